Source: an optimization exercise on an open RTL-to-GDS flow (aim: a short achievable clock period and few clock cycles). Production flows keep margins and buffers that such runs may drop.
RTL that was checked went through simulation tests only; none was proved equivalent to the original.
Runs are listed by start time; runs that overlapped did not see each other's results, and the first one shown may already differ from the original design.
Not every run is shown, and edits may drop behaviour that the tests do not exercise.
For run 3, only the layout was checked, not whether the RTL still works.
Power is estimated from default activity; no workload was simulated.

$ cat design/flow/config.mk
export PLATFORM = sky130hd
export DESIGN_NAME = processor
export DESIGN_NICKNAME = processor
export VERILOG_FILES = /design/flow/design.v
export SDC_FILE = /design/flow/constraint.sdc
export NUM_CORES = 4
export LEC_CHECK = 0
export CAP_MARGIN = 20
export CORE_MARGIN = 2
export CORE_UTILIZATION = 40
export SLEW_MARGIN = 20
$ cat design/flow/constraint.sdc
create_clock -name core_clock -period 12.5 [get_ports {clk}]
set_input_delay 2.5000 -clock core_clock [delete_from_list [all_inputs] [get_ports {clk}]]
set_output_delay 2.5000 -clock core_clock [all_outputs]
set_load 0.01 [all_outputs]
$ cat design/flow/design.v
module processor( input         clk, reset,
                  output [31:0] PC,
                  input  [31:0] instruction,
                  output        WE,
                  output [31:0] address_to_mem,
                  output [31:0] data_to_mem,
                  input  [31:0] data_from_mem
                );
    wire 		PC_Jal_J;
    wire 		PC_Jr;
    wire 		Branch;
    wire 		RegWrite;
    wire 		MemToReg;
    wire 		RegDst;
    wire 		ALUSrc;
    wire [3:0]  ALUControl;
    control_unit control_inst(instruction[31:26], 
    						  instruction[5:0], 
    						  instruction[10:6], 
    						  PC_Jal_J, 
    						  PC_Jr, 
    						  Branch, 
    						  RegWrite, 
    						  MemToReg, 
    						  WE, 
    						  RegDst, 
    						  ALUSrc, 
    						  ALUControl);
    data_path  execution_inst(clk, 
    					      reset, 
    					      instruction, 
    					      data_from_mem, 
    					      ALUControl, 
    					      PC_Jal_J, 
    					      PC_Jr, 
    					      Branch, 
    					      RegWrite, 
    					      MemToReg, 
    					      RegDst, 
    					      ALUSrc, 
    					      PC, 
    					      address_to_mem, 
    					      data_to_mem);
endmodule
module control_unit (input [5:0] OpCode,
					 input [5:0] Funct,
					 input [4:0] Shamt,
					 output reg PC_Jal_J, PC_Jr, Branch, RegWrite, MemToReg, WE, RegDst, ALUSrc,
					 output reg [3:0] ALUControl);
always @(OpCode or Funct or Shamt) begin
	case(OpCode)
		6'b000010 :	begin		 
			{PC_Jal_J, PC_Jr, Branch, RegWrite, WE, MemToReg, ALUSrc, ALUControl, RegDst} = 12'b100000000000;
		end
		6'b000011 :	begin		 
			{PC_Jal_J, PC_Jr, Branch, RegWrite, WE, MemToReg, ALUSrc, ALUControl, RegDst} = 12'b100100000000;
		end
		6'b000111 :	begin		 
			{PC_Jal_J, PC_Jr, Branch, RegWrite, WE, MemToReg, ALUSrc, ALUControl, RegDst} = 12'b010000000000;
		end
		6'b000100 :	begin		 
			{PC_Jal_J, PC_Jr, Branch, RegWrite, WE, MemToReg, ALUSrc, ALUControl, RegDst} = 12'b001000001100;
		end
		6'b100011 :	begin		 
			{PC_Jal_J, PC_Jr, Branch, RegWrite, WE, MemToReg, ALUSrc, ALUControl, RegDst} = 12'b000101100100;
		end
		6'b101011 :	begin		 
			{PC_Jal_J, PC_Jr, Branch, RegWrite, WE, MemToReg, ALUSrc, ALUControl, RegDst} = 12'b000010100100;
		end
		6'b001000 :	begin		 
			{PC_Jal_J, PC_Jr, Branch, RegWrite, WE, MemToReg, ALUSrc, ALUControl, RegDst} = 12'b000100100100;
		end
		6'b011111 :	begin		 
			if (Funct == 6'b010000) begin
				case (Shamt) 
					5'b00000 : begin 		 
						{PC_Jal_J, PC_Jr, Branch, RegWrite, WE, MemToReg, ALUSrc, ALUControl, RegDst} = 12'b000100010001;
					end
					5'b00100 : begin 		 
						{PC_Jal_J, PC_Jr, Branch, RegWrite, WE, MemToReg, ALUSrc, ALUControl, RegDst} = 12'b000100010011;
					end
					default : begin 	     
						{PC_Jal_J, PC_Jr, Branch, RegWrite, WE, MemToReg, ALUSrc, ALUControl, RegDst} = 12'b000000000000;
					end
				endcase					
			end else begin 		 
				{PC_Jal_J, PC_Jr, Branch, RegWrite, WE, MemToReg, ALUSrc, ALUControl, RegDst} = 12'b000000000000;
			end
		end
		6'b000000 :	begin		 
			case (Funct) 
				6'b100000 : begin 		 
					{PC_Jal_J, PC_Jr, Branch, RegWrite, WE, MemToReg, ALUSrc, ALUControl, RegDst} = 12'b000100000101;
				end
				6'b100010 : begin 		 
					{PC_Jal_J, PC_Jr, Branch, RegWrite, WE, MemToReg, ALUSrc, ALUControl, RegDst} = 12'b000100001101;
				end 
				6'b100100 : begin 		 
					{PC_Jal_J, PC_Jr, Branch, RegWrite, WE, MemToReg, ALUSrc, ALUControl, RegDst} = 12'b000100000001;
				end
				6'b100101 : begin 		 
					{PC_Jal_J, PC_Jr, Branch, RegWrite, WE, MemToReg, ALUSrc, ALUControl, RegDst} = 12'b000100000011;
				end
				6'b101010 : begin 		 
					{PC_Jal_J, PC_Jr, Branch, RegWrite, WE, MemToReg, ALUSrc, ALUControl, RegDst} = 12'b000100001111;
				end
				6'b000100 : begin 		 
					{PC_Jal_J, PC_Jr, Branch, RegWrite, WE, MemToReg, ALUSrc, ALUControl, RegDst} = 12'b000100010101;
				end
				6'b000110 : begin 		 
					{PC_Jal_J, PC_Jr, Branch, RegWrite, WE, MemToReg, ALUSrc, ALUControl, RegDst} = 12'b000100010111;
				end	
				6'b000111 : begin 		 
					{PC_Jal_J, PC_Jr, Branch, RegWrite, WE, MemToReg, ALUSrc, ALUControl, RegDst} = 12'b000100011001;
				end
				default : begin 		 
					{PC_Jal_J, PC_Jr, Branch, RegWrite, WE, MemToReg, ALUSrc, ALUControl, RegDst} = 12'b000000000000;
				end	
			endcase
		end
		default : begin 	     
			{PC_Jal_J, PC_Jr, Branch, RegWrite, WE, MemToReg, ALUSrc, ALUControl, RegDst} = 12'b000000000000;
		end
	endcase	
end
endmodule
module data_path (input  		clk, reset,
				  input  [31:0] instruction,
				  input  [31:0] data_from_mem,
				  input  [3:0]  ALUControl,
				  input         PC_Jal_J, PC_Jr, Branch, RegWrite, MemToReg, RegDst, ALUSrc,
				  output [31:0] PC,
				  output [31:0] address_to_mem,
				  output [31:0] data_to_mem);
wire 		PC_Beq;
wire 		Zero;
wire [31:0] SrcA;
wire [31:0] SrcB;
wire [31:0] PC_Jal_J_v;
wire [31:0] PC_Beq_v;
wire [31:0] PCPlus4;
wire [31:0] PCNext;
wire [31:0] ExtData;
wire [31:0] ExtData4;
wire [31:0] Resault;
wire [31:0] WD3;
wire [4:0]  A3;
wire [4:0]  A3Dst;
alu 			alu32bit   (ALUControl, 			 
							SrcA, 					 
							SrcB, 					 
							address_to_mem, 		 
							Zero);					 
file_register 	registers  (WD3, 					 
							instruction[25:21], 	 
							instruction[20:16], 	 
							A3, 					 
							RegWrite, 				 
							clk, 					 
							SrcA, 					 
							data_to_mem);			 
summator_32    PCsummator  (PC,									  	 
							32'b00000000000000000000000000000100, 	 
							PCPlus4);								 
summator_32   BEQsummator  (ExtData4,								 
							PCPlus4, 								 
							PC_Beq_v);								 
and_1x1        andBeqZero  (Zero, 			 
							Branch, 		 
							PC_Beq);    	 
pc_jal_j  PC_Jal_J_vector  (PCPlus4[31:28],  		 
							instruction[25:0],		 
							PC_Jal_J_v);			 
sign_ext       signed_ext  (instruction[15:0], 		 
							ExtData);				 
left_shift_2  	     ls_2  (ExtData, 				 
							ExtData4);				 
mux_5_5      mux_WriteDst  (RegDst,					 
							instruction[20:16],		 
							instruction[15:11],		 
							A3Dst);					 
mux_5_5 mux_WriteJalOrDst  (PC_Jal_J,				 
							A3Dst,					 
							5'b11111,				 
							A3);					 
mux_32_32 mux_WriteDataReg (PC_Jal_J,				 
							Resault,				 
							PCPlus4,				 
							WD3);					 
mux_32_32      mux_ALUSrc  (ALUSrc,					 
							data_to_mem,			 
							ExtData,				 
							SrcB);					 
mux_32_32    mux_MemToReg  (MemToReg,				 
							address_to_mem,			 
							data_from_mem,			 
							Resault);				 
mux_PC		mux_PCounter   (PC_Jr,					 
							PC_Jal_J,				 
							PC_Beq,					 
							SrcA,					 
							PC_Jal_J_v,				 
							PC_Beq_v,				 
							PCPlus4,				 
							PCNext);				 
PCounter   CounterControl  (PCNext,					 
							clk,					 
							reset,					 
							PC);					 
endmodule
module alu (input 	   [3:0]  ALUControl,
            input 	   [31:0] SrcA, SrcB,
            output reg [31:0] ALUResult,
            output reg 		  Zero );
    always @(ALUControl or SrcA or SrcB) begin
    	case(ALUControl) 
    		4'b0010 : begin 					 
    			ALUResult = SrcA + SrcB;
    		end
    		4'b0110 : begin 					 
    			ALUResult = SrcA - SrcB;
    		end
    		4'b0000 : begin 					 
    			ALUResult = SrcA & SrcB;
    		end
			4'b0001 : begin 					 
    			ALUResult = SrcA | SrcB;
    		end
    		4'b0111 : begin 					 
    			if (SrcA < SrcB) begin
    				ALUResult = 32'b00000000000000000000000000000001;
    			end else begin
    				ALUResult = 32'b00000000000000000000000000000000;
    			end
    		end
    		4'b1000 : begin 					 
    			ALUResult[7:0]   = SrcA[7:0]   + SrcB[7:0];
    			ALUResult[15:8]  = SrcA[15:8]  + SrcB[15:8];
    			ALUResult[23:16] = SrcA[23:16] + SrcB[23:16];
    			ALUResult[31:24] = SrcA[31:24] + SrcB[31:24];
    		end
    		4'b1001 : begin 					 
				ALUResult[7:0] = SrcA[6:0] + SrcB[6:0];
				if ((ALUResult[7] && (SrcA[7] || SrcB[7])) || (!ALUResult[7] && SrcA[7] && SrcB[7])) begin
					ALUResult[7:0] = 8'b11111111;
				end else begin
					ALUResult[7] = ALUResult[7] + SrcA[7] + SrcB[7];
				end
				ALUResult[15:8] = SrcA[14:8] + SrcB[14:8];
				if ((ALUResult[15] && (SrcA[15] || SrcB[15])) || (!ALUResult[15] && SrcA[15] && SrcB[15])) begin
					ALUResult[15:8] = 8'b11111111;
				end else begin
					ALUResult[15] = ALUResult[15] + SrcA[15] + SrcB[15];
				end
				ALUResult[23:16] = SrcA[22:16] + SrcB[22:16];
				if ((ALUResult[23] && (SrcA[23] || SrcB[23])) || (!ALUResult[23] && SrcA[23] && SrcB[23])) begin
					ALUResult[23:16] = 8'b11111111;
				end else begin
					ALUResult[23] = ALUResult[23] + SrcA[23] + SrcB[23];
				end
				ALUResult[31:24] = SrcA[30:24] + SrcB[30:24];
				if ((ALUResult[31] && (SrcA[31] || SrcB[31])) || (!ALUResult[31] && SrcA[31] && SrcB[31])) begin
					ALUResult[31:24] = 8'b11111111;
				end else begin
					ALUResult[31] = ALUResult[31] + SrcA[31] + SrcB[31];
				end
    		end
    		4'b1010 : begin 					 
    			ALUResult = SrcB << (SrcA[4:0]);	
    		end
    		4'b1011 : begin 					 
				ALUResult = SrcB >> (SrcA[4:0]);
    		end
    		4'b1100 : begin 					 
    			case(SrcA[4:0]) 
    			5'b00000 : ALUResult = SrcB;
    			5'b00001 : ALUResult = {{1{SrcB[31]}},  SrcB[31:1]};
    			5'b00010 : ALUResult = {{2{SrcB[31]}},  SrcB[31:2]};
    			5'b00011 : ALUResult = {{3{SrcB[31]}},  SrcB[31:3]};
    			5'b00100 : ALUResult = {{4{SrcB[31]}},  SrcB[31:4]};
    			5'b00101 : ALUResult = {{5{SrcB[31]}},  SrcB[31:5]};
    			5'b00110 : ALUResult = {{6{SrcB[31]}},  SrcB[31:6]};
    			5'b00111 : ALUResult = {{7{SrcB[31]}},  SrcB[31:7]};
    			5'b01000 : ALUResult = {{8{SrcB[31]}},  SrcB[31:8]};
    			5'b01001 : ALUResult = {{9{SrcB[31]}},  SrcB[31:9]};
    			5'b01010 : ALUResult = {{10{SrcB[31]}}, SrcB[31:10]};
    			5'b01011 : ALUResult = {{11{SrcB[31]}}, SrcB[31:11]};
    			5'b01100 : ALUResult = {{12{SrcB[31]}}, SrcB[31:12]};
    			5'b01101 : ALUResult = {{13{SrcB[31]}}, SrcB[31:13]};
    			5'b01110 : ALUResult = {{14{SrcB[31]}}, SrcB[31:14]};
    			5'b01111 : ALUResult = {{15{SrcB[31]}}, SrcB[31:15]};
    			5'b10000 : ALUResult = {{16{SrcB[31]}}, SrcB[31:16]};
    			5'b10001 : ALUResult = {{17{SrcB[31]}}, SrcB[31:17]};
    			5'b10010 : ALUResult = {{18{SrcB[31]}}, SrcB[31:18]};
    			5'b10011 : ALUResult = {{19{SrcB[31]}}, SrcB[31:19]};
    			5'b10100 : ALUResult = {{20{SrcB[31]}}, SrcB[31:20]};
    			5'b10101 : ALUResult = {{21{SrcB[31]}}, SrcB[31:21]};
    			5'b10110 : ALUResult = {{22{SrcB[31]}}, SrcB[31:22]};
    			5'b10111 : ALUResult = {{23{SrcB[31]}}, SrcB[31:23]};
    			5'b11000 : ALUResult = {{24{SrcB[31]}}, SrcB[31:24]};
    			5'b11001 : ALUResult = {{25{SrcB[31]}}, SrcB[31:25]};
    			5'b11010 : ALUResult = {{26{SrcB[31]}}, SrcB[31:26]};
    			5'b11011 : ALUResult = {{27{SrcB[31]}}, SrcB[31:27]};
    			5'b11100 : ALUResult = {{28{SrcB[31]}}, SrcB[31:28]};
    			5'b11101 : ALUResult = {{29{SrcB[31]}}, SrcB[31:29]};
    			5'b11110 : ALUResult = {{30{SrcB[31]}}, SrcB[31:30]};
    			5'b11111 : ALUResult = {{31{SrcB[31]}}, SrcB[31]};
    			default  : ALUResult = {{31{SrcB[31]}}, SrcB[31]};
    			endcase
    		end
    		default : begin
    			ALUResult[31:0] = 32'b00000000000000000000000000000000;
    		end
    	endcase
    end
    always @(ALUResult) begin
    	if (ALUResult == 0) begin
    		Zero = 1'b1;
    	end else begin
    		Zero = 1'b0;
    	end
    end
endmodule
module file_register (input 	 [31:0] WriteData_3,
					  input 	 [4:0]  A1, A2, A3,
					  input 			WriteEnable_3, clk,		
					  output reg [31:0] RegistrData_1, RegistrData_2);
	reg [31:0] register[31:0];
	always @(*) begin
		RegistrData_1 = (A1 == 5'd0) ? 32'h00000000 : register[A1];
		RegistrData_2 = (A2 == 5'd0) ? 32'h00000000 : register[A2];
	end
	always @(posedge clk) begin
		if (WriteEnable_3 && A3 != 0) begin
			register[A3] <= WriteData_3;
		end
	end
endmodule
module summator_32 (input 	[31:0] Data_0, Data_1,
					output  [31:0] ReturnData);
	assign ReturnData = Data_1 + Data_0;
endmodule
module and_1x1 (input 	   Data_0, Data_1, 
				output reg ReturnData);
	always @(Data_0 or Data_1) begin
		ReturnData = Data_1 & Data_0;
	end
endmodule
module pc_jal_j (input 		[3:0]  PcLeft_4,
				 input 		[25:0] Imm_26,
				 output reg [31:0] Pc_Jal_J);
	always @(*) begin
		Pc_Jal_J = {PcLeft_4[3:0], Imm_26[25:0], {2{1'b0}}};
	end
endmodule
module sign_ext (input 		[15:0] imm_16,
				 output reg [31:0] imm_32);
always @(imm_16) begin
	if (imm_16[15] == 1) begin
		imm_32 = 32'b11111111111111110000000000000000 + imm_16;
	end else begin
		imm_32 = 32'b00000000000000000000000000000000 + imm_16;
	end
end
endmodule
module left_shift_2 (input 		[31:0] InputNum,
					 output reg [31:0] OutputNum);
	always @(InputNum) begin
		OutputNum = {InputNum[29:0], {2'b00}};
	end
endmodule
module mux_5_5 (input 			  Control,
				input 		[4:0] Data_0, Data_1,
				output reg  [4:0] ReturnData);
	always @(Data_0 or Data_1 or Control) begin
		if (Control == 0) begin
			ReturnData = Data_0;
		end else begin
			ReturnData = Data_1;
		end
	end
endmodule
module mux_32_32 (input 			Control,
				  input 	 [31:0] Data_0, Data_1,
				  output reg [31:0] ReturnData);
	always @(Control or Data_0 or Data_1) begin
		if (Control == 0) begin
			ReturnData = Data_0;	
		end else begin
			ReturnData = Data_1;
		end
	end
endmodule
module mux_PC (input 	   		 jr, jal_j, beq,
			   input 	  [31:0] jr_pc, jal_j_pc, beq_pc, pointer_pc, 
			   output reg [31:0] ret_pc);
	always @(*) begin
		if (jr == 1) begin
			ret_pc = jr_pc;
		end else if (jal_j == 1) begin
			ret_pc = jal_j_pc;
		end else if (beq == 1) begin
			ret_pc = beq_pc;
		end else begin
			ret_pc = pointer_pc;
		end
	end
endmodule
module PCounter (input 		[31:0] newPC,
				 input 			   clk, reset,
				 output reg [31:0] PC);
always @(posedge clk) begin
	if (reset) begin
		PC <= 32'b00000000000000000000000000000000;
	end
	else begin
		PC <= newPC;
	end
end
endmodule
$ cat design/flow/run.sh
#!/bin/bash
# synth_recipe.tcl (not shown) runs the flow's synth.tcl, then flattens the netlist and writes it again
# the make line also repeats each setting of config.mk as NAME=value (left out here)
make -C /OpenROAD-flow-scripts/flow DESIGN_CONFIG=/design/flow/config.mk WORK_HOME=/design/flow/orfs CLKGATE_MAP_FILE= SYNTH_SCRIPT=/design/flow/synth_recipe.tcl finish
==> qor.txt, run 1 <==
WL/cell = 40.5 um
RSZ-0062 raised after global routing = no
root buffer cell = clkbuf_16
fraction of synthesis flops using an asynchronous set or reset pin = 0
worst slew pin tran = 1.29 ns
Post-Syn Instances = 5,079
area of the die = 168,000 sq um
starting density of the core = 0.404
status = timing/DRC/antenna clean
most frequent CP cell = buf_4
Hold Path Class = reg -> reg
Worst Path Required = 10.00 ns
Pleak = 25.9 nW
vias in the first global route = 52,600
gr ovfl total = 0
FF/Latch Area = 31,400 sq um
layout overhead on the synthesized area = 15.2%
Hold Fails Final Rpt = 0
IO buf count = 162
Pre-antenna DRT Iters = 8
CTS clock-pin slew for the worst setup and hold paths = 0.06 ns
slew margin rel. = 0.136
Unique masters post-synth = 118
total track usage = 0.360
Rows = 148
EDFF count, synth = 1,024
multi-input logic area = 32,600 sq um
TritonCTS Buffers = 108
total wire length = 309,000 um
crit path time final = 12.24 ns
fin nets = 5,546
Ports = 163
Seq/Total Area, Yosys = 0.477
die width = 409 um
synthesized area = 65,800 sq um
routability cong. = 1.18
Setup crit start kind = primary input
uppermost layer routed = met5
Power Total = 10.5 mW
CTS tree = yes
Final setup viols = 0
Worst Path Arrival = 9.74 ns
Final TNS setup = 0 ns
maximum capacitance violations = 0
Crit. End Element = primary output
max-slew violations = 0
Longest Clk Path Bufs = 3
layout cells sized above 1 = 0.235
Worst-Skew Late Latency = 0.77 ns
Crit path largest cell delay = 0.58 ns
worst-path cell chain = clkdlybuf4s50_1 -> nor4b_1 -> o21a_1 -> buf_4 -> nand2_1 -> o21ai_1 -> ha_1 -> or3_1 -> o211ai_1 -> o21bai_1 -> or3_1 -> mux2i_1 -> o211ai_1 -> buf_4 -> a21oi_1 -> o2111ai_1 -> a21bo_2 -> o21bai_1 -> a211o_1 -> nand2_1 -> o311ai_0 -> buf_4 -> clkdlybuf4s50_1
Worst path slowest cell = nor4b_1
worst-path maximum fanout = 24
peak supply drop = 119 uV
CP Launch Point = instruction[27]
Main synth FF type = edfxtp_1
first-pass GRT wire length = 424,000 um
CP Class = in -> out
Non-Filler Instances = 7,615
clock sink count = 1,056
CTS Hold Bufs = 0
syn_area_per_cell = 12.9 sq um
DR WL met3 = 44,600 um
DRC Markers = 0
hold path start = execution_inst.CounterControl.PC[0]
Metal-1 WL = 108,000 um
synth warn = 11
DR vias/cell = 7.20
CTS H-Tree Depth = 3
Die Ht = 409 um
via count = 54,800
Filler cells = 14,500
Peak Freq = 81.7 MHz
Iter 0 DRT Violations = 9,066
Core Area = 163,000 sq um
Final Cycle Share = 0.979
met2 wire length = 132,000 um
post-route ant nets = 0
Placed Instances = 7,405
pwr dens = 138 nW/um^2
largest net degree at the start of global routing = 66
Post-DP HPWL = 211,000 um
initial antenna violation count = 10
Critical R2R Launch = execution_inst.registers.register[29][14]
final setup skew = 0.0407 ns
register bit total from synthesis = 1,056
placed cells by master (no fill, tap or decap), types with 32 or more instances in the layout:
| cell | netlist | layout |
|---|---|---|
| nand2_1 | 350 | 348 |
| a21oi_1 | 209 | 179 |
| o221ai_1 | 64 | 64 |
| nor4_1 | 46 | 42 |
| a22oi_1 | 64 | 64 |
| mux4_2 | 495 | 495 |
| a211o_1 | 39 | 39 |
| nor2_1 | 344 | 303 |
| conb_1 | 1 | 32 |
| xnor2_1 | 65 | 65 |
| o22ai_1 | 92 | 92 |
| mux2i_1 | 243 | 242 |
| dfxtp_1 | 32 | 32 |
| nor3_1 | 114 | 108 |
| clkbuf_16 | 0 | 108 |
| o211ai_1 | 55 | 55 |
| a21o_1 | 42 | 42 |
| a221oi_1 | 35 | 35 |
| nor2_4 | 0 | 36 |
| clkdlybuf4s50_1 | 0 | 153 |
| or3_1 | 33 | 33 |
| nand3_1 | 104 | 104 |
| and3_1 | 39 | 39 |
| buf_4 | 11 | 341 |
| o21ai_0 | 160 | 157 |
| a211oi_1 | 46 | 45 |
| a22o_1 | 68 | 68 |
| edfxtp_1 | 1024 | 1024 |
| a31oi_1 | 40 | 37 |
| inv_1 | 109 | 107 |
| ha_1 | 126 | 126 |
| o2111ai_1 | 33 | 33 |
report_power, final:
group | total [mW] | switching [mW] | internal, mW
Combinational | 2.93 | 2.00 | 0.927
Clock | 3.46 | 1.48 | 1.98
Sequential | 4.08 | 0.0135 | 4.07
cell usage after synthesis (all sizes together), types with 49 or more instances:
library cell	instances	area, sq um
o211ai	56	425
a211oi	49	383
buf	181	1150
a22oi	64	480
ha	126	1580
xnor2	65	569
mux4	500	11300
o221ai	64	561
inv	128	480
nor2	345	1300
o21ai	167	843
nor3	117	601
nand3	105	531
nand2	352	1330
clkbuf	224	841
o22ai	93	588
nor4	50	347
edfxtp	1024	30700
a21oi	210	1050
mux2i	246	2490
a22o	68	596
worst paths after layout:
check / endpoint / slack, ns / cells past startpoint
worst max-delay path: address_to_mem[31] / 0.26 / 23
worst min-delay path: execution_inst.CounterControl.PC[0] / 0.55 / 2
worst max register to register: execution_inst.CounterControl.PC[18] / 4.30 / 26
worst min register to register: execution_inst.CounterControl.PC[0] / 0.55 / 2
repair_timing:
| item | in CTS | in global routing |
|---|---|---|
| resized for setup | 0 | 3 |
| setup endpoints to repair | 1 | 2 |
| buffers inserted | 3 | 0 |
cell families (layout without fill, tap and decap cells):
logic type,after synthesis,in the layout,synth area share
adder cells (fa/ha/maj),136,136,0.0270
other,1,36,0.0000570
XOR/XNOR,89,89,0.0119
buffers and inverters,538,864,0.0380
multiplexers,778,778,0.215
AND/OR/NAND/NOR,1199,1199,0.0862
flip-flops,1056,1056,0.477
AO/OA/AOI/OAI,1282,1282,0.145
critical path, delay by kind of cell:
family	cells	cell delay (ns)
compound gates	11	3.20
simple gates	5	1.45
mux	1	0.26
buf+inv	5	1.96
fa+ha+maj	1	0.34
cell type report:
class	count	area share
clock inverters	78	0.0132
repair buffers	529	0.0627
clock buffers	124	0.0365
diodes	4	0.000132
flip-flops and latches	1056	0.414
well taps	2175	0.0359
inverters	133	0.00675
multi-input cells	3516	0.431
metrics by stage:
| stage | hold slack (ns) | area (sq um) | setup WS (ns) | utilization |
|---|---|---|---|---|
| finish | 0.550 | 75800 | 0.262 | 0.465 |
| CTS | 0.543 | 75800 | 0.0686 | 0.465 |
| global placement | 0.515 | 72000 | 0.0471 | 0.442 |
| detailed placement | 0.527 | 72000 | 0.00260 | 0.442 |
| global route | 0.585 | 75800 | 0.0408 | 0.465 |
| floorplan | 0.557 | 65900 | 1.15 | - |
flip-flops by register name (all words and copies together) (netlist names):
register / flops
execution_inst.registers.register: 1024
execution_inst.CounterControl.PC: 32
per-layer routing:
layer | up-vias | track usage
met2 | 4683 | 0.529
li1 | 21300 | -
met1 | 27600 | 0.454
met4 | 14 | 0.220
met3 | 1208 | 0.130
met5 | - | 0
Testbench counts, summed over its fixed seeds: cycles 250,272.
==> inputs of run 2 (changes only) <==
==> design/flow/design.v (replaced) <==
module processor( input         clk, reset,
                  output [31:0] PC,
                  input  [31:0] instruction,
                  output        WE,
                  output [31:0] address_to_mem,
                  output [31:0] data_to_mem,
                  input  [31:0] data_from_mem
                );
    reg  [31:0] pc_f;
    reg  [31:0] ras;
    reg         ras_v;
    reg         d_v;
    reg  [31:0] d_ins;
    reg  [31:0] d_pc4;
    reg  [31:0] d_pnpc;         
    reg         e_v;
    reg         e_add, e_sub, e_and, e_or, e_slt, e_sll, e_srl, e_sra, e_qb, e_qbs, e_link;
    reg         e_lw, e_sw, e_beq, e_jr, e_wen;
    reg  [4:0]  e_rd;
    reg  [31:0] e_a, e_b, e_bi;
    reg         e_fa_m, e_fa_w, e_fb_m, e_fb_w, e_fbi_m, e_fbi_w;
    reg  [31:0] e_alt;          
    reg  [31:0] e_pnpc;         
    reg  [31:0] e_pc4;
    reg         m_we, m_lw, m_wen;
    reg  [4:0]  m_rd;
    reg  [31:0] m_res, m_sd;
    reg         w_wen;
    reg  [4:0]  w_rd;
    reg  [31:0] w_val;
    reg  [31:0] rf [31:0];
    wire [31:0] pc4_f = pc_f + 32'd4;
    wire [5:0]  f_op  = instruction[31:26];
    wire        f_j   = (f_op[5:1] == 5'b00001);      
    wire        f_jal = (f_op == 6'b000011);
    wire        f_jr  = (f_op == 6'b000111) && ras_v;
    wire [5:0]  d_op = d_ins[31:26];
    wire [4:0]  d_rs = d_ins[25:21];
    wire [4:0]  d_rt = d_ins[20:16];
    wire [4:0]  d_rdf = d_ins[15:11];
    wire [4:0]  d_sh = d_ins[10:6];
    wire [5:0]  d_fn = d_ins[5:0];
    wire [31:0] d_imm = {{16{d_ins[15]}}, d_ins[15:0]};
    wire d_rtype = (d_op == 6'b000000);
    wire d_add  = d_rtype && d_fn == 6'h20;
    wire d_sub  = d_rtype && d_fn == 6'h22;
    wire d_and  = d_rtype && d_fn == 6'h24;
    wire d_or   = d_rtype && d_fn == 6'h25;
    wire d_slt  = d_rtype && d_fn == 6'h2a;
    wire d_sll  = d_rtype && d_fn == 6'h04;
    wire d_srl  = d_rtype && d_fn == 6'h06;
    wire d_sra  = d_rtype && d_fn == 6'h07;
    wire d_qbx  = (d_op == 6'h1f) && (d_fn == 6'h10);
    wire d_qb   = d_qbx && d_sh == 5'd0;
    wire d_qbs  = d_qbx && d_sh == 5'd4;
    wire d_addi = (d_op == 6'h08);
    wire d_lw   = (d_op == 6'h23);
    wire d_sw   = (d_op == 6'h2b);
    wire d_beqx = (d_op == 6'h04);
    wire d_beqs = d_beqx && (d_rs == d_rt);           
    wire d_beq  = d_beqx && (d_rs != d_rt);
    wire d_jal  = (d_op == 6'h03);
    wire d_jr   = (d_op == 6'h07);
    wire d_r3   = d_add | d_sub | d_and | d_or | d_slt | d_sll | d_srl | d_sra | d_qb | d_qbs;
    wire d_use_imm = d_addi | d_lw | d_sw;
    wire d_use_rs = d_r3 | d_use_imm | d_beq | d_jr;
    wire d_use_rt = d_r3 | d_sw | d_beq;
    wire [4:0] d_dst = d_jal ? 5'd31 : d_r3 ? d_rdf : (d_addi | d_lw) ? d_rt : 5'd0;
    wire d_wen = (d_r3 | d_addi | d_lw | d_jal) && (d_dst != 5'd0);
    wire [31:0] d_tgt = d_pc4 + {d_imm[29:0], 2'b00};
    wire e_w = e_v && e_wen;
    wire m_w = m_wen;
    wire haz_rs = d_use_rs && (d_rs != 5'd0);
    wire haz_rt = d_use_rt && (d_rt != 5'd0);
    wire d_stall = d_v && e_w && e_lw &&
                   ((haz_rs && e_rd == d_rs) || (haz_rt && e_rd == d_rt));
    wire fa_m = haz_rs && e_w && e_rd == d_rs;
    wire fa_w = haz_rs && !fa_m && m_w && m_rd == d_rs;
    wire fb_m = haz_rt && e_w && e_rd == d_rt;
    wire fb_w = haz_rt && !fb_m && m_w && m_rd == d_rt;
    wire [31:0] rf_a = (d_rs == 5'd0) ? 32'd0 :
                       (w_wen && w_rd == d_rs) ? w_val : rf[d_rs];
    wire [31:0] rf_b = (d_rt == 5'd0) ? 32'd0 :
                       (w_wen && w_rd == d_rt) ? w_val : rf[d_rt];
    wire [31:0] opa = e_fa_m ? m_res : e_fa_w ? w_val : e_a;
    wire [31:0] rtv = e_fb_m ? m_res : e_fb_w ? w_val : e_b;
    wire [31:0] opb = e_fbi_m ? m_res : e_fbi_w ? w_val : e_bi;
    wire [31:0] sum  = opa + opb;
    wire [31:0] diff = opa - opb;
    wire        lt   = opa < opb;
    wire [31:0] shl  = opb << opa[4:0];
    wire [31:0] shr  = opb >> opa[4:0];
    wire [63:0] sha64 = {{32{opb[31]}}, opb} >> opa[4:0];
    wire [31:0] sha  = sha64[31:0];
    reg  [31:0] qb, qbs;
    reg  [7:0]  lane;
    integer i;
    always @(*) begin
        for (i = 0; i < 4; i = i + 1) begin
            qb[8*i +: 8] = opa[8*i +: 8] + opb[8*i +: 8];
            lane = opa[8*i +: 7] + opb[8*i +: 7];
            if ((lane[7] && (opa[8*i+7] || opb[8*i+7])) || (!lane[7] && opa[8*i+7] && opb[8*i+7]))
                qbs[8*i +: 8] = 8'hff;
            else
                qbs[8*i +: 8] = {lane[7] ^ opa[8*i+7] ^ opb[8*i+7], lane[6:0]};
        end
    end
    wire [31:0] e_res = ({32{e_add}} & sum)  | ({32{e_sub}} & diff) |
                        ({32{e_and}} & (opa & opb)) | ({32{e_or}} & (opa | opb)) |
                        {31'd0, e_slt & lt} |
                        ({32{e_sll}} & shl) | ({32{e_srl}} & shr) | ({32{e_sra}} & sha) |
                        ({32{e_qb}} & qb) | ({32{e_qbs}} & qbs) |
                        ({32{e_link}} & e_pc4);
    wire e_eq = (opa == rtv);
    wire e_mis_beq = e_v && e_beq && e_eq;
    wire e_mis_jr  = e_v && e_jr && (opa != e_pnpc);
    wire e_redir   = e_mis_beq | e_mis_jr;
    wire [31:0] e_rpc = e_jr ? opa : e_alt;
    wire d_redir = d_v && d_beqs && !e_redir;
    wire hold    = d_stall && !e_redir;
    wire f_take  = !e_redir && !d_redir && !hold;
    wire [31:0] npc_early = e_redir ? e_rpc : d_redir ? d_tgt : hold ? pc_f : pc4_f;
    wire [31:0] jtgt = {pc4_f[31:28], instruction[25:0], 2'b00};
    wire [31:0] npc = (f_take && f_j)  ? jtgt :
                      (f_take && f_jr) ? ras  : npc_early;
    always @(posedge clk) begin
        if (reset) begin
            pc_f  <= 32'd0;
            ras_v <= 1'b0;
        end else begin
            pc_f <= npc;
            if (f_take && f_jal) begin
                ras   <= pc4_f;
                ras_v <= 1'b1;
            end
        end
    end
    always @(posedge clk) begin
        if (reset)
            d_v <= 1'b0;
        else if (!hold)
            d_v <= !e_redir && !d_redir;
        if (!hold) begin
            d_ins  <= instruction;
            d_pc4  <= pc4_f;
            d_pnpc <= (f_jr) ? ras : pc4_f;
        end
    end
    always @(posedge clk) begin
        if (reset)
            e_v <= 1'b0;
        else
            e_v <= d_v && !d_stall && !e_redir;
        e_add  <= d_add | d_addi | d_lw | d_sw;
        e_sub  <= d_sub;
        e_and  <= d_and;
        e_or   <= d_or;
        e_slt  <= d_slt;
        e_sll  <= d_sll;
        e_srl  <= d_srl;
        e_sra  <= d_sra;
        e_qb   <= d_qb;
        e_qbs  <= d_qbs;
        e_link <= d_jal;
        e_lw   <= d_lw;
        e_sw   <= d_sw;
        e_beq  <= d_beq;
        e_jr   <= d_jr;
        e_wen  <= d_wen;
        e_rd   <= d_dst;
        e_a    <= rf_a;
        e_b    <= rf_b;
        e_bi   <= d_use_imm ? d_imm : rf_b;
        e_fa_m <= fa_m;
        e_fa_w <= fa_w;
        e_fb_m <= fb_m;
        e_fb_w <= fb_w;
        e_fbi_m <= fb_m && !d_use_imm;
        e_fbi_w <= fb_w && !d_use_imm;
        e_alt  <= d_tgt;
        e_pnpc <= d_pnpc;
        e_pc4  <= d_pc4;
    end
    always @(posedge clk) begin
        if (reset) begin
            m_we  <= 1'b0;
            m_wen <= 1'b0;
        end else begin
            m_we  <= e_v && e_sw;
            m_wen <= e_v && e_wen;
        end
        m_lw  <= e_lw;
        m_rd  <= e_rd;
        m_res <= e_res;
        m_sd  <= rtv;
    end
    always @(posedge clk) begin
        if (reset)
            w_wen <= 1'b0;
        else
            w_wen <= m_wen;
        w_rd  <= m_rd;
        w_val <= m_lw ? data_from_mem : m_res;
    end
    always @(posedge clk) begin
        if (w_wen)
            rf[w_rd] <= w_val;
    end
    assign PC             = pc_f;
    assign WE             = m_we;
    assign address_to_mem = m_res;
    assign data_to_mem    = m_sd;
endmodule
==> run 2 against run 1 <==
Sequential power grew 42%. Sequential share of layout area grew 7.0 points. Critical path depth shrank 8. Still clean on timing, DRC and antenna. Area after synthesis grew 16%. Sequential cell count grew 463. Final area grew 14%. First-iteration DRC count shrank 31%. Power grew 23%. Critical path type is now reg -> reg. Synthesized cell count grew 4.4%. Clock skew shrank 0.0036 ns. Largest power group unchanged. Utilization shrank 0.87 points. Routed wire length shrank 11%.
==> qor.txt, run 2 <==
status = timing/DRC/antenna clean
Setup crit start kind = flop
max reg flops = 1,024
DRC Markers = 0
via count = 50,800
die width = 441 um
Final TNS setup = 0 ns
top cells by area, synth = edfxtp_1, mux4_2, dfxtp_1, mux2i_1, ha_1
CTS tree = yes
Filler cells = 16,600
Pleak = 29.9 nW
maximum capacitance violations = 0
CTS Hold Bufs = 0
DR vias/cell = 6.31
max-slew violations = 0
post_cts resized = 0
Worst Path Required = 13.24 ns
clock sink count = 1,519
worst-path maximum fanout = 19
Worst Path Arrival = 7.07 ns
Peak Freq = 158 MHz
register bit total from synthesis = 1,519
initial antenna violation count = 13
final setup skew = 0.0370 ns
Core Area = 190,000 sq um
Non-Filler Instances = 8,062
WL/cell = 33.9 um
IO buf count = 162
Main synth FF type = edfxtp_1
first-pass GRT wire length = 384,000 um
vias in the first global route = 49,900
multi-input logic area = 32,600 sq um
most numerous cell in the Yosys netlist = edfxtp_1
Post-CTS Setup Bufs = 0
slew margin rel. = 0.206
Final setup viols = 0
root buffer cell = clkbuf_16
TritonCTS Buffers = 163
Hold Fails Final Rpt = 0
synth warn = 1
layout cells sized above 1 = 0.220
Hold Path Class = reg -> reg
Final Cycle Share = 0.507
synthesized area = 76,400 sq um
gr ovfl total = 0
Biggest register = rf
Longest Clk Path Bufs = 3
Iter 0 DRT Violations = 6,275
Unique masters post-synth = 101
Seq/Total Area, Yosys = 0.549
fin nets = 5,610
total wire length = 273,000 um
crit path time final = 6.33 ns
commonest non-fill, non-tap cells in the layout = edfxtp_1, mux4_2, dfxtp_1, mux2i_1, nand2_1
top cells by count, synth = edfxtp_1, mux4_2, dfxtp_1, nor2_1, mux2i_1
Pre-antenna DRT Iters = 6
total track usage = 0.279
syn_area_per_cell = 14.4 sq um
Comb pwr share = 0.158
switch share = 0.277
fraction of synthesis flops using an asynchronous set or reset pin = 0
routability cong. = 1.01
worst-path cell chain = buf_4 -> mux2i_1 -> o21ai_0 -> ha_1 -> fa_1 -> o21bai_1 -> a21oi_1 -> o21bai_1 -> a311oi_1 -> a211oi_1 -> o31ai_1 -> o21ai_0 -> o211ai_1 -> mux2_2 -> a211o_1
EDFF count, synth = 1,152
area of the die = 194,000 sq um
Placed Instances = 7,754
pwr dens = 148 nW/um^2
Crit. End Element = flop
internal power = 9.30 mW
CP Class = reg -> reg
CTS H-Tree Depth = 4
Post-Syn Instances = 5,302
post-route ant nets = 0
Rows = 160
most common cell after layout, fill and taps aside = edfxtp_1
Ports = 163
largest net degree at the start of global routing = 132
sequential share of power = 0.451
FF/Latch Area = 42,000 sq um
Synth top area share = 0.453
peak supply drop = 172 uV
Die Ht = 441 um
Worst-Skew Late Latency = 0.84 ns
layout overhead on the synthesized area = 13.5%
Worst path slowest cell = o31ai_1
clock network fraction of total power = 0.391
Final Core Density = 0.456
RSZ-0062 raised after global routing = no
starting density of the core = 0.402
Post-DP HPWL = 178,000 um
P_sw = 3.56 mW
Crit path largest cell delay = 0.88 ns
Power Total = 12.9 mW
CTS clock-pin slew for the worst setup and hold paths = 0.08 ns
worst slew pin tran = 1.16 ns
leading area contributor after synthesis = edfxtp_1
Final Hold Slack = 0.331 ns
==> run 2: path summary, 6_finish.rpt <==
| path | startpoint | endpoint | slack [ns] | cells past startpoint |
|---|---|---|---|---|
| hold / removal | d_pnpc[5] | e_pnpc[5] | 0.33 | 0 |
| setup reg to reg | e_fbi_w | m_res[30] | 6.17 | 15 |
| hold reg to reg | d_pnpc[5] | e_pnpc[5] | 0.33 | 0 |
| setup / recovery | e_fbi_w | m_res[30] | 6.17 | 15 |
==> run 2: kinds of logic after synthesis <==
family,after synthesis,synth area share
flops,1519,0.549
mux,1010,0.235
compound gates,978,0.0860
simple gates,943,0.0564
buf+inv,525,0.0278
xor+xnor,191,0.0219
fa+ha+maj,136,0.0233
==> run 2: area by class of cell <==
type	count	area share
diodes	6	0.000173
clock buffers	214	0.0530
clock inverters	88	0.0106
inverters	146	0.00635
multi-input cells	3258	0.376
flip-flops and latches	1519	0.484
well taps	2511	0.0362
repair buffers	320	0.0334
==> run 2: per-layer routing <==
metal	global-route usage	vias to the layer above	wire length [um]
met5	0	-	20
met4	0.134	4	14400
met3	0.0470	525	22300
met2	0.446	2656	130000
met1	0.370	26400	107000
li1	-	21200	-
==> run 2: worst max-delay path: cells and delay by family (launching register included) <==
family | cells | cell delay, ns
compound gates | 10 | 3.89
fa+ha+maj | 2 | 0.75
buf+inv | 1 | 0.47
flops | 1 | 0.60
mux | 2 | 0.51
==> run 2: through the flow <==
stage | cell area (sq um) | setup WS (ns)
4_1_cts | 86700 | 6.29
2_1_floorplan | 76400 | 7.61
3_5_place_dp | 81200 | 6.30
5_1_grt | 86700 | 5.88
3_3_place_gp | 81200 | 6.37
6_report | 86700 | 6.17
==> run 2: power groups by stage <==
stage / logic [mW] / clock network (mW) / registers [mW]
floorplan: 1.21 / 0 / 5.86
global placement: 1.99 / 0 / 5.90
detailed placement: 1.99 / 0 / 5.90
CTS: 2.00 / 5.10 / 5.79
global route: 2.15 / 5.29 / 5.80
finish: 2.03 / 5.03 / 5.79
Testbench counts for the RTL of run 2, summed over its fixed seeds: cycles 269,091.
==> inputs of run 3 (changes only) <==
--- a/design/flow/design.v
+++ b/design/flow/design.v
@@ -85,26 +85,26 @@
     wire [31:0] opa = e_fa_m ? m_res : e_fa_w ? w_val : e_a;
     wire [31:0] rtv = e_fb_m ? m_res : e_fb_w ? w_val : e_b;
     wire [31:0] opb = e_fbi_m ? m_res : e_fbi_w ? w_val : e_bi;
-    wire [31:0] sum  = opa + opb;
-    wire [31:0] diff = opa - opb;
-    wire        lt   = opa < opb;
+    wire [31:0] sum, diff;
+    wire        c_add, c_sub;
+    ksadd #(32) u_add (.a(opa), .b(opb),  .cin(1'b0), .s(sum),  .cout(c_add));
+    ksadd #(32) u_sub (.a(opa), .b(~opb), .cin(1'b1), .s(diff), .cout(c_sub));
+    wire        lt   = ~c_sub;                  
     wire [31:0] shl  = opb << opa[4:0];
     wire [31:0] shr  = opb >> opa[4:0];
     wire [63:0] sha64 = {{32{opb[31]}}, opb} >> opa[4:0];
     wire [31:0] sha  = sha64[31:0];
-    reg  [31:0] qb, qbs;
-    reg  [7:0]  lane;
-    integer i;
-    always @(*) begin
-        for (i = 0; i < 4; i = i + 1) begin
-            qb[8*i +: 8] = opa[8*i +: 8] + opb[8*i +: 8];
-            lane = opa[8*i +: 7] + opb[8*i +: 7];
-            if ((lane[7] && (opa[8*i+7] || opb[8*i+7])) || (!lane[7] && opa[8*i+7] && opb[8*i+7]))
-                qbs[8*i +: 8] = 8'hff;
-            else
-                qbs[8*i +: 8] = {lane[7] ^ opa[8*i+7] ^ opb[8*i+7], lane[6:0]};
-        end
-    end
+    wire [31:0] qb, qbs;
+    genvar gi;
+    generate
+        for (gi = 0; gi < 4; gi = gi + 1) begin : g_lane
+            wire [7:0] ls;
+            wire       lc;
+            ksadd #(8) u_lane (.a(opa[8*gi +: 8]), .b(opb[8*gi +: 8]), .cin(1'b0), .s(ls), .cout(lc));
+            assign qb[8*gi +: 8]  = ls;
+            assign qbs[8*gi +: 8] = ls | {8{lc}};
+        end
+    endgenerate
     wire [31:0] e_res = ({32{e_add}} & sum)  | ({32{e_sub}} & diff) |
                         ({32{e_and}} & (opa & opb)) | ({32{e_or}} & (opa | opb)) |
                         {31'd0, e_slt & lt} |
@@ -116,13 +116,14 @@
     wire e_mis_jr  = e_v && e_jr && (opa != e_pnpc);
     wire e_redir   = e_mis_beq | e_mis_jr;
     wire [31:0] e_rpc = e_jr ? opa : e_alt;
-    wire d_redir = d_v && d_beqs && !e_redir;
-    wire hold    = d_stall && !e_redir;
+    wire d_redir = d_v && d_beqs;                
+    wire hold    = d_stall;
     wire f_take  = !e_redir && !d_redir && !hold;
-    wire [31:0] npc_early = e_redir ? e_rpc : d_redir ? d_tgt : hold ? pc_f : pc4_f;
     wire [31:0] jtgt = {pc4_f[31:28], instruction[25:0], 2'b00};
-    wire [31:0] npc = (f_take && f_j)  ? jtgt :
-                      (f_take && f_jr) ? ras  : npc_early;
+    wire [31:0] npc_d = d_redir ? d_tgt : pc_f;
+    wire [31:0] npc_f = f_j ? jtgt : f_jr ? ras : pc4_f;
+    wire [31:0] npc_n = (d_redir | hold) ? npc_d : npc_f;
+    wire [31:0] npc   = e_redir ? e_rpc : npc_n;
     always @(posedge clk) begin
         if (reset) begin
             pc_f  <= 32'd0;
@@ -138,8 +139,10 @@
     always @(posedge clk) begin
         if (reset)
             d_v <= 1'b0;
+        else if (e_redir)
+            d_v <= 1'b0;
         else if (!hold)
-            d_v <= !e_redir && !d_redir;
+            d_v <= !d_redir;
         if (!hold) begin
             d_ins  <= instruction;
             d_pc4  <= pc4_f;
@@ -211,3 +214,31 @@
     assign address_to_mem = m_res;
     assign data_to_mem    = m_sd;
 endmodule
+module ksadd #(parameter W = 32)
+             (input  [W-1:0] a, b,
+              input          cin,
+              output [W-1:0] s,
+              output         cout);
+    wire [W-1:0] p0 = a ^ b;
+    localparam L = $clog2(W + 1);
+    wire [W:0]   g [0:L];
+    wire [W:0]   p [0:L];
+    assign g[0] = {a & b, cin};
+    assign p[0] = {p0, 1'b0};
+    genvar l, i;
+    generate
+        for (l = 0; l < L; l = l + 1) begin : g_lvl
+            for (i = 0; i <= W; i = i + 1) begin : g_bit
+                if (i >= (1 << l)) begin : g_op
+                    assign g[l+1][i] = g[l][i] | (p[l][i] & g[l][i - (1 << l)]);
+                    assign p[l+1][i] = p[l][i] & p[l][i - (1 << l)];
+                end else begin : g_pass
+                    assign g[l+1][i] = g[l][i];
+                    assign p[l+1][i] = p[l][i];
+                end
+            end
+        end
+    endgenerate
+    assign s    = p0 ^ g[L][W-1:0];
+    assign cout = g[L][W];
+endmodule
==> design/flow/flow/run.sh (new file) <==
#!/bin/bash
# Standard ORFS layout; timing repair aims for the given setup slack at the design's clock.
set -euo pipefail
bash standard.sh SETUP_SLACK_MARGIN=8.5 finish > flow_make.log 2>&1
==> design/flow/standard.sh (new file) <==
#!/bin/bash
# synth_recipe.tcl (not shown) runs the flow's synth.tcl, then flattens the netlist and writes it again
# the make line also repeats each setting of config.mk as NAME=value (left out here)
make -C /OpenROAD-flow-scripts/flow DESIGN_CONFIG=/design/flow/config.mk WORK_HOME=/design/flow/orfs CLKGATE_MAP_FILE= SYNTH_SCRIPT=/design/flow/synth_recipe.tcl "${@:-finish}"
removed: design/flow/run.sh
==> run 3 against run 2 <==
Combinational power rose by 29%. Area after synthesis fell by 0.18%. Power rose by 6.1%. Critical endpoint is now m_res[31]. Non-clock buffer count rose by 226. Final area rose by 5.6%. Clock-buffer cell count fell by 1. Global-route usage rose by 1.5 points. Fmax rose by 53%. Largest power group unchanged.
==> qor.txt, run 3 <==
status = timing/DRC/antenna clean
Die Ht = 441 um
Pre-antenna DRT Iters = 6
fraction of synthesis flops using an asynchronous set or reset pin = 0
multi-input logic area = 33,700 sq um
met1 track demand over resource = 0.391
Iter 0 DRT Violations = 7,272
grt met3 use = 0.0587
layout cells sized above 1 = 0.319
post-route ant nets = 0
max reg flops = 1,024
Placed Instances = 7,715
Worst Path Arrival = 4.81 ns
worst slew pin tran = 1.15 ns
top cells by area, synth = edfxtp_1, mux4_2, dfxtp_1, mux2i_1, ha_1
CTS H-Tree Depth = 4
Rows = 160
slew margin rel. = 0.236
Worst-Skew Late Latency = 0.83 ns
setup ws final = 8.37 ns
fin nets = 5,799
max-slew violations = 0
TritonCTS Buffers = 167
Setup crit start kind = flop
Non-Filler Instances = 8,262
Ports = 163
Biggest register = rf
clock sink count = 1,519
largest net degree at the start of global routing = 96
Synth top area share = 0.454
top cells by count, synth = edfxtp_1, mux4_2, dfxtp_1, nand2_1, mux2i_1
register bit total from synthesis = 1,519
total track usage = 0.294
most numerous cell in the Yosys netlist = edfxtp_1
CTS tree = yes
CTS clock-pin slew for the worst setup and hold paths = 0.06 ns
Final Cycle Share = 0.331
Peak Freq = 242 MHz
routability cong. = 0.991
gr ovfl total = 0
leading area contributor after synthesis = edfxtp_1
first-pass GRT wire length = 400,000 um
Unique masters post-synth = 87
Hold Fails Final Rpt = 0
commonest non-fill, non-tap cells in the layout = edfxtp_1, mux4_2, nand2_1, mux2i_1
Final TNS setup = 0 ns
gr busiest metal = met2
area of the die = 194,000 sq um
via count = 53,200
crit path time final = 4.13 ns
worst-path maximum fanout = 6
worst-path cell chain = buf_12 -> buf_16 -> mux2i_1 -> o21a_2 -> buf_4 -> inv_1 -> ha_1 -> a21oi_2 -> o21ai_1 -> a32oi_2 -> a21oi_1 -> a21oi_4 -> o211ai_1 -> a31o_2 -> a21boi_1 -> xnor2_1 -> a211o_1
pwr dens = 149 nW/um^2
die width = 441 um
root buffer cell = clkbuf_16
starting density of the core = 0.402
synth warn = 3
Worst Path Required = 13.18 ns
CTS Hold Bufs = 0
FF/Latch Area = 42,300 sq um
Crit. End Element = flop
layout overhead on the synthesized area = 20.1%
Crit path largest cell delay = 0.42 ns
DR vias/cell = 6.44
Longest Clk Path Bufs = 3
Post-Syn Instances = 5,266
EDFF count, synth = 1,152
Worst path slowest cell = dfxtp_4
CP Class = reg -> reg
peak supply drop = 159 uV
Seq/Total Area, Yosys = 0.550
Core Area = 190,000 sq um
syn_area_per_cell = 14.5 sq um
met2 Usage GRT = 0.448
initial antenna violation count = 15
final setup skew = 0.0652 ns
WL/cell = 35.5 um
Hold Path Class = reg -> reg
most common cell after layout, fill and taps aside = edfxtp_1
total wire length = 293,000 um
Main synth FF type = edfxtp_1
IO buf count = 162
Filler cells = 16,200
maximum capacitance violations = 0
Post-DP HPWL = 179,000 um
DRC Markers = 0
vias in the first global route = 51,100
Pleak = 31.9 nW
RSZ-0062 raised after global routing = yes
synthesized area = 76,200 sq um
Final setup viols = 0
pre-CTS setup slack = 6.52 ns
-- run 3: changes by cell type after synthesis, sizes merged, moves of 15 or more --
cell	previous run	this run
nor2	321	301
a221oi	11	27
o21ai	227	204
buf	167	152
and2	10	31
a22oi	29	10
mux2	75	97
nor3	46	29
a222oi	1	30
clkbuf	212	228
a211oi	142	157
nor2b	40	22
a21oi	208	185
-- run 3: cell families after synthesis --
logic type	Yosys count	synth area share
adder cells (fa/ha/maj)	133	0.0223
multiplexers	1023	0.238
AO/OA/AOI/OAI	948	0.0851
buffers and inverters	538	0.0286
flip-flops	1519	0.550
AND/OR/NAND/NOR	921	0.0548
XOR/XNOR	184	0.0211
-- run 3: metal layers --
| metal | up-vias | wire length, um |
|---|---|---|
| li1 | 21600 | - |
| met1 | 27400 | 112000 |
| met2 | 3388 | 133000 |
| met3 | 773 | 28000 |
| met4 | 10 | 20200 |
| met5 | - | 58 |
-- run 3: area by class of cell --
cell class	count	share of cell area
Multi-Input combinational cell	3209	0.368
Sequential cell	1519	0.462
Timing Repair Buffer	546	0.0660
Inverter	158	0.00697
Antenna cell	12	0.000328
Clock buffer	213	0.0505
Clock inverter	94	0.0117
Tap cell	2511	0.0343
-- run 3: final timing paths --
kind | start | endpoint | slack [ns] | cells past startpoint
min | d_pnpc[27] | e_pnpc[27] | 0.34 | 0
min reg2reg | d_pnpc[27] | e_pnpc[27] | 0.34 | 0
max | e_fa_w | m_res[31] | 8.37 | 17
max reg2reg | e_fa_w | m_res[31] | 8.37 | 17
-- run 3: where the power goes --
group	internal (mW)	switching, mW	total (mW)
Sequential	5.72	0.186	5.90
Combinational	1.00	1.62	2.62
Clock	2.96	2.15	5.11
Total	9.68	3.95	13.6
-- run 3: stage by stage --
step | cell area [sq um] | power [mW] | utilization | hold WS, ns
floorplan | 76600 | 7.26 | - | 0.323
global placement | 81200 | 8.19 | 0.428 | 0.325
detailed placement | 81200 | 8.19 | 0.428 | 0.328
CTS | 90200 | 13.5 | 0.475 | 0.342
global route | 91500 | 14.0 | 0.482 | 0.348
finish | 91500 | 13.6 | 0.482 | 0.340
-- run 3: critical path: cells and delay by family, from the launching register on --
family	cells	cell delay [ns]
AO/OA/AOI/OAI	10	2.48
buffers and inverters	4	0.49
flip-flops	1	0.42
adder cells (fa/ha/maj)	1	0.27
multiplexers	1	0.22
XOR/XNOR	1	0.10
-- run 3: timing repair --
action	in CTS	in global routing
setup buffers	132	60
gates cloned	28	8
endpoints found under the setup margin	316	106
pin swaps	39	65
resized for setup	669	153
==> inputs of run 4 (changes only) <==
==> design/flow/design.v (replaced) <==
module processor( input         clk, reset,
                  output [31:0] PC,
                  input  [31:0] instruction,
                  output        WE,
                  output [31:0] address_to_mem,
                  output [31:0] data_to_mem,
                  input  [31:0] data_from_mem
                );
    reg  [31:0] pc_f;
    reg  [31:0] ras;
    reg         ras_v;
    localparam BI = 4;
    localparam BN = 1 << BI;
    localparam TW = 6;
    reg  [BN-1:0] btb_v;
    reg  [TW-1:0] btb_tag [0:BN-1];
    reg  [31:0]   btb_tgt [0:BN-1];
    reg         d_v;
    reg  [31:0] d_ins;
    reg  [31:0] d_pc;
    reg  [31:0] d_pc4;
    reg  [31:0] d_pnpc;         
    reg         d_bp;           
    reg         e_v;
    reg         e_add, e_sub, e_and, e_or, e_slt, e_sll, e_sr, e_q;
    reg         e_qsat, e_sfill;
    reg         e_lw, e_sw, e_beq, e_jr, e_wen, e_bpw;
    reg  [4:0]  e_rd;
    reg  [31:0] e_a, e_b, e_bi;
    reg         e_fa, e_fb, e_fbi;
    reg  [31:0] e_alt;          
    reg  [31:0] e_pnpc;         
    reg  [31:0] e_pc;
    reg         m_we, m_lw, m_wen;
    reg  [4:0]  m_rd;
    reg  [31:0] m_res, m_sd;
    reg         w_wen;
    reg  [4:0]  w_rd;
    reg  [31:0] w_val;
    reg  [31:0] rf [31:0];
    wire [31:0]   pc4_f = pc_f + 32'd4;
    wire [5:0]    f_op  = instruction[31:26];
    wire          f_j   = (f_op[5:1] == 5'b00001);      
    wire          f_jr  = (f_op == 6'b000111);
    wire [BI-1:0] f_bi  = pc_f[BI+1:2];
    wire          f_bh  = btb_v[f_bi] && (btb_tag[f_bi] == pc_f[BI+TW+1:BI+2]);
    wire [31:0]   f_bt  = btb_tgt[f_bi];
    wire [5:0]  d_op  = d_ins[31:26];
    wire [4:0]  d_rs  = d_ins[25:21];
    wire [4:0]  d_rt  = d_ins[20:16];
    wire [4:0]  d_rdf = d_ins[15:11];
    wire [4:0]  d_sh  = d_ins[10:6];
    wire [5:0]  d_fn  = d_ins[5:0];
    wire [31:0] d_imm = {{16{d_ins[15]}}, d_ins[15:0]};
    wire d_rtype = (d_op == 6'b000000);
    wire d_add  = d_rtype && d_fn == 6'h20;
    wire d_sub  = d_rtype && d_fn == 6'h22;
    wire d_and  = d_rtype && d_fn == 6'h24;
    wire d_or   = d_rtype && d_fn == 6'h25;
    wire d_slt  = d_rtype && d_fn == 6'h2a;
    wire d_sll  = d_rtype && d_fn == 6'h04;
    wire d_srl  = d_rtype && d_fn == 6'h06;
    wire d_sra  = d_rtype && d_fn == 6'h07;
    wire d_qbx  = (d_op == 6'h1f) && (d_fn == 6'h10);
    wire d_qb   = d_qbx && d_sh == 5'd0;
    wire d_qbs  = d_qbx && d_sh == 5'd4;
    wire d_addi = (d_op == 6'h08);
    wire d_lw   = (d_op == 6'h23);
    wire d_sw   = (d_op == 6'h2b);
    wire d_beqx = (d_op == 6'h04);
    wire d_beqs = d_beqx && (d_rs == d_rt);           
    wire d_beq  = d_beqx && (d_rs != d_rt);
    wire d_jal  = (d_op == 6'h03);
    wire d_jr   = (d_op == 6'h07);
    wire d_r3   = d_add | d_sub | d_and | d_or | d_slt | d_sll | d_srl | d_sra | d_qb | d_qbs;
    wire d_use_imm = d_addi | d_lw | d_sw;
    wire d_use_rs = d_r3 | d_use_imm | d_beq | d_jr;
    wire d_use_rt = d_r3 | d_sw | d_beq;
    wire [4:0] d_dst = d_jal ? 5'd31 : d_r3 ? d_rdf : (d_addi | d_lw) ? d_rt : 5'd0;
    wire d_wen = (d_r3 | d_addi | d_lw | d_jal) && (d_dst != 5'd0);
    wire [31:0] d_tgt = d_pc4 + {d_imm[29:0], 2'b00};
    wire e_w = e_v && e_wen;
    wire haz_rs = d_use_rs && (d_rs != 5'd0);
    wire haz_rt = d_use_rt && (d_rt != 5'd0);
    wire d_stall = d_v && e_w && e_lw &&
                   ((haz_rs && e_rd == d_rs) || (haz_rt && e_rd == d_rt));
    wire fa_e = haz_rs && e_w && e_rd == d_rs;        
    wire fb_e = haz_rt && e_w && e_rd == d_rt;
    wire fa_m = m_wen && m_rd == d_rs;                
    wire fb_m = m_wen && m_rd == d_rt;
    wire [31:0] m_val = m_lw ? data_from_mem : m_res;    
    wire [31:0] rf_a = (d_rs == 5'd0) ? 32'd0 :
                       fa_m ? m_val :
                       (w_wen && w_rd == d_rs) ? w_val : rf[d_rs];
    wire [31:0] rf_b = (d_rt == 5'd0) ? 32'd0 :
                       fb_m ? m_val :
                       (w_wen && w_rd == d_rt) ? w_val : rf[d_rt];
    wire [31:0] opa = e_fa  ? m_res : e_a;
    wire [31:0] rtv = e_fb  ? m_res : e_b;
    wire [31:0] opb = e_fbi ? m_res : e_bi;
    wire [31:0] sum, diff;
    wire        c_add, c_sub;
    ksadd #(32, 6) u_add (.a(opa), .b(opb),  .cin(1'b0), .s(sum),  .cout(c_add));
    ksadd #(32, 6) u_sub (.a(opa), .b(~opb), .cin(1'b1), .s(diff), .cout(c_sub));
    wire        lt   = ~c_sub;                  
    wire [31:0] shl  = opb << opa[4:0];
    wire [63:0] sr64 = {{32{e_sfill & opb[31]}}, opb} >> opa[4:0];
    wire [31:0] shr  = sr64[31:0];
    wire [31:0] q;
    genvar gi;
    generate
        for (gi = 0; gi < 4; gi = gi + 1) begin : g_lane
            wire [7:0] ls;
            wire       lc;
            ksadd #(8, 4) u_lane (.a(opa[8*gi +: 8]), .b(opb[8*gi +: 8]), .cin(1'b0), .s(ls), .cout(lc));
            assign q[8*gi +: 8] = ls | {8{lc & e_qsat}};
        end
    endgenerate
    wire [31:0] e_res = ({32{e_add}} & sum)  | ({32{e_sub}} & diff) |
                        ({32{e_and}} & (opa & opb)) | ({32{e_or}} & (opa | opb)) |
                        {31'd0, e_slt & lt} |
                        ({32{e_sll}} & shl) | ({32{e_sr}} & shr) |
                        ({32{e_q}} & q);
    wire e_eq = (opa == rtv);
    wire e_mis_beq = e_v && e_beq && e_eq;
    wire e_mis_jr  = e_v && e_jr && (opa != e_pnpc);
    wire e_mis_bt  = e_v && e_bpw;
    wire e_redir   = e_mis_beq | e_mis_jr | e_mis_bt;
    wire [31:0] e_rpc = e_jr ? opa : e_alt;
    wire d_bad   = d_v && d_bp && !d_beqs;
    wire d_ins_b = d_v && !d_bp && d_beqs;        
    wire d_redir = d_bad || d_ins_b;
    wire hold    = d_stall;
    wire [31:0] d_rpc = d_bad ? d_pc : d_tgt;
    wire        ras_vn = ras_v || (d_v && d_jal);
    wire [31:0] ras_n  = (d_v && d_jal) ? d_pc4 : ras;
    wire        early  = e_redir || d_redir || hold || f_bh;
    wire [31:0] npc_e  = e_redir ? e_rpc : d_redir ? d_rpc : hold ? pc_f : f_bh ? f_bt : pc4_f;
    wire        take_j  = f_j && !early;
    wire        take_jr = f_jr && ras_vn && !early;
    wire [31:0] jtgt   = {pc4_f[31:28], instruction[25:0], 2'b00};
    wire [31:0] npc    = take_j ? jtgt : take_jr ? ras_n : npc_e;
    always @(posedge clk) begin
        if (reset) begin
            pc_f  <= 32'd0;
            ras_v <= 1'b0;
        end else begin
            pc_f  <= npc;
            ras_v <= ras_vn;
        end
        ras <= ras_n;
    end
    always @(posedge clk) begin
        if (reset)
            d_v <= 1'b0;
        else if (e_redir)
            d_v <= 1'b0;
        else if (!hold)
            d_v <= !d_redir;
        if (!hold) begin
            d_ins  <= instruction;
            d_pc   <= pc_f;
            d_pc4  <= pc4_f;
            d_pnpc <= f_bh ? f_bt : (f_jr && ras_vn) ? ras_n : pc4_f;
            d_bp   <= f_bh;
        end
    end
    always @(posedge clk) begin
        if (reset)
            e_v <= 1'b0;
        else
            e_v <= d_v && !d_stall && !e_redir && !d_bad;
        e_add  <= d_add | d_addi | d_lw | d_sw | d_jal;
        e_sub  <= d_sub;
        e_and  <= d_and;
        e_or   <= d_or;
        e_slt  <= d_slt;
        e_sll  <= d_sll;
        e_sr   <= d_srl | d_sra;
        e_sfill <= d_sra;
        e_q    <= d_qb | d_qbs;
        e_qsat <= d_qbs;
        e_lw   <= d_lw;
        e_sw   <= d_sw;
        e_beq  <= d_beq;
        e_jr   <= d_jr;
        e_wen  <= d_wen;
        e_rd   <= d_dst;
        e_bpw  <= d_bp && (d_pnpc != d_tgt);
        e_a    <= d_jal ? d_pc4 : rf_a;
        e_b    <= rf_b;
        e_bi   <= d_jal ? 32'd0 : d_use_imm ? d_imm : rf_b;
        e_fa   <= fa_e;
        e_fb   <= fb_e;
        e_fbi  <= fb_e && !d_use_imm;
        e_alt  <= d_tgt;
        e_pnpc <= d_pnpc;
        e_pc   <= d_pc;
    end
    always @(posedge clk) begin
        if (reset) begin
            m_we  <= 1'b0;
            m_wen <= 1'b0;
        end else begin
            m_we  <= e_v && e_sw;
            m_wen <= e_v && e_wen;
        end
        m_lw  <= e_lw;
        m_rd  <= e_rd;
        m_res <= e_res;
        m_sd  <= rtv;
    end
    always @(posedge clk) begin
        if (reset)
            w_wen <= 1'b0;
        else
            w_wen <= m_wen;
        w_rd  <= m_rd;
        w_val <= m_val;
    end
    always @(posedge clk) begin
        if (w_wen)
            rf[w_rd] <= w_val;
    end
    wire          bw_e  = e_mis_bt;
    wire          bw_d  = !e_redir && d_ins_b;
    wire [31:0]   bw_pc = bw_e ? e_pc : d_pc;
    wire [BI-1:0] bw_i  = bw_pc[BI+1:2];
    always @(posedge clk) begin
        if (reset)
            btb_v <= {BN{1'b0}};
        else if (bw_e || bw_d)
            btb_v[bw_i] <= 1'b1;
        else if (!e_redir && d_bad)
            btb_v[d_pc[BI+1:2]] <= 1'b0;
        if (bw_e || bw_d) begin
            btb_tag[bw_i] <= bw_pc[BI+TW+1:BI+2];
            btb_tgt[bw_i] <= bw_e ? e_alt : d_tgt;
        end
    end
    assign PC             = pc_f;
    assign WE             = m_we;
    assign address_to_mem = m_res;
    assign data_to_mem    = m_sd;
endmodule
module ksadd #(parameter W = 32, parameter L = 6)    
             (input  [W-1:0] a, b,
              input          cin,
              output [W-1:0] s,
              output         cout);
    wire [W-1:0] p0 = a ^ b;
    wire [W:0]   g [0:L];
    wire [W:0]   p [0:L];
    assign g[0] = {a & b, cin};
    assign p[0] = {p0, 1'b0};
    genvar l, i;
    generate
        for (l = 0; l < L; l = l + 1) begin : g_lvl
            for (i = 0; i <= W; i = i + 1) begin : g_bit
                if (i >= (1 << l)) begin : g_op
                    assign g[l+1][i] = g[l][i] | (p[l][i] & g[l][i - (1 << l)]);
                    assign p[l+1][i] = p[l][i] & p[l][i - (1 << l)];
                end else begin : g_pass
                    assign g[l+1][i] = g[l][i];
                    assign p[l+1][i] = p[l][i];
                end
            end
        end
    endgenerate
    assign s    = p0 ^ g[L][W-1:0];
    assign cout = g[L][W];
endmodule
==> design/flow/flow/run.sh (replaced) <==
#!/bin/bash
# Standard ORFS layout with two changes: timing repair aims for extra setup
# slack at the design's own clock and constraints, and the port buffers are
# buf_4 cells rather than the default delay-cell buffers.
set -euo pipefail
bash standard.sh SETUP_SLACK_MARGIN=8.7 "BUFFER_PORTS_ARGS=-buffer_cell sky130_fd_sc_hd__buf_4" finish > flow_make.log 2>&1
==> run 4 against run 3 <==
Now fails the layout checks on capacitance limit, slew limit. Utilization up 2.2 points. Sequential cell count up 641. Register-to-register slack lost 0.14 ns. Critical endpoint is now btb_tgt[10][24].
==> qor.txt, run 4 <==
CTS clock-pin slew for the worst setup and hold paths = 0.06 ns
commonest non-fill, non-tap cells in the layout = edfxtp_1, mux4_2, nor2_1, buf_4, nand2_1
worst-path maximum fanout = 8
Final Cycle Share = 0.342
EDFF count, synth = 1,759
Final TNS setup = 0 ns
DRC Markers = 0
worst-path cell chain = buf_16 -> mux2i_4 -> bufinv_16 -> nor2_4 -> o221ai_2 -> or4b_1 -> or4_4 -> a211oi_4 -> a21oi_4 -> buf_12 -> a21oi_4 -> nand2b_4 -> buf_12 -> nor2_4 -> buf_12 -> buf_12 -> buf_16
Hold Path Stages = 0
Worst path slowest cell = or4b_1
Ports = 163
Crit path max-delay family = simple AND/OR/NAND/NOR gates
IO buf count = 162
clock sink count = 2,160
Non-Filler Instances = 11,000
Pre-antenna DRT Iters = 8
fin nets = 7,654
largest net degree at the start of global routing = 67
violated checks = capacitance limit, slew limit
total wire length = 396,000 um
Synth top area share = 0.515
max-slew violations = 24
RSZ-0062 raised after global routing = yes
most common cell after layout, fill and taps aside = edfxtp_1
layout overhead on the synthesized area = 25.2%
area of the die = 261,000 sq um
syn_area_per_cell = 15.2 sq um
Pleak = 44.9 nW
hold path start = m_rd[0]
Power Total = 18.6 mW
top cells by area, synth = edfxtp_1, mux4_2, dfxtp_1, mux2i_1, nor2_1
CP Class = reg -> reg
peak supply drop = 149 uV
Worst Path Arrival = 4.88 ns
Main synth FF type = edfxtp_1
worst slew pin tran = 1.58 ns
gr ovfl total = 0
via count = 70,600
Core Area = 255,000 sq um
slew margin rel. = -0.0563
CTS Hold Bufs = 0
Worst-Skew Late Latency = 0.93 ns
Hold Fails Final Rpt = 0
WL/cell = 35.9 um
vias in the first global route = 68,500
Levels on crit path = 17
Unique masters post-synth = 95
CTS tree = yes
status = finished with violations
largest registers = rf (1024), btb_tgt (512), btb_tag (96)
layout cells sized above 1 = 0.362
first-pass GRT wire length = 539,000 um
initial antenna violation count = 23
Final setup viols = 0
CP Launch Point = e_fa
register bit total from synthesis = 2,160
Die Ht = 511 um
Crit. End Element = flop
total track usage = 0.295
leading area contributor after synthesis = edfxtp_1
starting density of the core = 0.403
TritonCTS Buffers = 222
Hold Path Class = reg -> reg
Peak Freq = 234 MHz
DR vias/cell = 6.40
Iter 0 DRT Violations = 10,500
Placed Instances = 9,999
top cells by count, synth = edfxtp_1, mux4_2, nor2_1, dfxtp_1, a21oi_1
post-route ant nets = 0
crit path time final = 4.27 ns
Longest Clk Path Bufs = 3
root buffer cell = clkbuf_16
Rows = 185
reg2reg path depth = 17
Worst Path Required = 13.11 ns
CTS H-Tree Depth = 4
crit path buf inv count = 7
Post-DP HPWL = 231,000 um
FF-to-FF setup slack = 8.23 ns
die width = 511 um
Crit path largest cell delay = 0.49 ns
maximum capacitance violations = 1
synth warn = 3
max reg flops = 1,024
synthesized area = 103,000 sq um
Post-Syn Instances = 6,773
final setup skew = 0.124 ns
Biggest register = rf
routability cong. = 0.976
most numerous cell in the Yosys netlist = edfxtp_1
Critical R2R Launch = e_fa
pwr dens = 145 nW/um^2
Setup crit start kind = flop
most frequent CP cell = buf_12
Seq/Total Area, Yosys = 0.593
fraction of synthesis flops using an asynchronous set or reset pin = 0
==> run 4: worst paths after layout <==
check,endpoint
max,btb_tgt[10][24]
min,w_rd[0]
max reg2reg,btb_tgt[10][24]
min reg2reg,w_rd[0]
==> run 4: what timing repair did <==
| item | 4_1_cts | 5_1_grt |
|---|---|---|
| endpoints found under the setup margin | 1383 | 1062 |
| pin swaps | 81 | 119 |
| setup buffers | 310 | 125 |
| resized for setup | 858 | 285 |
| gates cloned | 136 | 19 |
==> run 4: cell type report <==
class / instances / area [sq um]
timing repair buffer: 908 / 12200
fill: 20800 / 126000
timing repair inverter: 5 / 43.8
clock inverter: 138 / 1720
tap: 3366 / 4210
antenna: 6 / 15.0
inverter: 213 / 882
clock buffer: 283 / 6020
sequential: 2160 / 61200
multi-input combinational: 3938 / 42200
==> run 4: worst register-to-register path, stage by stage, from the launching register on <==
cell,delay (ns)
dfxtp_4,0.44
buf_16,0.16
mux2i_4,0.27
bufinv_16,0.21
nor2_4,0.10
o221ai_2,0.10
or4b_1,0.49
or4_4,0.45
a211oi_4,0.38
a21oi_4,0.08
buf_12,0.17
a21oi_4,0.32
nand2b_4,0.26
buf_12,0.12
nor2_4,0.03
buf_12,0.17
buf_12,0.14
buf_16,0.13
==> run 4: kinds of logic (layout without fill, tap and decap cells) <==
logic type               count (synthesis)  after routing  synth area share
buffers and inverters                  679           1547            0.0258
other                                    0              6                 0
flip-flops                            2160           2160             0.593
AO/OA/AOI/OAI                         1124           1124            0.0710
multiplexers                          1181           1181             0.217
XOR/XNOR                               247            247            0.0212
adder cells (fa/ha/maj)                140            140            0.0174
AND/OR/NAND/NOR                       1242           1246            0.0542
==> run 4: layer usage <==
| metal | wire length [um] | GRT usage |
|---|---|---|
| met1 | 150000 | 0.398 |
| met3 | 44100 | 0.0725 |
| met5 | 125 | 0 |
| met4 | 25400 | 0.151 |
| met2 | 176000 | 0.443 |
==> run 4: stage by stage <==
step           setup WS, ns  instance area [sq um]   util  hold WS [ns]
6_report               8.23                 128000  0.505         0.394
5_1_grt                8.28                 128000  0.505         0.398
4_1_cts                8.40                 126000  0.494         0.393
3_5_place_dp           6.40                 108000  0.425         0.387
3_3_place_gp           6.42                 108000  0.425         0.382
2_1_floorplan          7.52                 103000      -         0.331
==> run 4: report_power, final <==
| part | internal (mW) | total (mW) | switching [mW] |
|---|---|---|---|
| combinational | 1.29 | 3.18 | 1.89 |
| sequential | 8.06 | 8.37 | 0.308 |
| clock | 4.03 | 7.04 | 3.02 |
Testbench counts for the RTL of run 4, summed over its fixed seeds: cycles 260,732.
==> inputs of run 5 (changes only) <==
--- a/design/flow/design.v
+++ b/design/flow/design.v
@@ -15,22 +15,40 @@
     reg  [BN-1:0] btb_v;
     reg  [TW-1:0] btb_tag [0:BN-1];
     reg  [31:0]   btb_tgt [0:BN-1];
+    reg  [BN-1:0] btb_c;                  
+    reg  [1:0]    btb_ctr [0:BN-1];
     reg         d_v;
     reg  [31:0] d_ins;
     reg  [31:0] d_pc;
     reg  [31:0] d_pc4;
-    reg  [31:0] d_pnpc;         
+    reg  [31:0] d_bnpc;         
+    reg  [31:0] d_ras;          
+    reg         d_jrp;          
     reg         d_bp;           
+    reg         d_hc;           
+    reg  [1:0]  d_ctr;
+    reg         d_urs, d_urt, d_pbeqs, d_pbeqx, d_puimm;    
     reg         e_v;
-    reg         e_add, e_sub, e_and, e_or, e_slt, e_sll, e_sr, e_q;
+    reg         e_and, e_or, e_sll, e_sr, e_q;
+    reg  [3:0]  e_add, e_sub, e_slt;    
     reg         e_qsat, e_sfill;
-    reg         e_lw, e_sw, e_beq, e_jr, e_wen, e_bpw;
+    reg         e_lw, e_sw, e_beq, e_jr, e_wen;
+    reg         nopred;         
+    reg         e_ww, e_lww;    
+    reg         e_sdl;          
+    reg         d_urtx;         
     reg  [4:0]  e_rd;
     reg  [31:0] e_a, e_b, e_bi;
     reg         e_fa, e_fb, e_fbi;
     reg  [31:0] e_alt;          
     reg  [31:0] e_pnpc;         
     reg  [31:0] e_pc;
+    reg  [31:0] e_tgt;
+    reg         e_bp, e_hc, e_beqs;
+    reg  [1:0]  e_ctr;
+    reg         m_bw, m_bc;     
+    reg  [31:0] m_bpc, m_btgt;
+    reg  [1:0]  m_bctr;
     reg         m_we, m_lw, m_wen;
     reg  [4:0]  m_rd;
     reg  [31:0] m_res, m_sd;
@@ -43,8 +61,30 @@
     wire          f_j   = (f_op[5:1] == 5'b00001);      
     wire          f_jr  = (f_op == 6'b000111);
     wire [BI-1:0] f_bi  = pc_f[BI+1:2];
-    wire          f_bh  = btb_v[f_bi] && (btb_tag[f_bi] == pc_f[BI+TW+1:BI+2]);
+    reg  [BN-1:0] f_hv, f_pv;
+    integer k;
+    always @(*) begin
+        for (k = 0; k < BN; k = k + 1) begin
+            f_hv[k] = btb_v[k] && (btb_tag[k] == pc_f[BI+TW+1:BI+2]);
+            f_pv[k] = f_hv[k] && (!btb_c[k] || btb_ctr[k][1]);
+        end
+    end
+    wire          f_hit = f_hv[f_bi];
+    wire          f_bh  = f_pv[f_bi] && !nopred;
     wire [31:0]   f_bt  = btb_tgt[f_bi];
+    wire [4:0]    f_rs  = instruction[25:21];
+    wire [4:0]    f_rt  = instruction[20:16];
+    wire [5:0]    f_fn  = instruction[5:0];
+    wire [4:0]    f_sh  = instruction[10:6];
+    wire          f_r3  = ((f_op == 6'h00) && (f_fn == 6'h20 || f_fn == 6'h22 || f_fn == 6'h24 ||
+                                               f_fn == 6'h25 || f_fn == 6'h2a || f_fn == 6'h04 ||
+                                               f_fn == 6'h06 || f_fn == 6'h07)) ||
+                          ((f_op == 6'h1f) && (f_fn == 6'h10) && (f_sh == 5'd0 || f_sh == 5'd4));
+    wire          f_uimm = (f_op == 6'h08) || (f_op == 6'h23) || (f_op == 6'h2b);
+    wire          f_beqx = (f_op == 6'h04);
+    wire          f_beqs = f_beqx && (f_rs == f_rt);
+    wire          f_urs  = f_r3 || f_uimm || f_beqx || f_jr;
+    wire          f_urt  = f_r3 || (f_op == 6'h2b) || f_beqx;
     wire [5:0]  d_op  = d_ins[31:26];
     wire [4:0]  d_rs  = d_ins[25:21];
     wire [4:0]  d_rt  = d_ins[20:16];
@@ -80,32 +120,38 @@
     wire d_wen = (d_r3 | d_addi | d_lw | d_jal) && (d_dst != 5'd0);
     wire [31:0] d_tgt = d_pc4 + {d_imm[29:0], 2'b00};
     wire e_w = e_v && e_wen;
-    wire haz_rs = d_use_rs && (d_rs != 5'd0);
-    wire haz_rt = d_use_rt && (d_rt != 5'd0);
-    wire d_stall = d_v && e_w && e_lw &&
-                   ((haz_rs && e_rd == d_rs) || (haz_rt && e_rd == d_rt));
-    wire fa_e = haz_rs && e_w && e_rd == d_rs;        
-    wire fb_e = haz_rt && e_w && e_rd == d_rt;
-    wire fa_m = m_wen && m_rd == d_rs;                
-    wire fb_m = m_wen && m_rd == d_rt;
+    wire d_stall = d_v && e_lww && ((d_urs && e_rd == d_rs) || (d_urtx && e_rd == d_rt));
+    wire fa_e = d_urs && e_ww && e_rd == d_rs;        
+    wire fb_e = d_urt && e_ww && e_rd == d_rt;
+    wire fa_m = d_urs && m_wen && m_rd == d_rs;       
+    wire fb_m = d_urt && m_wen && m_rd == d_rt;
     wire [31:0] m_val = m_lw ? data_from_mem : m_res;    
+    wire       fbi_e = fb_e && !d_puimm;
+    wire [3:0] e_fsel = {fa_e && fbi_e, !fa_e && fbi_e, fa_e && !fbi_e, !fa_e && !fbi_e};
     wire [31:0] rf_a = (d_rs == 5'd0) ? 32'd0 :
-                       fa_m ? m_val :
                        (w_wen && w_rd == d_rs) ? w_val : rf[d_rs];
     wire [31:0] rf_b = (d_rt == 5'd0) ? 32'd0 :
-                       fb_m ? m_val :
                        (w_wen && w_rd == d_rt) ? w_val : rf[d_rt];
     wire [31:0] opa = e_fa  ? m_res : e_a;
     wire [31:0] rtv = e_fb  ? m_res : e_b;
     wire [31:0] opb = e_fbi ? m_res : e_bi;
-    wire [31:0] sum, diff;
-    wire        c_add, c_sub;
-    ksadd #(32, 6) u_add (.a(opa), .b(opb),  .cin(1'b0), .s(sum),  .cout(c_add));
-    ksadd #(32, 6) u_sub (.a(opa), .b(~opb), .cin(1'b1), .s(diff), .cout(c_sub));
-    wire        lt   = ~c_sub;                  
-    wire [31:0] shl  = opb << opa[4:0];
-    wire [63:0] sr64 = {{32{e_sfill & opb[31]}}, opb} >> opa[4:0];
-    wire [31:0] shr  = sr64[31:0];
+    wire [31:0] s00, s10, s01, s11, d00, d10, d01, d11;
+    wire        c00, c10, c01, c11, b00, b10, b01, b11;
+    ksadd #(32, 6) u_s00 (.a(e_a),   .b(e_bi),   .cin(1'b0), .s(s00), .cout(c00));
+    ksadd #(32, 6) u_s10 (.a(m_res), .b(e_bi),   .cin(1'b0), .s(s10), .cout(c10));
+    ksadd #(32, 6) u_s01 (.a(e_a),   .b(m_res),  .cin(1'b0), .s(s01), .cout(c01));
+    ksadd #(32, 6) u_s11 (.a(m_res), .b(m_res),  .cin(1'b0), .s(s11), .cout(c11));
+    ksadd #(32, 6) u_d00 (.a(e_a),   .b(~e_bi),  .cin(1'b1), .s(d00), .cout(b00));
+    ksadd #(32, 6) u_d10 (.a(m_res), .b(~e_bi),  .cin(1'b1), .s(d10), .cout(b10));
+    ksadd #(32, 6) u_d01 (.a(e_a),   .b(~m_res), .cin(1'b1), .s(d01), .cout(b01));
+    ksadd #(32, 6) u_d11 (.a(m_res), .b(~m_res), .cin(1'b1), .s(d11), .cout(b11));
+    wire [31:0] sum  = ({32{e_add[0]}} & s00) | ({32{e_add[1]}} & s10) |
+                       ({32{e_add[2]}} & s01) | ({32{e_add[3]}} & s11);
+    wire [31:0] diff = ({32{e_sub[0]}} & d00) | ({32{e_sub[1]}} & d10) |
+                       ({32{e_sub[2]}} & d01) | ({32{e_sub[3]}} & d11);
+    wire        lt   = (e_slt[0] & ~b00) | (e_slt[1] & ~b10) | (e_slt[2] & ~b01) | (e_slt[3] & ~b11);
+    wire [31:0] shl, shr;
+    shifter u_sh (.d(opb), .amt(opa[4:0]), .fill(e_sfill & opb[31]), .l(shl), .r(shr));
     wire [31:0] q;
     genvar gi;
     generate
@@ -116,30 +162,41 @@
             assign q[8*gi +: 8] = ls | {8{lc & e_qsat}};
         end
     endgenerate
-    wire [31:0] e_res = ({32{e_add}} & sum)  | ({32{e_sub}} & diff) |
+    wire [31:0] e_res = sum | diff |
                         ({32{e_and}} & (opa & opb)) | ({32{e_or}} & (opa | opb)) |
-                        {31'd0, e_slt & lt} |
+                        {31'd0, lt} |
                         ({32{e_sll}} & shl) | ({32{e_sr}} & shr) |
                         ({32{e_q}} & q);
-    wire e_eq = (opa == rtv);
-    wire e_mis_beq = e_v && e_beq && e_eq;
-    wire e_mis_jr  = e_v && e_jr && (opa != e_pnpc);
-    wire e_mis_bt  = e_v && e_bpw;
+    wire q_ab, q_mb, q_am, q_aj, q_mj;
+    eq32 u_qab (.a(e_a),   .b(e_b),    .eq(q_ab));
+    eq32 u_qmb (.a(m_res), .b(e_b),    .eq(q_mb));
+    eq32 u_qam (.a(e_a),   .b(m_res),  .eq(q_am));
+    eq32 u_qaj (.a(e_a),   .b(e_pnpc), .eq(q_aj));
+    eq32 u_qmj (.a(m_res), .b(e_pnpc), .eq(q_mj));
+    wire e_eq  = e_fa ? (e_fb || q_mb) : (e_fb ? q_am : q_ab);    
+    wire e_jeq = e_fa ? q_mj : q_aj;                               
+    wire e_teq;
+    eq32 u_teq (.a(e_pnpc), .b(e_tgt), .eq(e_teq));
+    wire e_bpw     = e_bp && !e_teq;
+    wire e_mis_beq = e_v && e_beq && (e_bpw || (e_eq != e_bp));
+    wire e_mis_jr  = e_v && e_jr && !e_jeq;
+    wire e_mis_bt  = e_v && e_beqs && e_bpw;
     wire e_redir   = e_mis_beq | e_mis_jr | e_mis_bt;
-    wire [31:0] e_rpc = e_jr ? opa : e_alt;
-    wire d_bad   = d_v && d_bp && !d_beqs;
-    wire d_ins_b = d_v && !d_bp && d_beqs;        
+    wire [31:0] e_rpc = e_jr ? opa : e_bpw ? e_pc : e_alt;
+    wire d_bad   = d_v && d_bp && !d_pbeqx;
+    wire d_ins_b = d_v && !d_bp && d_pbeqs;       
     wire d_redir = d_bad || d_ins_b;
-    wire hold    = d_stall;
+    wire hold    = d_stall && !d_redir;
     wire [31:0] d_rpc = d_bad ? d_pc : d_tgt;
     wire        ras_vn = ras_v || (d_v && d_jal);
     wire [31:0] ras_n  = (d_v && d_jal) ? d_pc4 : ras;
-    wire        early  = e_redir || d_redir || hold || f_bh;
-    wire [31:0] npc_e  = e_redir ? e_rpc : d_redir ? d_rpc : hold ? pc_f : f_bh ? f_bt : pc4_f;
-    wire        take_j  = f_j && !early;
-    wire        take_jr = f_jr && ras_vn && !early;
-    wire [31:0] jtgt   = {pc4_f[31:28], instruction[25:0], 2'b00};
-    wire [31:0] npc    = take_j ? jtgt : take_jr ? ras_n : npc_e;
+    wire        f_jt   = f_j || (f_jr && ras_vn);
+    wire        early  = d_redir || hold;
+    wire [31:0] npc_e  = d_redir ? d_rpc : hold ? pc_f : f_bh ? f_bt : pc4_f;
+    wire [31:0] npc;
+    fetch_sel u_fsel (.op(f_op), .tgt(instruction[25:0]), .early(early), .ras_ok(ras_vn),
+                      .pc4_hi(pc4_f[31:28]), .ras(ras_n), .npc_e(npc_e),
+                      .e_redir(e_redir), .e_rpc(e_rpc), .npc(npc));
     always @(posedge clk) begin
         if (reset) begin
             pc_f  <= 32'd0;
@@ -161,20 +218,35 @@
             d_ins  <= instruction;
             d_pc   <= pc_f;
             d_pc4  <= pc4_f;
-            d_pnpc <= f_bh ? f_bt : (f_jr && ras_vn) ? ras_n : pc4_f;
-            d_bp   <= f_bh;
+            d_bnpc <= f_bh ? f_bt : pc4_f;
+            d_ras  <= ras_n;
+            d_jrp  <= f_jr && ras_vn;
+            d_bp   <= f_bh && !f_jt;
+            d_urs  <= f_urs;
+            d_urt  <= f_urt;
+            d_urtx <= f_urt && (f_op != 6'h2b);
+            d_pbeqs <= f_beqs;
+            d_pbeqx <= f_beqx;
+            d_puimm <= f_uimm;
+            d_hc   <= f_hit && btb_c[f_bi];
+            d_ctr  <= btb_ctr[f_bi];
         end
     end
     always @(posedge clk) begin
-        if (reset)
-            e_v <= 1'b0;
-        else
-            e_v <= d_v && !d_stall && !e_redir && !d_bad;
-        e_add  <= d_add | d_addi | d_lw | d_sw | d_jal;
-        e_sub  <= d_sub;
+        if (reset) begin
+            e_v   <= 1'b0;
+            e_ww  <= 1'b0;
+            e_lww <= 1'b0;
+        end else begin
+            e_v   <= d_v && !d_stall && !e_redir && !d_bad;
+            e_ww  <= d_v && !d_stall && !e_redir && !d_bad && d_wen;
+            e_lww <= d_v && !d_stall && !e_redir && !d_bad && d_wen && d_lw;
+        end
+        e_add  <= {4{d_add | d_addi | d_lw | d_sw | d_jal}} & e_fsel;
+        e_sub  <= {4{d_sub}} & e_fsel;
         e_and  <= d_and;
         e_or   <= d_or;
-        e_slt  <= d_slt;
+        e_slt  <= {4{d_slt}} & e_fsel;
         e_sll  <= d_sll;
         e_sr   <= d_srl | d_sra;
         e_sfill <= d_sra;
@@ -186,15 +258,20 @@
         e_jr   <= d_jr;
         e_wen  <= d_wen;
         e_rd   <= d_dst;
-        e_bpw  <= d_bp && (d_pnpc != d_tgt);
-        e_a    <= d_jal ? d_pc4 : rf_a;
-        e_b    <= rf_b;
-        e_bi   <= d_jal ? 32'd0 : d_use_imm ? d_imm : rf_b;
+        e_bp   <= d_bp;
+        e_hc   <= d_hc;
+        e_ctr  <= d_ctr;
+        e_beqs <= d_beqs;
+        e_tgt  <= d_tgt;
+        e_a    <= fa_m ? m_val : d_jal ? d_pc4 : rf_a;
+        e_b    <= fb_m ? m_val : rf_b;
+        e_bi   <= (fb_m && !d_puimm) ? m_val : d_jal ? 32'd0 : d_puimm ? d_imm : rf_b;
         e_fa   <= fa_e;
         e_fb   <= fb_e;
-        e_fbi  <= fb_e && !d_use_imm;
-        e_alt  <= d_tgt;
-        e_pnpc <= d_pnpc;
+        e_sdl  <= fb_e && e_lww && d_sw;
+        e_fbi  <= fbi_e;
+        e_alt  <= (d_beq && d_bp) ? d_pc4 : d_tgt;
+        e_pnpc <= d_jrp ? d_ras : d_bnpc;
         e_pc   <= d_pc;
     end
     always @(posedge clk) begin
@@ -208,7 +285,7 @@
         m_lw  <= e_lw;
         m_rd  <= e_rd;
         m_res <= e_res;
-        m_sd  <= rtv;
+        m_sd  <= e_sdl ? data_from_mem : rtv;
     end
     always @(posedge clk) begin
         if (reset)
@@ -219,25 +296,46 @@
         w_val <= m_val;
     end
     always @(posedge clk) begin
-        if (w_wen)
+        if (w_wen && w_rd != 5'd0)
             rf[w_rd] <= w_val;
     end
-    wire          bw_e  = e_mis_bt;
-    wire          bw_d  = !e_redir && d_ins_b;
-    wire [31:0]   bw_pc = bw_e ? e_pc : d_pc;
+    wire          e_cu  = e_v && e_beq && (e_eq || e_hc);
+    wire [1:0]    e_cn  = e_eq ? (!e_hc ? 2'd2 : (e_ctr == 2'd3) ? 2'd3 : e_ctr + 2'd1)
+                               : ((e_ctr == 2'd0) ? 2'd0 : e_ctr - 2'd1);
+    always @(posedge clk) begin
+        if (reset)
+            m_bw <= 1'b0;
+        else
+            m_bw <= e_mis_bt || e_cu;
+        m_bc   <= e_beq;
+        m_bctr <= e_bpw ? 2'd1 : e_cn;
+        m_bpc  <= e_pc;
+        m_btgt <= e_tgt;
+    end
+    wire          bw_d  = d_ins_b;
+    wire [31:0]   bw_pc = d_bad ? d_pc : m_bw ? m_bpc : d_pc;
     wire [BI-1:0] bw_i  = bw_pc[BI+1:2];
+    wire          bw_en = !d_bad && (m_bw || bw_d);
     always @(posedge clk) begin
         if (reset)
             btb_v <= {BN{1'b0}};
-        else if (bw_e || bw_d)
-            btb_v[bw_i] <= 1'b1;
-        else if (!e_redir && d_bad)
-            btb_v[d_pc[BI+1:2]] <= 1'b0;
-        if (bw_e || bw_d) begin
+        else if (d_bad || m_bw || bw_d)
+            btb_v[bw_i] <= !d_bad;
+        if (bw_en) begin
             btb_tag[bw_i] <= bw_pc[BI+TW+1:BI+2];
-            btb_tgt[bw_i] <= bw_e ? e_alt : d_tgt;
+            btb_tgt[bw_i] <= m_bw ? m_btgt : d_tgt;
+            btb_c[bw_i]   <= m_bw && m_bc;
+            btb_ctr[bw_i] <= m_bctr;
         end
     end
+    always @(posedge clk) begin
+        if (reset)
+            nopred <= 1'b0;
+        else if (e_redir)
+            nopred <= e_v && e_bpw;
+        else if (!hold)
+            nopred <= d_bad;
+    end
     assign PC             = pc_f;
     assign WE             = m_we;
     assign address_to_mem = m_res;
@@ -270,3 +368,27 @@
     assign s    = p0 ^ g[L][W-1:0];
     assign cout = g[L][W];
 endmodule
+module fetch_sel (input  [5:0]  op,
+                  input  [25:0] tgt,
+                  input         early, ras_ok,
+                  input  [3:0]  pc4_hi,
+                  input  [31:0] ras, npc_e,
+                  input         e_redir,
+                  input  [31:0] e_rpc,
+                  output [31:0] npc);
+    wire take_j  = (op[5:1] == 5'b00001) && !early;
+    wire take_jr = (op == 6'b000111) && ras_ok && !early;
+    wire [31:0] n = take_j ? {pc4_hi, tgt, 2'b00} : take_jr ? ras : npc_e;
+    assign npc = e_redir ? e_rpc : n;
+endmodule
+module eq32 (input [31:0] a, b, output eq);
+    assign eq = (a == b);
+endmodule
+module shifter (input  [31:0] d,
+                input  [4:0]  amt,
+                input         fill,
+                output [31:0] l, r);
+    wire [63:0] r64 = {{32{fill}}, d} >> amt;
+    assign l = d << amt;
+    assign r = r64[31:0];
+endmodule
==> design/flow/flow/run.sh (replaced) <==
#!/bin/bash
# Standard ORFS layout with two changes: timing repair aims for extra setup
# slack at the design's own clock and constraints, and the port buffers are
# buf_4 cells rather than the default delay-cell buffers. Timing repair does
# not remove buffers (removing them left max-slew violations).
set -euo pipefail
bash standard.sh SETUP_SLACK_MARGIN=8.7 SKIP_BUFFER_REMOVAL=1 "BUFFER_PORTS_ARGS=-buffer_cell sky130_fd_sc_hd__buf_4" finish > flow_make.log 2>&1
--- a/design/flow/config.mk
+++ b/design/flow/config.mk
@@ -9,3 +9,5 @@
 export CORE_MARGIN = 2
 export CORE_UTILIZATION = 40
 export SLEW_MARGIN = 20
+export SYNTH_HIERARCHICAL = 1
+export SYNTH_MINIMUM_KEEP_SIZE = 0
==> run 5 against run 4 <==
Combinational power increased to 2.7 times the previous value. Via count increased by 29%. Clock power increased by 9.7%. Global-route usage increased by 1.4 points. Sequential power increased by 24%. Non-clock buffer count decreased by 246. Final cell count increased by 27%. Critical path type is now reg -> out. Sequential cell count increased by 199. Worst hold slack got worse by 0.11 ns. The run now finishes clean. Synthesized cell count increased by 36%. Setup slack improved by 0.056 ns. First-iteration DRC count increased by 26%.
==> qor.txt, run 5 <==
DR WL met3 = 52,400 um
synthesized area = 126,000 sq um
Hold Fails Final Rpt = 0
Metal-1 WL = 189,000 um
synth warn = 9
Post-Syn Instances = 9,242
maximum capacitance violations = 0
starting density of the core = 0.403
via count = 91,000
slew margin rel. = 0.201
Peak Freq = 237 MHz
CTS tree = yes
Longest Clk Path Bufs = 4
CP Class = reg -> out
Die Ht = 564 um
first-pass GRT wire length = 691,000 um
most common cell after layout, fill and taps aside = edfxtp_1
DR vias/cell = 6.50
status = timing/DRC/antenna clean
Biggest register = rf
fin nets = 10,000
setup ws final = 8.28 ns
RSZ-0062 raised after global routing = yes
Rows = 205
Final Cycle Share = 0.337
Power Total = 26.6 mW
worst-path maximum fanout = 2
CTS clock-pin slew for the worst setup and hold paths = 0.08 ns
uppermost layer routed = met5
Core Area = 312,000 sq um
area of the die = 319,000 sq um
DRC Markers = 0
Ports = 163
largest registers = rf (1024), btb_tgt (512), btb_tag (96)
Pleak = 52.0 nW
max-slew violations = 0
largest net degree at the start of global routing = 170
root buffer cell = clkbuf_16
pre-CTS setup slack = 7.32 ns
peak supply drop = 137 uV
commonest non-fill, non-tap cells in the layout = edfxtp_1, mux4_2, nand2_1, buf_4, xor2_1
total wire length = 506,000 um
TritonCTS Buffers = 248
Iter 0 DRT Violations = 13,200
layout cells sized above 1 = 0.283
worst slew pin tran = 1.17 ns
total track usage = 0.309
Worst Path Required = 10.00 ns
final setup skew = 0.123 ns
Final TNS setup = 0 ns
pwr dens = 182 nW/um^2
Worst Path Arrival = 1.72 ns
vias in the first global route = 87,500
Pre-antenna DRT Iters = 8
post-route ant nets = 0
clock sink count = 2,359
met2 wire length = 226,000 um
max reg flops = 1,024
Non-Filler Instances = 14,000
Setup crit start kind = flop
Placed Instances = 13,200
layout overhead on the synthesized area = 16.5%
initial antenna violation count = 53
IO buf count = 162
routability cong. = 1.06
crit path time final = 4.22 ns
Final setup viols = 0
syn_area_per_cell = 13.6 sq um
WL/cell = 36.2 um
Worst-Skew Late Latency = 0.97 ns
CTS H-Tree Depth = 4
gr ovfl total = 0
Crit. End Element = primary output
Post-DP HPWL = 327,000 um
Hold Path Class = reg -> reg
die width = 564 um
Final Core Density = 0.469
-- run 5: power by group --
part / total, mW / switching, mW / internal, mW
clock: 7.72 / 3.22 / 4.50
sequential: 10.4 / 0.819 / 9.58
combinational: 8.48 / 5.21 / 3.27
-- run 5: through the flow --
| step | area, sq um | hold WS, ns |
|---|---|---|
| finish | 146000 | 0.289 |
| global route | 146000 | 0.307 |
| CTS | 144000 | 0.285 |
| detailed placement | 132000 | 0.318 |
| global placement | 132000 | 0.314 |
| floorplan | 126000 | 0.310 |
-- run 5: critical path, cell delays in order, from the launching register on --
cell and delay (ns):
dfxtp_4 0.47, buf_12 0.17, buf_6 0.11
-- run 5: path summary, 6_finish.rpt --
check	from	to	slack (ns)	cells past startpoint
min	e_tgt[15]	m_btgt[15]	0.29	0
max	m_res[9]	address_to_mem[9]	8.28	2
min reg2reg	e_tgt[15]	m_btgt[15]	0.29	0
max reg2reg	m_res[16]	m_res[30]	8.44	15
-- run 5: what timing repair did --
action / 4_1_cts / 5_1_grt
hold buffers: 0 / 0
cloned: 9 / 12
pin swaps: 16 / 58
setup endpoints to repair: 1135 / 453
buffers inserted: 156 / 96
resized for setup: 539 / 303
-- run 5: layer usage --
layer  vias up  global-route usage
met3      1426              0.0722
met2      5562               0.473
met1     46700               0.394
met4        30               0.200
li1      37400                   -
met5         -                   0
-- run 5: area by class of cell --
cell class                      count  area, sq um
Tap cell                         4140         5180
Antenna cell                       27         67.6
Clock buffer                      309         6770
Sequential cell                  2359        66100
Clock inverter                    148         1690
Inverter                          222          851
Timing Repair Buffer              662         7090
Fill cell                       27000       166000
Multi-Input combinational cell   6136        58600
Testbench counts for the RTL of run 5, summed over its fixed seeds: cycles 259,320.
==> inputs of run 6 (changes only) <==
--- a/design/flow/design.v
+++ b/design/flow/design.v
@@ -17,6 +17,9 @@
     reg  [31:0]   btb_tgt [0:BN-1];
     reg  [BN-1:0] btb_c;                  
     reg  [1:0]    btb_ctr [0:BN-1];
+    reg  [3:0]    btb_lc [0:BN-1];
+    reg  [3:0]    btb_tr [0:BN-1];
+    reg  [BN-1:0] btb_lf, btb_pt;
     reg         d_v;
     reg  [31:0] d_ins;
     reg  [31:0] d_pc;
@@ -27,6 +30,8 @@
     reg         d_bp;           
     reg         d_hc;           
     reg  [1:0]  d_ctr;
+    reg  [3:0]  d_lc, d_tr;
+    reg         d_lf;
     reg         d_urs, d_urt, d_pbeqs, d_pbeqx, d_puimm;    
     reg         e_v;
     reg         e_and, e_or, e_sll, e_sr, e_q;
@@ -46,6 +51,10 @@
     reg  [31:0] e_tgt;
     reg         e_bp, e_hc, e_beqs;
     reg  [1:0]  e_ctr;
+    reg  [3:0]  e_lc, e_tr;
+    reg         e_lf;
+    reg  [3:0]  m_blc, m_btr;
+    reg         m_blf, m_bpt;
     reg         m_bw, m_bc;     
     reg  [31:0] m_bpc, m_btgt;
     reg  [1:0]  m_bctr;
@@ -66,7 +75,7 @@
     always @(*) begin
         for (k = 0; k < BN; k = k + 1) begin
             f_hv[k] = btb_v[k] && (btb_tag[k] == pc_f[BI+TW+1:BI+2]);
-            f_pv[k] = f_hv[k] && (!btb_c[k] || btb_ctr[k][1]);
+            f_pv[k] = f_hv[k] && (!btb_c[k] || btb_pt[k]);
         end
     end
     wire          f_hit = f_hv[f_bi];
@@ -230,6 +239,9 @@
             d_puimm <= f_uimm;
             d_hc   <= f_hit && btb_c[f_bi];
             d_ctr  <= btb_ctr[f_bi];
+            d_lc   <= btb_lc[f_bi];
+            d_tr   <= btb_tr[f_bi];
+            d_lf   <= btb_lf[f_bi];
         end
     end
     always @(posedge clk) begin
@@ -261,6 +273,9 @@
         e_bp   <= d_bp;
         e_hc   <= d_hc;
         e_ctr  <= d_ctr;
+        e_lc   <= d_lc;
+        e_tr   <= d_tr;
+        e_lf   <= d_lf;
         e_beqs <= d_beqs;
         e_tgt  <= d_tgt;
         e_a    <= fa_m ? m_val : d_jal ? d_pc4 : rf_a;
@@ -300,8 +315,20 @@
             rf[w_rd] <= w_val;
     end
     wire          e_cu  = e_v && e_beq && (e_eq || e_hc);
-    wire [1:0]    e_cn  = e_eq ? (!e_hc ? 2'd2 : (e_ctr == 2'd3) ? 2'd3 : e_ctr + 2'd1)
-                               : ((e_ctr == 2'd0) ? 2'd0 : e_ctr - 2'd1);
+    wire          e_lend = (e_lc == e_tr);
+    wire [1:0]    cn_t  = !e_hc ? 2'd2 : (e_ctr == 2'd3) ? 2'd3 : e_ctr + 2'd1;
+    wire [1:0]    cn_n  = (e_ctr == 2'd0) ? 2'd0 : e_ctr - 2'd1;
+    wire [3:0]    tn_t  = !e_hc ? 4'd15 : e_lc;
+    wire [3:0]    ln_n  = (e_lc == 4'd15) ? 4'd15 : e_lc + 4'd1;
+    wire          fn_t  = e_hc && e_lend;
+    wire          fn_n  = e_hc && e_lf && !e_lend;
+    wire          pt_t  = (fn_t && tn_t == 4'd0) || cn_t[1];
+    wire          pt_n  = (fn_n && ln_n == e_tr) || cn_n[1];
+    wire [1:0]    e_cn  = e_eq ? cn_t : cn_n;
+    wire [3:0]    e_ln  = e_eq ? 4'd0 : ln_n;
+    wire [3:0]    e_tn  = e_eq ? tn_t : e_tr;
+    wire          e_fn  = e_eq ? fn_t : fn_n;
+    wire          e_pn  = e_eq ? pt_t : pt_n;
     always @(posedge clk) begin
         if (reset)
             m_bw <= 1'b0;
@@ -309,6 +336,10 @@
             m_bw <= e_mis_bt || e_cu;
         m_bc   <= e_beq;
         m_bctr <= e_bpw ? 2'd1 : e_cn;
+        m_blc  <= e_ln;
+        m_btr  <= e_tn;
+        m_blf  <= e_fn && !e_bpw;
+        m_bpt  <= !e_bpw && e_pn;
         m_bpc  <= e_pc;
         m_btgt <= e_tgt;
     end
@@ -326,6 +357,10 @@
             btb_tgt[bw_i] <= m_bw ? m_btgt : d_tgt;
             btb_c[bw_i]   <= m_bw && m_bc;
             btb_ctr[bw_i] <= m_bctr;
+            btb_lc[bw_i]  <= m_blc;
+            btb_tr[bw_i]  <= m_btr;
+            btb_lf[bw_i]  <= m_blf;
+            btb_pt[bw_i]  <= m_bpt;
         end
     end
     always @(posedge clk) begin
==> run 6 against run 5 <==
First-iteration DRC count up 2.5%. Non-clock buffer count up 72. Worst hold slack improved by 0.039 ns. Sequential share of layout area up 0.67 points. Fmax rose by 1.9%.
==> qor.txt, run 6 <==
CTS H-Tree Depth = 5
worst slew pin tran = 1.28 ns
slew margin rel. = 0.140
crit path time final = 4.14 ns
sequential share of power = 0.388
initial antenna violation count = 53
worst-path cell chain = buf_12 -> buf_8
Worst Path Required = 10.00 ns
Ports = 163
fin nets = 10,500
switch share = 0.350
layout overhead on the synthesized area = 17.3%
Die Ht = 581 um
commonest non-fill, non-tap cells in the layout = edfxtp_1, mux4_2, nand2_1, buf_4, xor2_1
Power Total = 29.4 mW
met2 Usage GRT = 0.467
Setup crit start kind = flop
Core Area = 331,000 sq um
starting density of the core = 0.402
gr ovfl total = 0
Worst Path Arrival = 1.64 ns
total track usage = 0.314
grt met3 use = 0.0719
cell area after layout = 156,000 sq um
Post-DP HPWL = 362,000 um
Hold Fails Final Rpt = 0
Final Core Density = 0.472
Placed Instances = 13,800
CTS tree = yes
IO buf count = 162
Non-Filler Instances = 14,700
Pre-antenna DRT Iters = 12
Comb pwr share = 0.327
crit path buf inv count = 2
maximum capacitance violations = 0
Iter 0 DRT Violations = 13,500
peak supply drop = 137 uV
synthesized area = 133,000 sq um
Biggest register = rf
Peak Freq = 242 MHz
DRC Markers = 0
met1 track demand over resource = 0.423
routability cong. = 1.04
Levels on crit path = 2
clock network fraction of total power = 0.285
max reg flops = 1,024
die width = 581 um
CTS clock-pin slew for the worst setup and hold paths = 0.07 ns
Final Cycle Share = 0.331
Crit path max-delay family = flip-flops
status = timing/DRC/antenna clean
Crit. End Element = primary output
Placement Cell Area = 140,000 sq um
Final TNS setup = 0 ns
RSZ-0062 raised after global routing = yes
gr busiest metal = met2
root buffer cell = clkbuf_16
Pleak = 55.4 nW
reg2reg path depth = 15
max-slew violations = 0
internal power = 19.1 mW
Worst path slowest cell = dfxtp_4
Final setup viols = 0
Crit path largest cell delay = 0.36 ns
Post-Syn Instances = 9,570
CP Class = reg -> out
P_sw = 10.3 mW
most common cell after layout, fill and taps aside = edfxtp_1
setup ws final = 8.36 ns
Final Hold Slack = 0.328 ns
pre-CTS setup slack = 7.38 ns
TritonCTS Buffers = 285
largest net degree at the start of global routing = 131
WL/cell = 37.3 um
via count = 96,000
Hold Path Stages = 0
DR vias/cell = 6.55
final setup skew = 0.109 ns
clock sink count = 2,547
post-route ant nets = 0
syn_area_per_cell = 13.9 sq um
Rows = 211
area of the die = 337,000 sq um
Longest Clk Path Bufs = 4
synth warn = 9
layout cells sized above 1 = 0.291
worst-path maximum fanout = 2
total wire length = 548,000 um
vias in the first global route = 92,300
Worst-Skew Late Latency = 1.01 ns
first-pass GRT wire length = 747,000 um
largest registers = rf (1024), btb_tgt (512), btb_tag (96)
pwr dens = 188 nW/um^2
CTS Hold Bufs = 0
Hold Path Class = reg -> reg
==> run 6: timing repair <==
item,in CTS,in global routing
gates cloned,20,8
buffers inserted,250,68
pin swaps,31,74
resized for setup,621,270
setup endpoints to repair,1310,546
==> run 6: power by group through the flow <==
stage / Sequential [mW] / Clock (mW) / Combinational [mW]
finish: 11.4 / 8.39 / 9.61
global route: 11.4 / 8.81 / 9.99
CTS: 11.4 / 8.49 / 9.07
detailed placement: 11.6 / 0 / 7.97
global placement: 11.6 / 0 / 7.95
floorplan: 11.0 / 0 / 5.25
==> run 6: worst paths after layout <==
path             start  slack, ns                  to
max          m_res[10]       8.36  address_to_mem[10]
min               e_lw       0.33                m_lw
max reg2reg   e_bi[13]       8.39            m_res[0]
min reg2reg       e_lw       0.33                m_lw
==> run 6: routing by layer <==
metal,share of wire,wire length [um],vias up
li1,-,-,39100
met1,0.39,214000,49600
met2,0.44,239000,5967
met3,0.10,56700,1399
met4,0.069,37900,30
met5,0.00036,195,-
==> run 6: final cells by class <==
type,instances,area [sq um]
tap,4366,5460
fill,28600,175000
multi-input combinational,6266,61000
sequential,2547,71600
clock buffer,392,7860
clock inverter,123,1300
timing repair buffer,734,8010
inverter,219,875
antenna,24,60.1
==> run 6: worst register-to-register path: stages (launching register included) <==
cell	delay, ns
dfxtp_1	0.46
inv_1	0.32
ha_2	0.56
nand2_1	0.16
o21ai_1	0.28
a2111oi_4	0.11
buf_4	0.19
nor3_2	0.41
o211a_1	0.25
o21ai_1	0.09
a21oi_1	0.20
buf_4	0.25
o21ai_0	0.11
a221oi_1	0.23
nand4_1	0.17
a311o_1	0.29
Testbench counts for the RTL of run 6, summed over its fixed seeds: cycles 257,794.
==> inputs of run 7 (changes only) <==
--- a/design/flow/design.v
+++ b/design/flow/design.v
@@ -7,6 +7,7 @@
                   input  [31:0] data_from_mem
                 );
     reg  [31:0] pc_f;
+    reg  [31:0] pc_o;           
     reg  [31:0] ras;
     reg         ras_v;
     localparam BI = 4;
@@ -61,6 +62,7 @@
     reg         m_we, m_lw, m_wen;
     reg  [4:0]  m_rd;
     reg  [31:0] m_res, m_sd;
+    reg  [31:0] m_addr;         
     reg         w_wen;
     reg  [4:0]  w_rd;
     reg  [31:0] w_val;
@@ -206,12 +208,18 @@
     fetch_sel u_fsel (.op(f_op), .tgt(instruction[25:0]), .early(early), .ras_ok(ras_vn),
                       .pc4_hi(pc4_f[31:28]), .ras(ras_n), .npc_e(npc_e),
                       .e_redir(e_redir), .e_rpc(e_rpc), .npc(npc));
+    wire [31:0] npc_o;
+    fetch_sel u_fsel_o (.op(f_op), .tgt(instruction[25:0]), .early(early), .ras_ok(ras_vn),
+                        .pc4_hi(pc4_f[31:28]), .ras(ras_n), .npc_e(npc_e),
+                        .e_redir(e_redir), .e_rpc(e_rpc), .npc(npc_o));
     always @(posedge clk) begin
         if (reset) begin
             pc_f  <= 32'd0;
+            pc_o  <= 32'd0;
             ras_v <= 1'b0;
         end else begin
             pc_f  <= npc;
+            pc_o  <= npc_o;
             ras_v <= ras_vn;
         end
         ras <= ras_n;
@@ -300,6 +308,7 @@
         m_lw  <= e_lw;
         m_rd  <= e_rd;
         m_res <= e_res;
+        m_addr <= sum;              
         m_sd  <= e_sdl ? data_from_mem : rtv;
     end
     always @(posedge clk) begin
@@ -371,9 +380,9 @@
         else if (!hold)
             nopred <= d_bad;
     end
-    assign PC             = pc_f;
+    assign PC             = pc_o;
     assign WE             = m_we;
-    assign address_to_mem = m_res;
+    assign address_to_mem = m_addr;
     assign data_to_mem    = m_sd;
 endmodule
 module ksadd #(parameter W = 32, parameter L = 6)    
==> run 7 against run 6 <==
Still clean. Power shrank 0.28%. Clock skew shrank 0.049 ns. Combinational power shrank 7.3%. Via count is essentially flat. Worst hold slack gained 0.0020 ns. Setup slack gained 0.11 ns. Sequential cell count grew 64. Final area is the same.
==> qor.txt, run 7 <==
WL/cell = 36.4 um
final setup skew = 0.0603 ns
Hold Path Class = reg -> reg
most common cell after layout, fill and taps aside = edfxtp_1
commonest non-fill, non-tap cells in the layout = edfxtp_1, mux4_2, nand2_1, a21oi_1, nor2_1
Rows = 213
largest net degree at the start of global routing = 131
Final Hold Slack = 0.330 ns
routability cong. = 1.01
worst-path maximum fanout = 1
Crit path max-delay family = flip-flops
Post-DP HPWL = 360,000 um
Iter 0 DRT Violations = 13,200
largest registers = rf (1024), btb_tgt (512), btb_tag (96)
Hold Fails Final Rpt = 0
FF-to-FF setup slack = 8.61 ns
clock sink count = 2,611
Biggest register = rf
max-slew violations = 0
DRC Markers = 0
Critical R2R Launch = e_bi[21]
hold path start = e_lw
Worst Path Required = 10.00 ns
Ports = 163
max reg flops = 1,024
slew margin rel. = 0.152
fin nets = 10,500
IO buf count = 162
Non-Filler Instances = 14,900
DR vias/cell = 6.46
syn_area_per_cell = 13.8 sq um
maximum capacitance violations = 0
Crit. End Element = primary output
Worst-Skew Late Latency = 0.93 ns
pre-CTS setup slack = 6.92 ns
Post-Syn Instances = 9,833
Die Ht = 586 um
gr ovfl total = 0
CP Class = reg -> out
Min-Delay Endpoint = m_lw
vias in the first global route = 91,700
initial antenna violation count = 52
reg2reg path depth = 12
Worst path slowest cell = dfxtp_4
Crit path largest cell delay = 0.46 ns
crit path time final = 4.02 ns
CTS H-Tree Depth = 5
layout overhead on the synthesized area = 15.0%
synth warn = 9
Longest Clk Path Bufs = 4
synthesized area = 136,000 sq um
peak supply drop = 107 uV
CTS tree = yes
CTS clock-pin slew for the worst setup and hold paths = 0.06 ns
worst slew pin tran = 1.26 ns
via count = 96,100
first-pass GRT wire length = 733,000 um
total track usage = 0.304
post-route ant nets = 0
Worst Path Arrival = 1.52 ns
starting density of the core = 0.403
Worst R2R End = m_res[0]
area of the die = 344,000 sq um
Pleak = 55.3 nW
status = timing/DRC/antenna clean
worst-path cell chain = buf_6
Setup crit start kind = flop
TritonCTS Buffers = 287
die width = 586 um
setup ws final = 8.48 ns
Core Area = 337,000 sq um
Hold Path Stages = 0
total wire length = 542,000 um
layout cells sized above 1 = 0.268
Peak Freq = 249 MHz
cell area after layout = 156,000 sq um
Placement Cell Area = 142,000 sq um
crit path buf inv count = 1
pwr dens = 188 nW/um^2
Placed Instances = 14,200
RSZ-0062 raised after global routing = yes
root buffer cell = clkbuf_16
Pre-antenna DRT Iters = 6
Final Cycle Share = 0.322
CTS Hold Bufs = 0
Final TNS setup = 0 ns
Final setup viols = 0
## run 7: area by class of cell
cell class,instances,area (sq um)
Fill cell,29500,181000
Sequential cell,2611,72900
Multi-Input combinational cell,6462,61600
Clock buffer,382,8020
Timing Repair Buffer,516,5680
Tap cell,4515,5650
Clock inverter,140,1400
Inverter,205,801
Antenna cell,30,75.1
## run 7: how the worst max path moves through the flow
| stage | startpoint | to | slack [ns] | cells after the start |
|---|---|---|---|---|
| floorplan | d_ins[22] | pc_f[31] | 7.52 | 13 |
| detailed placement | pc_f[2] | pc_o[13] | 6.92 | 10 |
| CTS | d_bp | pc_o[16] | 8.43 | 10 |
| finish | pc_o[19] | PC[19] | 8.48 | 1 |
| global placement | pc_f[2] | pc_o[13] | 6.89 | 10 |
| global route | pc_o[20] | PC[20] | 8.49 | 1 |
## run 7: power breakdown
part	switching (mW)	internal, mW	total (mW)	leakage (nW)
clock	3.64	4.95	8.59	4.62
sequential	1.15	10.7	11.8	23.9
combinational	5.44	3.46	8.91	26.8
## run 7: per-layer routing
layer	vias up	part of all wire	GRT usage
li1	39400	-	-
met1	49600	0.39	0.408
met2	5749	0.44	0.460
met3	1254	0.096	0.0617
met4	12	0.069	0.176
met5	-	0.00013	0
## run 7: repair_timing
item	CTS	global route
gates cloned	7	14
endpoints found under the setup margin	1152	591
setup buffers	37	57
pin swaps	18	37
endpoints found under the hold margin	0	0
resized for setup	462	301
## run 7: stage by stage
stage	util	power (mW)
5_1_grt	0.463	30.1
4_1_cts	0.457	28.8
3_3_place_gp	0.422	19.9
3_5_place_dp	0.422	20.0
2_1_floorplan	-	16.6
6_report	0.463	29.3
Testbench counts for the RTL of run 7, summed over its fixed seeds: cycles 257,794.
==> inputs of run 8 (changes only) <==
==> design/flow/flow/run.sh (replaced) <==
#!/bin/bash
# Standard ORFS layout with two changes: timing repair aims for extra setup
# slack at the design's own clock and constraints, and the port buffers are
# buf_4 cells rather than the default delay-cell buffers. Timing repair does
# not remove buffers (removing them left max-slew violations).
set -euo pipefail
bash standard.sh SETUP_SLACK_MARGIN=9.0 SKIP_BUFFER_REMOVAL=1 "BUFFER_PORTS_ARGS=-buffer_cell sky130_fd_sc_hd__buf_4" finish > flow_make.log 2>&1
==> run 8 against run 7 <==
Fmax up 0.51%. Largest cell class unchanged. Sequential power about the same. Largest power group unchanged. Worst hold slack better by 0.0092 ns. Via count up 3.1%. Routed wire length up 4.5%. Still clean.
==> qor.txt, run 8 <==
status = timing/DRC/antenna clean
starting density of the core = 0.403
Core Area = 337,000 sq um
cell area after layout = 164,000 sq um
Placement Cell Area = 143,000 sq um
max reg flops = 1,024
largest net degree at the start of global routing = 68
most common cell after layout, fill and taps aside = edfxtp_1
Crit. End Element = primary output
layout cells sized above 1 = 0.333
Pre-antenna DRT Iters = 8
DR vias/cell = 6.51
Iter 0 DRT Violations = 13,200
gr ovfl total = 0
CTS H-Tree Depth = 5
pwr dens = 186 nW/um^2
Power Total = 30.5 mW
Final TNS setup = 0 ns
layout overhead on the synthesized area = 20.5%
largest registers = rf (1024), btb_tgt (512), btb_tag (96)
CTS Hold Bufs = 0
syn_area_per_cell = 13.8 sq um
Post-DP HPWL = 371,000 um
routability cong. = 1.03
Final Hold Slack = 0.339 ns
DRC Markers = 0
Final setup viols = 0
Filler cells = 28,800
initial antenna violation count = 74
Worst Path Arrival = 1.50 ns
via count = 99,000
area of the die = 344,000 sq um
Metal-1 WL = 217,000 um
Die Ht = 586 um
CP Class = reg -> out
total wire length = 566,000 um
TritonCTS Buffers = 286
synthesized area = 136,000 sq um
Final Core Density = 0.485
maximum capacitance violations = 0
peak supply drop = 169 uV
Crit path max-delay family = flip-flops
Worst-Skew Late Latency = 0.93 ns
Worst Path Required = 10.00 ns
crit path buf inv count = 1
final setup skew = 0.0646 ns
vias in the first global route = 94,200
CTS clock-pin slew for the worst setup and hold paths = 0.06 ns
root buffer cell = clkbuf_16
worst-path maximum fanout = 1
uppermost layer routed = met5
synth warn = 9
Longest Clk Path Bufs = 4
Rows = 213
clock sink count = 2,611
commonest non-fill, non-tap cells in the layout = edfxtp_1, mux4_2, nand2_1, buf_4, a21oi_1
DR WL met3 = 56,800 um
Biggest register = rf
RSZ-0062 raised after global routing = yes
slew margin rel. = 0.181
Final Cycle Share = 0.320
Post-Syn Instances = 9,833
max-slew violations = 0
first-pass GRT wire length = 766,000 um
crit path time final = 4.00 ns
Worst path slowest cell = dfxtp_4
Hold Fails Final Rpt = 0
WL/cell = 37.2 um
IO buf count = 162
Pleak = 58.1 nW
Crit path largest cell delay = 0.45 ns
Ports = 163
fin nets = 10,800
worst-path cell chain = buf_6
worst slew pin tran = 1.22 ns
Setup crit start kind = flop
met2 wire length = 250,000 um
total track usage = 0.320
die width = 586 um
post-route ant nets = 0
Peak Freq = 250 MHz
Hold Path Class = reg -> reg
CTS tree = yes
run 8: worst reg2reg max path, cell delays in order, from the launching register on:
cell and delay (ns):
dfxtp_1 0.76, xor2_1 0.17, nor4_1 0.43, nand4_1 0.23, nor2_1 0.22, mux2i_4 0.15, nand2_1 0.18, o311a_4 0.24
nor2_4 0.04, buf_6 0.13, buf_12 0.13, buf_16 0.14, a21oi_4 0.25, buf_6 0.17, buf_12 0.10, buf_16 0.16
a21oi_2 0.07, nor2b_2 0.16
run 8: timing repair:
item,in CTS,in global routing
gates resized for setup,1095,450
pin swaps,159,246
endpoints found under the setup margin,1590,759
setup buffers,221,160
gates cloned,44,14
run 8: cell type report:
class                      instances  area (sq um)  share of cell area
multi-input combinational       6472         65000               0.397
timing repair buffer             834          9530              0.0582
inverter                         205           830             0.00507
tap                             4515          5650              0.0345
sequential                      2611         72900               0.446
clock buffer                     386          8010              0.0489
clock inverter                   138          1480             0.00906
antenna                           51           128            0.000780
run 8: layer usage:
layer | up-vias | track usage
met5 | - | 0
li1 | 40100 | -
met3 | 1423 | 0.0744
met4 | 34 | 0.199
met1 | 51100 | 0.418
met2 | 6262 | 0.481
run 8: final timing paths:
check	start	end	slack [ns]	cells after the start
max	pc_o[20]	PC[20]	8.50	1
min	e_tgt[27]	m_btgt[27]	0.34	0
max reg2reg	e_pnpc[19]	pc_o[29]	8.62	17
min reg2reg	e_tgt[27]	m_btgt[27]	0.34	0
run 8: power by group:
part           internal [mW]  leakage [nW]  total [mW]  switching, mW
Sequential              10.7          23.9        11.8           1.09
Clock                   5.01          4.63        8.65           3.65
Combinational           4.07          29.5        10.1           5.98
run 8: stage by stage:
stage / cells / setup slack, ns
2_1_floorplan: 9887 / 7.53
3_3_place_gp: 14200 / 6.72
3_5_place_dp: 14200 / 6.66
4_1_cts: 15000 / 8.43
5_1_grt: 15200 / 8.48
6_report: 15200 / 8.50
==> inputs of run 9 (changes only) <==
==> design/flow/flow/run.sh (replaced) <==
#!/bin/bash
# Standard ORFS layout with two changes: timing repair aims for extra setup
# slack at the design's own clock and constraints, and the port buffers are
# buf_4 cells rather than the default delay-cell buffers. Timing repair does
# not remove buffers (removing them left max-slew violations).
set -euo pipefail
bash standard.sh SETUP_SLACK_MARGIN=9.4 SKIP_BUFFER_REMOVAL=1 "BUFFER_PORTS_ARGS=-buffer_cell sky130_fd_sc_hd__buf_4" finish > flow_make.log 2>&1
==> run 9 against run 8 <==
Via count is 2.3% higher. Register-to-register slack better by 0.03 ns. Fmax is 0.41% lower. Highest routed layer unchanged. Sequential share of layout area is 2.0 points lower. Final area is 4.8% higher. Combinational power is 12% higher. Power is 4.6% higher. Clock power is 2.3% higher. Area after synthesis stayed put. Sequential cell count stayed put. Die area stayed put. Largest cell class unchanged. Still clean.
==> qor.txt, run 9 <==
total track usage = 0.337
final setup skew = 0.0776 ns
max reg flops = 1,024
gr ovfl total = 0
status = timing/DRC/antenna clean
fin nets = 11,100
CP Class = reg -> out
Worst path slowest cell = dfxtp_4
layout overhead on the synthesized area = 26.4%
routability cong. = 1.03
commonest non-fill, non-tap cells in the layout = edfxtp_1, mux4_2, buf_4, nand2_1, a21oi_1
Filler cells = 27,800
Hold Path Class = reg -> reg
vias in the first global route = 97,500
largest net degree at the start of global routing = 66
worst-path maximum fanout = 1
root buffer cell = clkbuf_16
CTS tree = yes
first-pass GRT wire length = 804,000 um
total wire length = 595,000 um
crit path time final = 4.02 ns
Ports = 163
most common cell after layout, fill and taps aside = edfxtp_1
slew margin rel. = 0.0907
RSZ-0062 raised after global routing = yes
starting density of the core = 0.403
WL/cell = 38.4 um
met2 wire length = 256,000 um
uppermost layer routed = met5
clock sink count = 2,611
max-slew violations = 0
Post-DP HPWL = 375,000 um
Worst Path Required = 10.00 ns
Crit. End Element = primary output
crit path buf inv count = 1
syn_area_per_cell = 13.8 sq um
Final setup viols = 0
Crit path largest cell delay = 0.48 ns
Pre-antenna DRT Iters = 8
Crit path max-delay family = flip-flops
Final Cycle Share = 0.321
CTS H-Tree Depth = 5
Iter 0 DRT Violations = 14,600
largest registers = rf (1024), btb_tgt (512), btb_tag (96)
via count = 101,000
Worst-Skew Late Latency = 0.96 ns
Final TNS setup = 0 ns
Core Area = 337,000 sq um
initial antenna violation count = 49
layout cells sized above 1 = 0.393
die width = 586 um
Hold Fails Final Rpt = 0
Rows = 213
DRC Markers = 0
Peak Freq = 249 MHz
TritonCTS Buffers = 290
worst-path cell chain = buf_6
worst slew pin tran = 1.35 ns
DR WL met3 = 64,000 um
synthesized area = 136,000 sq um
maximum capacitance violations = 0
Pleak = 61.2 nW
Power Total = 31.9 mW
Biggest register = rf
peak supply drop = 137 uV
post-route ant nets = 0
CTS clock-pin slew for the worst setup and hold paths = 0.06 ns
DR vias/cell = 6.54
IO buf count = 162
Longest Clk Path Bufs = 4
area of the die = 344,000 sq um
pwr dens = 186 nW/um^2
Worst Path Arrival = 1.52 ns
Setup crit start kind = flop
Post-Syn Instances = 9,833
Die Ht = 586 um
Metal-1 WL = 226,000 um
synth warn = 9
## run 9: cell type report
cell class | instances | area (sq um) | share of cell area
clock buffers | 362 | 7710 | 0.0450
flip-flops and latches | 2611 | 73000 | 0.426
diodes | 25 | 62.6 | 0.000365
inverters | 205 | 873 | 0.00509
multi-input cells | 6472 | 68200 | 0.398
repair buffers | 1144 | 14000 | 0.0815
clock inverters | 165 | 2020 | 0.0118
well taps | 4515 | 5650 | 0.0329
## run 9: power breakdown
part | total [mW] | leakage [nW] | switching (mW) | internal, mW
Clock | 8.85 | 4.71 | 3.75 | 5.10
Sequential | 11.8 | 23.9 | 1.08 | 10.7
Combinational | 11.3 | 32.5 | 6.57 | 4.71
Total | 31.9 | 61.2 | 11.4 | 20.5
## run 9: metrics by stage
step                setup slack [ns]  instance area (sq um)  utilization  hold slack (ns)  instances
floorplan                       7.53                 136000            -            0.310       9887
global placement                6.98                 143000        0.423            0.315      14200
detailed placement              7.03                 143000        0.423            0.317      14200
CTS                             8.46                 167000        0.495            0.329      15300
global route                    8.50                 171000        0.509            0.330      15500
finish                          8.48                 171000        0.509            0.327      15500
## run 9: what timing repair did
item | CTS | global route
gates cloned | 90 | 23
buffers inserted | 471 | 188
gates resized for setup | 1807 | 544
hold buffers | 0 | 0
pin swaps | 396 | 289
hold endpoints to repair | 0 | 0
setup endpoints to repair | 1991 | 1080
## run 9: path summary, 6_finish.rpt
check             startpoint       end  slack, ns  depth (start not counted)
setup reg to reg  e_pnpc[13]  pc_o[31]       8.65                         16
hold / removal          e_lw      m_lw       0.33                          0
hold reg to reg         e_lw      m_lw       0.33                          0
setup / recovery    pc_o[22]    PC[22]       8.48                          1
## run 9: metal layers
metal	track usage	vias up
met5	0	-
met4	0.224	26
met3	0.0799	1654
met2	0.498	6630
met1	0.441	52300
li1	-	40700
==> inputs of run 10 (changes only) <==
==> design/flow/flow/run.sh (replaced) <==
#!/bin/bash
# Standard ORFS layout with two changes: timing repair aims for extra setup
# slack at the design's own clock and constraints, and the port buffers are
# buf_4 cells rather than the default delay-cell buffers. Timing repair does
# not remove buffers (removing them left max-slew violations).
set -euo pipefail
bash standard.sh SETUP_SLACK_MARGIN=9.0 SKIP_BUFFER_REMOVAL=1 "BUFFER_PORTS_ARGS=-buffer_cell sky130_fd_sc_hd__buf_4" finish > flow_make.log 2>&1
--- a/design/flow/config.mk
+++ b/design/flow/config.mk
@@ -8,6 +8,7 @@
 export CAP_MARGIN = 20
 export CORE_MARGIN = 2
 export CORE_UTILIZATION = 40
+export PLACE_DENSITY = 0.75
 export SLEW_MARGIN = 20
 export SYNTH_HIERARCHICAL = 1
 export SYNTH_MINIMUM_KEEP_SIZE = 0
==> run 10 against run 9 <==
Still clean on timing, DRC and antenna. Register-to-register slack worse by 0.12 ns. Combinational power is 13% lower. Fmax is 2.6% lower. Setup slack worse by 0.11 ns. Critical endpoint is now PC[14]. Largest power group unchanged. Highest routed layer unchanged.
==> qor.txt, run 10 <==
status = timing/DRC/antenna clean
total track usage = 0.305
area of the die = 344,000 sq um
P_sw = 10.7 mW
root buffer cell = clkbuf_16
total wire length = 553,000 um
Comb pwr share = 0.328
CTS clock-pin slew for the worst setup and hold paths = 0.07 ns
clock network fraction of total power = 0.276
peak supply drop = 130 uV
starting density of the core = 0.403
RSZ-0062 raised after global routing = yes
final setup skew = 0.109 ns
CTS H-Tree Depth = 5
slew margin rel. = 0.132
Final TNS setup = 0 ns
Iter 0 DRT Violations = 16,900
CTS Hold Bufs = 0
switch share = 0.357
Power Total = 29.9 mW
first-pass GRT wire length = 743,000 um
Rows = 213
gr ovfl total = 0
CTS tree = yes
Worst path slowest cell = dfxtp_4
Pleak = 57.0 nW
Crit. End Element = primary output
Die Ht = 586 um
worst-path maximum fanout = 1
Longest Clk Path Bufs = 4
Worst Path Required = 10.00 ns
worst-path cell chain = buf_6
Post-DP HPWL = 340,000 um
Final setup viols = 0
synthesized area = 136,000 sq um
Pre-antenna DRT Iters = 10
sequential share of power = 0.396
Ports = 163
layout cells sized above 1 = 0.319
synth warn = 9
initial antenna violation count = 56
routability cong. = 1.06
clock sink count = 2,611
fin nets = 10,800
largest net degree at the start of global routing = 96
Filler cells = 28,100
most common cell after layout, fill and taps aside = edfxtp_1
Final Cycle Share = 0.330
via count = 102,000
crit path time final = 4.12 ns
layout overhead on the synthesized area = 18.8%
vias in the first global route = 94,700
Setup crit start kind = flop
CP Class = reg -> out
pre-CTS setup slack = 7.22 ns
Core Area = 337,000 sq um
largest registers = rf (1024), btb_tgt (512), btb_tag (96)
WL/cell = 36.5 um
Peak Freq = 242 MHz
internal power = 19.2 mW
Post-Syn Instances = 9,833
max reg flops = 1,024
DRC Markers = 0
maximum capacitance violations = 0
DR vias/cell = 6.72
Worst-Skew Late Latency = 0.99 ns
worst slew pin tran = 1.29 ns
Crit path largest cell delay = 0.57 ns
post-route ant nets = 0
Worst Path Arrival = 1.62 ns
Hold Fails Final Rpt = 0
commonest non-fill, non-tap cells in the layout = edfxtp_1, mux4_2, nand2_1, buf_4, a21oi_1
max-slew violations = 0
pwr dens = 185 nW/um^2
crit path buf inv count = 1
syn_area_per_cell = 13.8 sq um
IO buf count = 162
Crit path max-delay family = flip-flops
TritonCTS Buffers = 272
die width = 586 um
setup ws final = 8.38 ns
Biggest register = rf
Hold Path Class = reg -> reg
## run 10: cell count changes in the layout (fill, tap and decap cells not counted), moves of 34 or more
cell | previous run | this run
ha_1 | 183 | 229
a21oi_4 | 62 | 27
buf_12 | 129 | 78
buf_6 | 238 | 139
buf_4 | 619 | 482
a21oi_2 | 124 | 60
a21oi_1 | 378 | 476
dfxtp_2 | 153 | 119
nor2b_1 | 120 | 154
buf_16 | 79 | 31
a22oi_1 | 92 | 136
nand2_1 | 483 | 521
a211oi_1 | 63 | 110
a22oi_2 | 68 | 24
## run 10: per-layer routing
metal	up-vias	share of wire	GRT usage
met5	-	0.00030	0
met4	26	0.10	0.254
met3	2234	0.14	0.0851
met2	9152	0.43	0.444
met1	50300	0.33	0.379
li1	40000	-	-
## run 10: stage by stage
stage,util,cells,hold WS [ns],instance area (sq um)
floorplan,-,9887,0.310,136000
global placement,0.422,14200,0.311,142000
detailed placement,0.422,14200,0.323,142000
CTS,0.465,14900,0.318,157000
global route,0.478,15100,0.331,161000
finish,0.478,15100,0.322,161000
## run 10: layout make-up
type	count	area [sq um]	share of cell area
Multi-Input combinational cell	6472	63900	0.396
Tap cell	4515	5650	0.0350
Timing Repair inverter	1	5.00	0.0000310
Antenna cell	40	100	0.000621
Clock inverter	149	1420	0.00880
Clock buffer	345	7340	0.0455
Inverter	205	920	0.00570
Sequential cell	2611	73000	0.453
Timing Repair Buffer	790	8920	0.0553
## run 10: final timing paths
path	start	end	slack [ns]	cells after the start
worst min register to register	e_pc[10]	m_bpc[10]	0.32	0
worst max-delay path	pc_o[14]	PC[14]	8.38	1
worst max register to register	e_pnpc[26]	pc_o[3]	8.53	11
worst min-delay path	e_pc[10]	m_bpc[10]	0.32	0
## run 10: repair_timing
| item | in CTS | in global routing |
|---|---|---|
| resized for setup | 847 | 523 |
| setup endpoints to repair | 1357 | 499 |
| pin swaps | 73 | 171 |
| buffers inserted | 179 | 175 |
| gates cloned | 34 | 29 |
## run 10: power by group through the flow
stage               combinational [mW]  sequential [mW]  clock (mW)
finish                            9.80             11.8        8.23
global placement                  7.79             11.9           0
floorplan                         5.42             11.2           0
CTS                               8.72             11.7        8.18
global route                      10.1             11.8        8.55
detailed placement                7.81             11.9           0

[afterwards: timing with drivers on the ports]
In the flow no input, the clock included, has a driving cell. The finished layouts below were timed again as built, in two steps.
Step 1 (the two cells are an assumption about what drives the block):
set clk [get_ports {clk}]
set_driving_cell -lib_cell sky130_fd_sc_hd__clkbuf_16 $clk
set_driving_cell -lib_cell sky130_fd_sc_hd__buf_2 [delete_from_list [all_inputs] $clk]
Step 2 moves the port delays by t, midway between the first and last clock arrival at a register: inputs arrive t later, outputs are due t later. That takes back most of the time a late clock gives input paths.
Three values: ideal ports, drivers, drivers and shift; two values: the first two.
| run | t (ns) | setup slack, ns | hold WS [ns] | worst data-port slew with drivers (ns) |
|---|---|---|---|---|
| run 1 | 0.833 | 0.262 / 0.195 / 0.195 | 0.550 / 0.550 / 0.550 | 0.08 |
| run 2 | 0.899 | 6.165 / 6.165 / 6.165 | 0.331 / 0.331 / 0.331 | 0.07 |
| run 3 | 0.890 | 8.366 / 8.366 / 7.748 | 0.340 / 0.340 / 0.340 | 0.09 |
| run 4 | 0.956 | 8.228 / 8.228 / 7.647 | 0.394 / 0.394 / 0.394 | 0.16 |
| run 5 | 1.018 | 8.284 / 8.176 / 8.103 | 0.289 / 0.289 / 0.289 | 0.24 |
| run 6 | 1.044 | 8.364 / 8.268 / 7.970 | 0.328 / 0.328 / 0.328 | 0.21 |
| run 7 | 1.002 | 8.478 / 8.377 / 7.926 | 0.330 / 0.330 / 0.330 | 0.32 |
| run 8 | 1.013 | 8.498 / 8.384 / 8.053 | 0.339 / 0.339 / 0.339 | 0.26 |
| run 9 | 1.032 | 8.481 / 8.369 / 8.213 | 0.327 / 0.327 / 0.327 | 0.30 |
| run 10 | 1.051 | 8.375 / 8.263 / 7.942 | 0.322 / 0.322 / 0.322 | 0.32 |
For run 3, which loses most, drivers alone change the setup slack by 0.000 ns; drivers and shift together by -0.618 ns.
